What follows belongs to an exercise in optimizing a design on an open flow for small area and a short achievable clock period; a production flow would make more cautious choices.
The RTL was checked by simulation tests, not by an equivalence proof against the original design.
Runs are listed by start time; runs that overlapped did not see each other's results, and the first one shown may already differ from the original design.
The series may have gaps, and a smaller design here may also do less where the tests do not look.
The clock cells of run 8 come from the design's own scripts or RTL, not from TritonCTS.
No driver is modelled on the clock port, so clock power and skew are understated where the tree is cut down; a real chip needs a root buffer or a tree.
Power and IR drop assume default switching activity.

==> design.v <==
module Decoder #(parameter ALU_FUN_WIDTH = 2)
(
	input 	wire  [ALU_FUN_WIDTH-1:0] 			ALU_FUN					,
	input   wire								ALU_EN					,
	output  reg 								Arith_Enable			,
	output 	reg 								Logic_Enable			,
	output 	reg 								CMP_Enable				,
	output 	reg 								Shift_Enable
);
	always@(*)
		begin
			if(ALU_EN)
				begin
					Arith_Enable = 1'b0										;
					Logic_Enable = 1'b0										;
					CMP_Enable	 = 1'b0										;
					Shift_Enable = 1'b0										;
					case (ALU_FUN)				
						'b00:
							begin
								Arith_Enable = 1'b1							;
								Logic_Enable = 1'b0							;
								CMP_Enable	 = 1'b0							;
								Shift_Enable = 1'b0							;
							end
						'b01:
							begin
								Arith_Enable = 1'b0							;
								Logic_Enable = 1'b1							;
								CMP_Enable	 = 1'b0							;
								Shift_Enable = 1'b0							;
							end
						'b10: 
							begin
								Arith_Enable = 1'b0							;
								Logic_Enable = 1'b0							;
								CMP_Enable	 = 1'b1							;
								Shift_Enable = 1'b0							;
							end
						'b11: 
							begin
								Arith_Enable = 1'b0							;
								Logic_Enable = 1'b0							;
								CMP_Enable	 = 1'b0							;
								Shift_Enable = 1'b1							;
							end
						default:
							begin
								Arith_Enable = 1'b0							;
								Logic_Enable = 1'b0							;
								CMP_Enable	 = 1'b0							;
								Shift_Enable = 1'b0							;
							end
					endcase
				end
			else
				begin
					Arith_Enable = 1'b0										;
					Logic_Enable = 1'b0										;
					CMP_Enable	 = 1'b0										;
					Shift_Enable = 1'b0										;
				end
		end
endmodule
module Arithmetic_unit #(parameter 	A_WIDTH = 8	, B_WIDTH = 8 , OUT_WIDTH = 16, ALU_FUN_WIDTH = 2)						
 (									
	input  wire [A_WIDTH-1:0] 			A												,
	input  wire [B_WIDTH-1:0] 			B												,
	input  wire [ALU_FUN_WIDTH-1:0] 	ALU_FUN											,
	input  wire 						Arith_Enable									,
	input  wire 		  				CLK												,
	input  wire						CLK_EN						,
	input  wire							RST												,
	output reg  [OUT_WIDTH-1:0] 		Arith_OUT										,						
	output reg							OUT_VALID							
 );				
	reg 		[OUT_WIDTH-1:0] 		Arith_Result									;
	reg									VALID											;
	always@(posedge CLK or negedge RST)	
		begin	
			if(!RST)
				begin
					Arith_OUT <= 'b0													;
					OUT_VALID <= 'b0													;
				end
			else if(CLK_EN)
				begin
					Arith_OUT <= Arith_Result											;
					OUT_VALID <= VALID													;
				end
		end	
	always@(*)	
		begin	
			VALID = 1'b0																;
			if (Arith_Enable)		
				begin		
					case (ALU_FUN)	
						'b00: Arith_Result = A + B 										; 							
						'b01: Arith_Result = A - B 										; 
						'b10: Arith_Result = A * B 										; 
						'b11: Arith_Result = (B == 'b0) ? 8'hFF : A / B 										; 
						default: Arith_Result = 'b0										;
					endcase
					VALID = 'b1															;
				end
			else
				begin
					Arith_Result = 'b0													;
					VALID = 'b0															;
				end
		end
endmodule
module Logic_unit #(parameter 	A_WIDTH = 8	, B_WIDTH = 8 , OUT_WIDTH = 16, ALU_FUN_WIDTH = 2)									
 (																
	input  wire [A_WIDTH-1:0] 			A									,
	input  wire [B_WIDTH-1:0] 			B									,
	input  wire [ALU_FUN_WIDTH-1:0] 	ALU_FUN								,
	input  wire 						Logic_Enable						,
	input  wire 		  				CLK									,
	input  wire						CLK_EN						,
	input  wire							RST									,
	output reg  [OUT_WIDTH-1:0] 		Logic_OUT							,
	output reg							OUT_VALID					
 );	
	reg 		[OUT_WIDTH-1:0] 		Logic_Result						;
	reg									VALID								;
	always@(posedge CLK or negedge RST)	
		begin	
			if(!RST)
				begin
					Logic_OUT <= 'b0										;
					OUT_VALID <= 'b0										;
				end
			else if(CLK_EN)
				begin
					Logic_OUT <= Logic_Result								;
					OUT_VALID <= VALID										;
				end
		end	
	always@(*)	
		begin	
			VALID = 1'b0													;
			if (Logic_Enable)		
				begin		
					case (ALU_FUN)	
						'b00: 	 Logic_Result = 	A & B					;
						'b01: 	 Logic_Result = 	A | B					;
						'b10: 	 Logic_Result =   ~(A & B)					;
						'b11:	 Logic_Result =   ~(A | B)					;
						default: Logic_Result =   'd0						;
					endcase
					VALID = 'b1												;
				end
			else
				begin
					Logic_Result = 'b0										;
					VALID = 'b0												;
				end
		end
endmodule
module CMP_unit #(parameter 	A_WIDTH = 8	, B_WIDTH = 8 , OUT_WIDTH = 16, ALU_FUN_WIDTH = 2)									
 (																
	input  wire [A_WIDTH-1:0] 			A											,
	input  wire [B_WIDTH-1:0] 			B											,
	input  wire [ALU_FUN_WIDTH-1:0] 	ALU_FUN										,
	input  wire 						CMP_Enable									,
	input  wire 		  				CLK											,
	input  wire						CLK_EN						,
	input  wire							RST											,
	output reg  [OUT_WIDTH-1:0] 		CMP_OUT										,
	output reg							OUT_VALID
 );	
	reg 		[OUT_WIDTH-1:0] 		CMP_Result									;
	reg									VALID										;
	always@(posedge CLK or negedge RST)	
		begin	
			if(!RST)
				begin
					CMP_OUT   <= 'b0												;
					OUT_VALID <= 'b0												;
				end
			else if(CLK_EN)
				begin
					CMP_OUT   <= CMP_Result											;
					OUT_VALID <= VALID												;
				end
		end	
	always@(*)	
		begin	
			VALID = 1'b0															;
			if (CMP_Enable)	
				begin	
					case (ALU_FUN)
						'b01: CMP_Result = (A == B) ? 'd1 : 'd0 					;				
						'b10: CMP_Result = (A > B)  ? 'd2 : 'd0 					;
						'b11: CMP_Result = (A < B)  ? 'd3 : 'd0 					;
						default: CMP_Result = 'd0  									;
					endcase
					VALID = 'b1														;
				end
			else
				begin
					CMP_Result = 'b0												;
					VALID = 'b0														;
				end
		end
endmodule
module Shift_unit #(parameter 	A_WIDTH = 8	, B_WIDTH = 8 , OUT_WIDTH = 16, ALU_FUN_WIDTH = 2)									
 (																
	input  wire [A_WIDTH-1:0] 			A									,
	input  wire [B_WIDTH-1:0] 			B									,
	input  wire [ALU_FUN_WIDTH-1:0] 	ALU_FUN								,
	input  wire 						Shift_Enable						,
	input  wire 		  				CLK									,
	input  wire						CLK_EN						,
	input  wire							RST									,
	output reg  [OUT_WIDTH-1:0] 		Shift_OUT							,
	output reg							OUT_VALID	
 );
	reg 		[OUT_WIDTH-1:0] 		Shift_Result						;
	reg									VALID								;
	always@(posedge CLK or negedge RST)	
		begin	
			if(!RST)
				begin
					Shift_OUT <= 'b0										;
					OUT_VALID <= 'b0										;
				end
			else if(CLK_EN)
				begin
					Shift_OUT <= Shift_Result								;
					OUT_VALID <= VALID										;
				end
		end	
	always@(*)	
		begin	
			VALID = 1'b0													;
			if (Shift_Enable)	
				begin	
					case (ALU_FUN)
						'b00: 	 Shift_Result = A >> 1'b1					;				
						'b01: 	 Shift_Result = A << 1'b1					;
						'b10:	 Shift_Result = B >> 1'b1					;
						'b11: 	 Shift_Result = B << 1'b1					;
						default: Shift_Result = 'd0							;
					endcase
					VALID = 'b1												;
				end
			else
				begin
					Shift_Result = 'b0										;
					VALID = 'b0												;
				end
		end
endmodule
module ALU_Top #(parameter 	A_WIDTH = 8	, B_WIDTH = 8 , OUT_WIDTH = 16, ALU_FUN_WIDTH = 4)
(	
	input  wire [A_WIDTH-1:0] 			A							,
	input  wire [B_WIDTH-1:0] 			B							,
	input  wire [ALU_FUN_WIDTH-1:0] 	ALU_FUN						,
	input  wire							ALU_EN						,
	input  wire 		  				CLK							,
	input  wire						CLK_EN						,
	input  wire							RST							,
	output reg  [OUT_WIDTH-1:0] 		ALU_OUT						,	
	output reg							OUT_VALID
);
	wire 								Arith_en					;
	wire 								Logic_en					;
	wire 								CMP_en						;
	wire 								Shift_en					;
	wire        [OUT_WIDTH-1:0]			Arith_OUT					;
	wire        [OUT_WIDTH-1:0]			Logic_OUT					;
	wire        [OUT_WIDTH-1:0]			CMP_OUT						;
	wire        [OUT_WIDTH-1:0]			Shift_OUT					;
	wire								Valid_Arith					;
	wire								Valid_Logic					;
	wire								Valid_CMP					;
	wire								Valid_Shift					;
	reg  		[OUT_WIDTH-1:0] 		Result_out					;
	reg									Valid						;
	always@(posedge CLK or negedge RST)
		begin
			if(!RST)
				begin
					ALU_OUT   <= 'b0								;
					OUT_VALID <= 'b0								;
				end			
			else if(CLK_EN)			
				begin			
					ALU_OUT   <= Result_out							;
					OUT_VALID <= Valid								;
				end
		end
	always@(*)
		begin
			if(ALU_EN)
				begin
					Result_out   = 'b0								;
					Valid = 1'b0									;
					case (ALU_FUN[3:2])				
						'b00:
							begin
								Result_out	 = Arith_OUT			;
								Valid		 = Valid_Arith			;
							end
						'b01:
							begin
								Result_out	 = Logic_OUT			;
								Valid		 = Valid_Logic			;
							end
						'b10: 
							begin
								Result_out	 = CMP_OUT				;
								Valid		 = Valid_CMP			;
							end
						'b11: 
							begin
								Result_out	 = Shift_OUT			;
								Valid		 = Valid_Shift			;
							end
						default:
							begin
								Result_out	 = 'b0					;
								Valid		 = 'b0					;
							end
					endcase
				end
			else
				begin
					Result_out	 = 'b0								;
					Valid		 = 'b0								;
				end
		end	
	Decoder #(.ALU_FUN_WIDTH (ALU_FUN_WIDTH-2))
	D1
	(																
		.ALU_FUN(ALU_FUN[3:2])										,
		.ALU_EN(ALU_EN)												,
		.Arith_Enable(Arith_en)										,
		.Logic_Enable(Logic_en)										,
		.CMP_Enable(CMP_en)											,
		.Shift_Enable(Shift_en)
	);
	Arithmetic_unit #(.A_WIDTH(A_WIDTH), .B_WIDTH(B_WIDTH), .OUT_WIDTH(OUT_WIDTH), .ALU_FUN_WIDTH(ALU_FUN_WIDTH-2))		
	Arith 
	(			
		.A(A)													,
		.B(B)													,
		.ALU_FUN(ALU_FUN[1:0])									,
		.Arith_Enable(Arith_en)									,
		.CLK(CLK)												,
		.CLK_EN(CLK_EN)											,
		.RST(RST)												,
		.Arith_OUT(Arith_OUT)									,						
		.OUT_VALID(Valid_Arith)	
	);
	Logic_unit #(.A_WIDTH(A_WIDTH), .B_WIDTH(B_WIDTH), .OUT_WIDTH(OUT_WIDTH), .ALU_FUN_WIDTH(ALU_FUN_WIDTH-2))			
	Logic 
	(				
		.A(A)														,
		.B(B)														,
		.ALU_FUN(ALU_FUN[1:0])										,
		.Logic_Enable(Logic_en)										,
		.CLK(CLK)													,
		.CLK_EN(CLK_EN)											,
		.RST(RST)													,
		.Logic_OUT(Logic_OUT)										,
		.OUT_VALID(Valid_Logic)			
	);		
	CMP_unit #(.A_WIDTH(A_WIDTH), .B_WIDTH(B_WIDTH), .OUT_WIDTH(OUT_WIDTH), .ALU_FUN_WIDTH(ALU_FUN_WIDTH-2))			
	CMP
	(		
		.A(A)														,
		.B(B)														,
		.ALU_FUN(ALU_FUN[1:0])										,
		.CMP_Enable(CMP_en)											,
		.CLK(CLK)													,
		.CLK_EN(CLK_EN)											,
		.RST(RST)													,
		.CMP_OUT(CMP_OUT)											,
		.OUT_VALID(Valid_CMP)
	);	  			
	Shift_unit #(.A_WIDTH(A_WIDTH), .B_WIDTH(B_WIDTH), .OUT_WIDTH(OUT_WIDTH), .ALU_FUN_WIDTH(ALU_FUN_WIDTH-2))				
	Shift 
	(							
		.A(A)														,
		.B(B)														,
		.ALU_FUN(ALU_FUN[1:0])										,
		.Shift_Enable(Shift_en)										,
		.CLK(CLK)													,
		.CLK_EN(CLK_EN)											,
		.RST(RST)													,
		.Shift_OUT(Shift_OUT)										,
		.OUT_VALID(Valid_Shift)								
	);
 endmodule
module Register8x16 #(parameter WIDTH = 8, DEPTH = 16, ADDRESS_WIDTH = 4)			
(			
	input 	wire [WIDTH-1:0] 			WrData					,
	input 	wire [ADDRESS_WIDTH-1:0] 	Address					,
	input 	wire		  				WrEn					,
	input 	wire		  				RdEn					,
	input 	wire		  				CLK						,
	input 	wire		  				RST						,
	output 	reg	 [WIDTH-1:0]			RdData					,
	output	reg							RdData_Valid			,
	output	wire [WIDTH-1:0]			REG0					,
	output	wire [WIDTH-1:0]			REG1					
);
	reg 		 [WIDTH-1:0] 			Register [DEPTH-1:0]	;
	integer 							i						;
	assign REG0 = Register[0]									;
	assign REG1 = Register[1]									;
	always@(posedge CLK or negedge RST)
		begin
			if(!RST)
				begin
					RdData       <= 'b0							;
					RdData_Valid <= 'b0							;
					for ( i = 0 ; i < DEPTH ; i = i + 1 )
						Register[i] <= 'd0						;
				end
			else
				begin
					if(WrEn)
						begin
							Register[Address] <= WrData 		;
							RdData_Valid 	  <= 'b0			;
						end
					else if(RdEn)	
						begin
							RdData <= Register[Address]			;
							RdData_Valid <= 'b1					;
						end
					else
						RdData_Valid <= 'b0						;	
				end
		end
endmodule
module SYST_CTRL #(parameter ADDRESS_WIDTH = 4, ALU_FUN_WIDTH = 4, ALU_OUT_WIDTH = 16, DATA_WIDTH = 8)
(
    input wire [DATA_WIDTH    - 1 : 0]		RdData					                ,
    input wire						        RdData_Valid			                ,
    input wire [ALU_OUT_WIDTH - 1 : 0] 	    ALU_OUT					                ,	
    input wire						        ALU_OUT_VALID                           ,
    input wire [DATA_WIDTH    - 1 : 0]      RX_P_DATA                               ,
    input wire                              RX_data_valid                           ,
    input wire                              TX_Busy                                 ,
    input wire		  				        REF_CLK					                ,
    input wire		  				        RST						                ,
    output reg [DATA_WIDTH    - 1 : 0]      WrData					                ,
    output reg [ADDRESS_WIDTH - 1 : 0] 	    Address					                ,
    output reg		  				        WrEn					                ,
    output reg		  				        RdEn					                ,
    output reg                              CLK_EN                                  ,
    output reg                              CLK_DIV_EN                              ,  
    output reg [ALU_FUN_WIDTH - 1 : 0] 	    ALU_FUN					                ,
    output reg						        ALU_EN					                ,   
    output reg [DATA_WIDTH    - 1 : 0]      TX_P_DATA                               ,
    output reg                              TX_DATA_VALID           					
);
    reg        [3 : 0]	                    current_state	                        ;
    reg        [3 : 0]	                    next_state		                        ;
    localparam [3 : 0]      IDLE                = 4'b0000                           ,
				            RF_Wr_Addr          = 4'b0001                           ,
				            RF_Wr_Data          = 4'b0010                           ,
				            RF_Rd_Addr          = 4'b0011                           ,
                            ALU_OPER_W_OP_A     = 4'b0100                           ,
                            ALU_OPER_W_OP_B     = 4'b0101                           ,
                            ALU_FUN_ST          = 4'b0110                           ,
                            ALU_Result          = 4'b0111                           ,
                            RF_Rd_Wait          = 4'b1000                           ,
                            TX_Send             = 4'b1001                           ,
                            TX_ALU2             = 4'b1010                           ;
    localparam [7 : 0]      RF_WRITE_CMD        = 8'hAA                             ,
                            RF_READ_CMD         = 8'hBB                             ,
                            ALU_W_OP_CMD        = 8'hCC                             ,
                            ALU_WN_OP_CMD       = 8'hDD                             ;
    reg        [ADDRESS_WIDTH - 1 : 0]          Address_REG                         ;
    reg                                         Address_En                          ;
    reg        [DATA_WIDTH    - 1 : 0]          TX_DATA_REG                         ;
    reg        [DATA_WIDTH    - 1 : 0]          TX_DATA_MUX_OUT                     ;
    reg        [1                 : 0]          MUX_SEL                             ;
    reg        [ALU_FUN_WIDTH - 1 : 0]          Fun_REG                             ;
    reg                                         Rsp_ALU                             ;
    always @ (posedge REF_CLK or negedge RST)
        begin
            if(!RST)
                current_state <= IDLE                                               ;
            else
                current_state <= next_state                                         ;
        end
    always @ (*)
        begin
            case(current_state)
                IDLE : 
                    begin
                        if(RX_data_valid)
                            begin
                                case(RX_P_DATA)
                                    RF_WRITE_CMD  : next_state = RF_Wr_Addr         ;
                                    RF_READ_CMD   : next_state = RF_Rd_Addr         ;
                                    ALU_W_OP_CMD  : next_state = ALU_OPER_W_OP_A    ;
                                    ALU_WN_OP_CMD : next_state = ALU_FUN_ST         ;
                                    default       : next_state = IDLE               ;
                                endcase
                            end
                        else
                            next_state = IDLE                                       ;
                    end       
                RF_Wr_Addr :
                    begin
                        if(RX_data_valid)
                            next_state = RF_Wr_Data                                 ;
                        else
                            next_state = RF_Wr_Addr                                 ;
                    end   
                RF_Wr_Data : 
                    begin
                        if(RX_data_valid)
                            next_state = IDLE                                       ;
                        else
                            next_state = RF_Wr_Data                                 ;
                    end             
                RF_Rd_Addr : 
                    begin
                        if(RX_data_valid)
                            next_state = RF_Rd_Wait                                 ;
                        else
                            next_state = RF_Rd_Addr                                 ;
                    end 
                RF_Rd_Wait:
                    begin
                        if(RdData_Valid)
                            next_state = TX_Send                                    ;
                        else
                            next_state = RF_Rd_Wait                                 ;
                    end
                ALU_OPER_W_OP_A : 
                    begin
                        if(RX_data_valid)
                            next_state = ALU_OPER_W_OP_B                            ;
                        else
                            next_state = ALU_OPER_W_OP_A                            ;
                    end  
                ALU_OPER_W_OP_B :
                    begin
                        if(RX_data_valid)
                            next_state = ALU_FUN_ST                                 ;
                        else
                            next_state = ALU_OPER_W_OP_B                            ;
                    end   
                ALU_FUN_ST : 
                    begin
                        if(RX_data_valid)
                            next_state = ALU_Result                                 ;
                        else
                            next_state = ALU_FUN_ST                                 ;
                    end   
                ALU_Result :
                    begin
                        if(ALU_OUT_VALID )
                            next_state = TX_Send                                    ;
                        else 
                            next_state = ALU_Result                                 ;
                    end  
                TX_Send:
                    begin
                        if(TX_Busy)
                            next_state = TX_Send                                    ;
                        else if (Rsp_ALU && ALU_OUT [DATA_WIDTH*2-1:DATA_WIDTH] != 'b0) 
                            next_state = TX_ALU2                                    ;
                        else
                            next_state = IDLE                                       ;    
                    end
                TX_ALU2:
                    begin
                        if(TX_Busy)
                            next_state = TX_ALU2                                    ;
                        else
                            next_state = IDLE                                       ;
                    end
                default: next_state = IDLE                                          ;
            endcase
        end
    always @ (*)
        begin
            WrData		  = 'b0                                                     ;
            Address_En    = 'b0                                                     ;
            WrEn		  = 'b0                                                     ;
            RdEn		  = 'b0                                                     ;
            CLK_EN        = 'b0                                                     ;
            CLK_DIV_EN    = 'b1                                                     ;
            ALU_FUN		  = 'b0                                                     ;
            ALU_EN		  = 'b0                                                     ;
            MUX_SEL       = 'b00                                                      ;
            TX_DATA_VALID = 'b0                                                     ;
            TX_P_DATA     = 'b0                                                     ;
            Address       = 'b0                                                     ;
            case(current_state)
                IDLE : 
                    begin
                        WrData		  = 'b0                                         ;
                        Address_En    = 'b0                                         ;
                        WrEn		  = 'b0                                         ;
                        RdEn		  = 'b0                                         ;
                        CLK_EN        = 'b0                                         ;
                        CLK_DIV_EN    = 'b1                                         ;
                        ALU_FUN		  = 'b0                                         ;
                        ALU_EN		  = 'b0                                         ;
                        MUX_SEL       = 'b00                                        ;
                        TX_DATA_VALID = 'b0                                         ;
                        TX_P_DATA     = 'b0                                         ;
                    end       
                RF_Wr_Addr :
                    begin
                        if(RX_data_valid)
                            Address_En = 'b1                                        ;
                        else
                            Address_En = 'b0                                        ;
                    end        
                RF_Wr_Data : 
                    begin
                        if(RX_data_valid)
                            begin
                                WrEn		= 'b1                                   ;
                                WrData		= RX_P_DATA                             ;
                                Address     = Address_REG                           ;
                            end
                        else
                            begin
                                WrEn		= 'b0                                   ;
                                WrData		= RX_P_DATA                             ;
                                Address     = Address_REG                           ;
                            end
                    end             
                RF_Rd_Addr : 
                    begin
                        if(RX_data_valid)
                            Address_En = 'b1                                        ;
                        else
                            Address_En = 'b0                                        ;
                    end
                RF_Rd_Wait:
                    begin
                        RdEn		= 'b1                                           ;
                        Address     = Address_REG                                   ;
                        if(RdData_Valid)
                            MUX_SEL     = 'b10                                      ;
                        else
                            MUX_SEL     = 'b00                                      ;
                    end
                ALU_OPER_W_OP_A : 
                    begin
                        if(RX_data_valid)
                            begin
                                WrEn		= 'b1                                   ;
                                WrData		= RX_P_DATA                             ;
                                Address     = 'b0                                   ;
                                ALU_EN      = 'b0                                   ;
                            end
                        else
                            begin
                                WrEn		= 'b0                                   ;
                                WrData		= RX_P_DATA                             ;
                                Address     = 'b0                                   ;
                                ALU_EN      = 'b0                                   ;
                            end
                    end  
                ALU_OPER_W_OP_B :
                    begin
                        if(RX_data_valid)
                            begin
                                WrEn		= 'b1                                   ;
                                WrData		= RX_P_DATA                             ;
                                Address     = 'b1                                   ;
                                ALU_EN      = 'b0                                   ;
                            end
                        else
                            begin
                                WrEn		= 'b0                                   ;
                                WrData		= RX_P_DATA                             ;
                                Address     = 'b1                                   ;
                                ALU_EN      = 'b0                                   ;
                            end
                    end   
                ALU_FUN_ST : 
                    begin
                        CLK_EN = 'b1                                                ;
                        if(RX_data_valid)
                            begin
                                ALU_EN = 'b1                                        ;	
                                ALU_FUN	= RX_P_DATA                                 ;
                            end
                        else
                            begin
                                ALU_EN = 'b0                                        ;	
                                ALU_FUN	= RX_P_DATA                                 ;
                            end
                    end   
                ALU_Result :
                    begin
                        CLK_EN = 'b1                                                ;
                        ALU_EN = 'b1                                                ;
                        ALU_FUN = Fun_REG                                           ;
                        if(ALU_OUT_VALID )
                        begin
                            CLK_EN      = 'b0                                       ;
                            ALU_EN      = 'b0                                       ;
                            MUX_SEL     = 'b01                                      ;
                        end
                        else
                            MUX_SEL     = 'b00                                      ;
                    end  
                TX_Send:
                    begin
                        if (TX_Busy) 
                            begin
                                TX_DATA_VALID = 'b0                                 ;
                                TX_P_DATA     = TX_DATA_REG                         ;
                            end
                        else
                            begin
                                TX_DATA_VALID = 'b1                                 ;
                                TX_P_DATA     = TX_DATA_REG                         ;
                                if(Rsp_ALU && ALU_OUT [DATA_WIDTH*2-1:DATA_WIDTH] != 'b0) 
                                    MUX_SEL = 'b11                                  ;
                                else
                                    MUX_SEL = 'b00                                  ;    
                            end
                    end
                TX_ALU2:
                    begin
                        if(TX_Busy)
                            begin
                                TX_DATA_VALID = 'b0                                 ;
                                TX_P_DATA     = TX_DATA_REG                         ;
                            end
                        else
                            begin
                                TX_DATA_VALID = 'b1                                 ;
                                TX_P_DATA     = TX_DATA_REG                         ;
                            end
                    end
                default:
                    begin
                        WrData		  = 'b0                                         ;
                        Address_En    = 'b0                                         ;
                        WrEn		  = 'b0                                         ;
                        RdEn		  = 'b0                                         ;
                        CLK_EN        = 'b0                                         ;
                        CLK_DIV_EN    = 'b1                                         ;
                        ALU_FUN		  = 'b0                                         ;
                        ALU_EN		  = 'b0                                         ;
                        MUX_SEL       = 'b00                                        ;
                        TX_DATA_VALID = 'b0                                         ;
                        TX_P_DATA     = 'b0                                         ;
                    end
            endcase
        end
    always@(*)
        begin
            case(MUX_SEL)
                'b00    :   TX_DATA_MUX_OUT = 'b0                                   ;
                'b01    :   TX_DATA_MUX_OUT = ALU_OUT [DATA_WIDTH:0]                ;
                'b11    :   TX_DATA_MUX_OUT = ALU_OUT [DATA_WIDTH*2-1:DATA_WIDTH]   ;
                'b10    :   TX_DATA_MUX_OUT = RdData                                ;
                default :   TX_DATA_MUX_OUT = 'b0                                   ;
            endcase
        end
    always@(posedge REF_CLK or negedge RST)
        begin
            if(!RST)
                TX_DATA_REG <= 'b0                                                  ;
            else if(MUX_SEL != 'b00)
                TX_DATA_REG <= TX_DATA_MUX_OUT                                      ;
        end
    always@(posedge REF_CLK or negedge RST)
        begin
            if(!RST)
                Address_REG <= 'b0                                                  ;
            else if(Address_En)
                Address_REG <= RX_P_DATA                                            ;
        end
    always@(posedge REF_CLK or negedge RST)
        begin
            if(!RST)
                Fun_REG <= 'b0                                                      ;
            else if(current_state == ALU_FUN_ST && RX_data_valid)
                Fun_REG <= RX_P_DATA                                                ;
        end
    always@(posedge REF_CLK or negedge RST)
        begin
            if(!RST)
                Rsp_ALU <= 'b0                                                      ;
            else if(current_state == ALU_Result)
                Rsp_ALU <= 'b1                                                      ;
            else if(current_state == RF_Rd_Wait)
                Rsp_ALU <= 'b0                                                      ;
        end
endmodule
module SYS_CORE (
    input  wire       CLK,
    input  wire       RST,
    input  wire [7:0] RX_P_DATA,
    input  wire       RX_data_valid,
    input  wire       TX_Busy,
    output wire [7:0] TX_P_DATA,
    output wire       TX_DATA_VALID
);
    wire [7:0]  RdData;
    wire        RdData_Valid;
    wire [7:0]  WrData;
    wire [3:0]  Address;
    wire        WrEn;
    wire        RdEn;
    wire [15:0] ALU_OUT;
    wire        ALU_OUT_VALID;
    wire [3:0]  ALU_FUN;
    wire        ALU_EN;
    wire        ALU_CLK_EN;
    wire        CLK_DIV_EN;
    wire [7:0]  Operand_A;
    wire [7:0]  Operand_B;
    SYST_CTRL #(.ADDRESS_WIDTH(4), .ALU_FUN_WIDTH(4), .ALU_OUT_WIDTH(16), .DATA_WIDTH(8))
    CTRL (
        .RdData(RdData), .RdData_Valid(RdData_Valid),
        .ALU_OUT(ALU_OUT), .ALU_OUT_VALID(ALU_OUT_VALID),
        .RX_P_DATA(RX_P_DATA), .RX_data_valid(RX_data_valid),
        .TX_Busy(TX_Busy),
        .REF_CLK(CLK), .RST(RST),
        .WrData(WrData), .Address(Address), .WrEn(WrEn), .RdEn(RdEn),
        .CLK_EN(ALU_CLK_EN), .CLK_DIV_EN(CLK_DIV_EN),
        .ALU_FUN(ALU_FUN), .ALU_EN(ALU_EN),
        .TX_P_DATA(TX_P_DATA), .TX_DATA_VALID(TX_DATA_VALID)
    );
    Register8x16 #(.WIDTH(8), .DEPTH(16), .ADDRESS_WIDTH(4))
    REG (
        .WrData(WrData), .Address(Address), .WrEn(WrEn), .RdEn(RdEn),
        .CLK(CLK), .RST(RST),
        .RdData(RdData), .RdData_Valid(RdData_Valid),
        .REG0(Operand_A), .REG1(Operand_B)
    );
    ALU_Top #(.A_WIDTH(8), .B_WIDTH(8), .OUT_WIDTH(16), .ALU_FUN_WIDTH(4))
    ALU (
        .A(Operand_A), .B(Operand_B), .ALU_FUN(ALU_FUN), .ALU_EN(ALU_EN),
        .CLK(CLK), .CLK_EN(ALU_CLK_EN), .RST(RST),
        .ALU_OUT(ALU_OUT), .OUT_VALID(ALU_OUT_VALID)
    );
endmodule
==> run.sh <==
#!/bin/bash
# synth_recipe.tcl (not shown) runs the flow's synth.tcl, then flattens the netlist and writes it again
# the make line also repeats each setting of config.mk as NAME=value (left out here)
make -C /OpenROAD-flow-scripts/flow DESIGN_CONFIG=/design/flow/config.mk WORK_HOME=/design/flow/orfs CLKGATE_MAP_FILE= SYNTH_SCRIPT=/design/flow/synth_recipe.tcl finish
==> config.mk <==
export PLATFORM = sky130hd
export DESIGN_NAME = SYS_CORE
export DESIGN_NICKNAME = SYS_CORE
export VERILOG_FILES = /design/flow/design.v
export SDC_FILE = /design/flow/constraint.sdc
export NUM_CORES = 4
export LEC_CHECK = 0
export CAP_MARGIN = 20
export CORE_MARGIN = 2
export CORE_UTILIZATION = 40
export SLEW_MARGIN = 20
==> constraint.sdc <==
create_clock -name core_clock -period 28.0 [get_ports {CLK}]
set_input_delay 5.6000 -clock core_clock [delete_from_list [all_inputs] [get_ports {CLK}]]
set_output_delay 5.6000 -clock core_clock [all_outputs]
set_load 0.01 [all_outputs]
==> summary.txt, run 1 <==
status=complete, no violations; Worst Path Arrival=26.99 ns; Worst slew margin=32.8%; most instantiated cells after synthesis=215 x dfrtp_1, 194 x nand2_1, 172 x nor2_1, 162 x ha_1, 158 x mux2_2; Async SR Flop Fraction=100%; crit start category=flop; pin count of the biggest net entering global routing=138; die width=217 um; Iteration-0 DRC Markers=1014; CTS buffer count=21; Via density=5.82; Die Y=217 um; placed cell areas=19300 sq um; EDFF count, synth=0; crit path kind=flop to flop; pins over their slew limit=0; Worst-Skew Late Latency=0.52 ns; Max Clock Skew=0.0104 ns; Yosys reg bits=215; fin crit period=26.60 ns; Pre-antenna DRT Iters=5; final instance area=20700 sq um; nets@finish=2248; final wirelength=52400 um; fill cell count=4339; Total Routing Usage GR=22.0%; TNS Setup=0 ns; Antenna Nets Post-Route=0; setup slack, reg-to-reg=1.40 ns; number of top-level pins=21; htree depth=1; most used cell, CP=o21a_1; TritonCTS clock tree=done; Mapped Cells=1965; hold_ws=0.477 ns; fraction of synthesized cell area taken by the top area cell type=29.6%; fin crit share=95.0%; Max Cap Violations=0; vias in the first global route=15.2k; std cell rows=78; CTS Hold Bufs=0; routability cong.=0.914; CP max stage delay=0.57 ns; die area=47200 sq um; initial antenna violation count=0; total core area=45100 sq um; Crit Path Max Fanout=9; WL met2=24300 um; top_reg_cell synth=dfrtp_1; largest cells by area after synthesis=dfrtp_1 30%, ha_1 11%, mux2_2 9.8%; Yosys top cell by area=dfrtp_1; worst hold path type=flop to flop; critical path's slowest cell=or4_1; via count=15.4k; Worst EP required=28.39 ns; Worst Path Buf+Inv=6; Achievable Freq=37.6 MHz; Worst-path clk slew=0.07 ns; most common cell in the synthesized netlist=dfrtp_1; Area growth, synth to finish=13.8%; first-pass GRT wire length=83300 um; distinct cell type count after synthesis=96; GR Overflow Total=0; Mapped Area=18200 sq um; mean routed wirelength per cell=19.8 um; hpwl dp=36600 um; number of port buffers=20; slew at the pin with the worst max-slew slack=1.01 ns; Initial Utilization=40.4%; Metal-1 WL=23800 um; crit-path leading delay family=compound AO/OA/AOI/OAI gates; Antenna Cells=0; Synth Warn #=9; Clock Tree Buf Depth=3; Clock Sinks=215; sequential area share after synthesis=29.6%; clock root buffer=clkbuf_16; WL met3=2500 um; share of cells above drive strength 1=20.4%; Setup violations, final=0; final hold vios=0; top sig layer=met4; drt drc=0; CP Capture Type=flop; average size of a mapped cell=9.26 sq um
==> flip-flops by register name (all words and copies together), names as in the netlist, 2 cells and up <==
signal and count:
ALU.ALU_OUT 16, ALU.Arith.Arith_OUT 16, ALU.CMP.CMP_OUT 2, ALU.Logic.Logic_OUT 9
ALU.Shift.Shift_OUT 9, CTRL.Address_REG 4, CTRL.Fun_REG 4, CTRL.TX_DATA_REG 8
CTRL.current_state 4, REG.RdData 8, REG.Register 128
==> routing by layer <==
metal,vias up,GRT usage (%)
li1,7333,-
met1,7556,30.6
met2,433,36.1
met3,109,2.32
met4,0,6.76
met5,-,0
==> metrics by stage <==
| step | worst slack (ns) | util (%) | instances |
|---|---|---|---|
| final | 1.40 | 45.9 | 2650 |
| after global routing | -0.174 | 45.9 | 2650 |
| after CTS | 0.0279 | 44.4 | 2606 |
| after detailed placement | -0.130 | 42.9 | 2566 |
| after global placement | 0.542 | 42.8 | 2565 |
| after floorplan | 0.947 | - | 1972 |
==> worst reg2reg max path, delay by kind of cell, from the launching register on <==
family / cells / cell delay [ns]
compound gates: 70 / 12.43
fa+ha+maj: 13 / 3.67
buf+inv: 6 / 0.96
flops: 1 / 0.37
mux: 4 / 1.15
simple gates: 42 / 7.89
==> cells in the final DEF, fill, tap and decap left out, types with 13 or more instances in the layout <==
cell,n
nor2b_1,18
nor3_1,56
a22oi_1,31
xnor2_1,38
dfrtp_1,215
a21oi_1,97
or3_1,20
nand2_1,189
o21a_1,47
nor4_1,14
nand2b_1,14
mux2i_1,25
nand3_1,37
a222oi_1,13
xor2_1,26
a21o_1,36
fa_1,38
mux2_2,158
buf_4,107
clkdlybuf4s50_1,19
o21ai_0,105
o211ai_1,13
a22o_1,24
o31ai_1,17
clkbuf_16,21
nor2_1,162
inv_1,81
ha_1,155
==> cell type report <==
class / instances / area, sq um / share of cell area (%)
multi-input combinational: 1585 / 12500 / 60.5
sequential: 215 / 5380 / 26.0
timing repair buffer: 130 / 1050 / 5.08
tap: 600 / 751 / 3.63
clock buffer: 28 / 592 / 2.86
inverter: 83 / 312 / 1.50
clock inverter: 9 / 83.8 / 0.405
==> final timing paths <==
kind | start | endpoint | depth (start not counted)
max | REG.Register[1][6] | ALU.Arith.Arith_OUT[0] | 135
min | ALU.Logic.Logic_OUT[7] | ALU.ALU_OUT[7] | 2
max reg2reg | REG.Register[1][6] | ALU.Arith.Arith_OUT[0] | 135
min reg2reg | ALU.Logic.Logic_OUT[7] | ALU.ALU_OUT[7] | 2
max in group asynchronous | RST | ALU.Arith.Arith_OUT[11] | 2
min in group asynchronous | RST | CTRL.TX_DATA_REG[6] | 1
==> logic make-up (layout without fill, tap and decap cells) <==
| family | Yosys count | count (layout) | synth area share (%) |
|---|---|---|---|
| flops | 215 | 215 | 29.6 |
| fa+ha+maj | 201 | 201 | 15.4 |
| mux | 201 | 201 | 13.1 |
| buf+inv | 173 | 250 | 3.73 |
| xor+xnor | 64 | 64 | 3.08 |
| compound gates | 517 | 518 | 19.9 |
| simple gates | 593 | 593 | 15.2 |
| other cells | 1 | 8 | 0.0206 |
==> repair_timing <==
action,4_1_cts,5_1_grt
resized for setup,4,67
setup buffers,3,42
pin swaps,2,33
endpoints found under the setup margin,1,2
gates cloned,0,1
Power of run 1 is left out: the tool's default activity adds up to more than one toggle a clock period on the data nets, which glitch-free logic cannot reach.
==> run 2, diff against run 1 <==
==> design.v (replaced) <==
module SYS_CORE (
    input  wire       CLK,
    input  wire       RST,
    input  wire [7:0] RX_P_DATA,
    input  wire       RX_data_valid,
    input  wire       TX_Busy,
    output wire [7:0] TX_P_DATA,
    output wire       TX_DATA_VALID
);
    localparam [3:0] S_IDLE  = 4'd0,
                     S_WADDR = 4'd1,    
                     S_WDATA = 4'd2,    
                     S_RADDR = 4'd3,    
                     S_RWAIT = 4'd4,    
                     S_OPA   = 4'd5,    
                     S_OPB   = 4'd6,    
                     S_FUN   = 4'd7,    
                     S_ARITH = 4'd8,    
                     S_MUL   = 4'd9,
                     S_DIV   = 4'd10,
                     S_SEND  = 4'd11;
    reg  [3:0]  state;
    reg  [3:0]  addr;       
    reg         wp;         
    reg         clr;        
    reg  [3:0]  pos;        
    reg  [7:0]  ring [0:13];
    reg  [7:0]  rf0, rf1;
    reg  [15:0] P;
    wire        rx  = RX_data_valid;
    wire [7:0]  rxd = RX_P_DATA;
    wire [3:0]  f   = rxd[3:0];
    wire        hit = (pos == addr) & ~clr;
    wire        lo_addr = (addr[3:1] == 3'b000);
    wire [7:0]  inj = clr ? 8'h00 : ((wp & hit) ? P[7:0] : ring[0]);
    integer i;
    always @(posedge CLK) begin
        for (i = 0; i < 13; i = i + 1)
            ring[i] <= ring[i+1];
        ring[13] <= inj;
    end
    always @(posedge CLK or negedge RST)
        if (!RST) begin
            pos <= 4'd2;
            clr <= 1'b1;
        end else begin
            pos <= (pos == 4'd15) ? 4'd2 : pos + 4'd1;
            if (pos == 4'd15) clr <= 1'b0;
        end
    always @(posedge CLK or negedge RST)
        if (!RST) begin
            rf0 <= 8'h00;
            rf1 <= 8'h00;
        end else if (rx) begin
            if (state == S_OPA || (state == S_WDATA && addr == 4'd0)) rf0 <= rxd;
            if (state == S_OPB || (state == S_WDATA && addr == 4'd1)) rf1 <= rxd;
        end
    wire [7:0] A = rf0;
    wire [7:0] B = rf1;
    wire        sub = (state == S_DIV) | ((state == S_ARITH) & (addr != 4'd0));
    wire [8:0]  ax  = (state == S_MUL) ? {1'b0, P[15:8]} :
                      (state == S_DIV) ? {P[15:8], P[7]} : {1'b0, P[7:0]};
    wire [7:0]  ay  = (state == S_MUL && !P[0]) ? 8'h00 : B;
    wire [9:0]  sum = {1'b0, ax} + ({2'b00, ay} ^ {10{sub}}) + {9'd0, sub};
    wire        nb  = ~sum[9];              
    wire        eq  = (sum[7:0] == 8'h00);
    wire        last = (addr[2:0] == 3'd7);
    always @(posedge CLK or negedge RST)
        if (!RST) begin
            state <= S_IDLE;
            wp    <= 1'b0;
        end else begin
            if (wp & hit) wp <= 1'b0;
            case (state)
                S_IDLE:
                    if (rx)
                        case (rxd)
                            8'hAA:   state <= S_WADDR;
                            8'hBB:   state <= S_RADDR;
                            8'hCC:   state <= S_OPA;
                            8'hDD:   state <= S_FUN;
                            default: state <= S_IDLE;
                        endcase
                S_WADDR: if (rx) state <= S_WDATA;
                S_WDATA: if (rx) begin
                             state <= S_IDLE;
                             if (!lo_addr) wp <= 1'b1;
                         end
                S_RADDR: if (rx) state <= S_RWAIT;
                S_RWAIT: if (lo_addr | hit) state <= S_SEND;
                S_OPA:   if (rx) state <= S_OPB;
                S_OPB:   if (rx) state <= S_FUN;
                S_FUN:   if (rx)
                             case (f)
                                 4'd0, 4'd1, 4'd9, 4'd10, 4'd11: state <= S_ARITH;
                                 4'd2:    state <= S_MUL;
                                 4'd3:    state <= S_DIV;
                                 default: state <= S_SEND;
                             endcase
                S_ARITH: state <= S_SEND;
                S_MUL:   if (last) state <= S_SEND;
                S_DIV:   if (last) state <= S_SEND;
                S_SEND:  if (!TX_Busy && P[15:8] == 8'h00) state <= S_IDLE;
                default: state <= S_IDLE;
            endcase
        end
    always @(posedge CLK) begin
        case (state)
            S_WADDR, S_RADDR: if (rx) addr <= rxd[3:0];
            S_FUN:            if (rx) addr <= (f[3:1] == 3'b001) ? 4'd0 : f;
            S_MUL, S_DIV:     addr <= addr + 4'd1;
            default: ;
        endcase
    end
    always @(posedge CLK) begin
        case (state)
            S_WDATA: if (rx) P[7:0] <= rxd;
            S_RWAIT:
                if (lo_addr)
                    P <= {8'h00, addr[0] ? B : A};
                else if (hit)
                    P <= {8'h00, ring[0]};
            S_FUN:
                if (rx)
                    case (f)
                        4'd4:    P <= {8'h00, A & B};
                        4'd5:    P <= {8'h00, A | B};
                        4'd6:    P <= {8'hFF, ~(A & B)};
                        4'd7:    P <= {8'hFF, ~(A | B)};
                        4'd8:    P <= 16'h0000;
                        4'd12:   P <= {9'h000, A[7:1]};
                        4'd13:   P <= {7'h00, A, 1'b0};
                        4'd14:   P <= {9'h000, B[7:1]};
                        4'd15:   P <= {7'h00, B, 1'b0};
                        default: P <= {8'h00, A};
                    endcase
            S_ARITH:
                case (addr)
                    4'd0:    P <= {7'h00, sum[8:0]};
                    4'd9:    P <= {15'h0000, eq};
                    4'd10:   P <= {14'h0000, nb & ~eq, 1'b0};
                    4'd11:   P <= {14'h0000, ~nb, ~nb};
                    default: P <= {{8{~nb}}, sum[7:0]};
                endcase
            S_MUL: P <= {sum[8:0], P[7:1]};
            S_DIV:
                if (nb)
                    P <= {last ? 8'h00 : sum[7:0], P[6:0], 1'b1};
                else
                    P <= {last ? 8'h00 : ax[7:0], P[6:0], 1'b0};
            S_SEND: if (!TX_Busy) P <= {8'h00, P[15:8]};
            default: ;
        endcase
    end
    assign TX_P_DATA     = P[7:0];
    assign TX_DATA_VALID = (state == S_SEND) & ~TX_Busy;
endmodule
==> summary.txt, run 2 <==
post-cts resize count=0 (-4); Pre-antenna DRT Iters=5 (unchanged); CTS buffer count=17 (-19%); first-pass GRT wire length=29000 um (-65%); CTS Hold Bufs=0 (unchanged); Yosys reg bits=158 (-27%); Area growth, synth to finish=12.7%; fin crit period=12.46 ns (-14.13 ns); hpwl dp=13300 um (-64%); Worst-path clk slew=0.06 ns (about the same); Synth Warn #=2 (-7); distinct cell type count after synthesis=73 (-24%); Via density=5.81 (-0.17%); die width=136 um (-37%); Clock Sinks=158 (-27%); most instantiated cells after synthesis=112 x dfxtp_1, 65 x nor2_1, 61 x nand2_1, 43 x o21ai_0, 42 x a21oi_1; status=complete, no violations; Mapped Cells=695 (-65%); Total Routing Usage GR=21.1% (-0.92 points); Mapped Area=6960 sq um (-62%); pre-CTS setup slack=15.55 ns (+15.68 ns); Largest Register=ring; crit start category=input port; slack of the critical path=15.54 ns (+14.13 ns); number of top-level pins=21 (unchanged); fin crit share=44.5% (-50 points); Antenna Cells=0 (unchanged); total core area=17200 sq um (-62%); htree depth=4 (+3); sequential area share after synthesis=50.3% (+21 points); fraction of synthesized cell area taken by the top area cell type=32.2% (+2.7 points); Iteration-0 DRC Markers=607 (-40%); top_reg_cell synth=dfxtp_1; mean routed wirelength per cell=20.1 um (+1.8%); TNS Setup=0 ns (unchanged); Crit Path Max Fanout=3 (-6); average size of a mapped cell=10.0 sq um (+8.1%); drt drc=0 (unchanged); nets@finish=719 (-68%); Yosys top cell by area=dfxtp_1; Worst Path Arrival=6.86 ns (-20.13 ns); Worst EP required=22.40 ns (-5.99 ns); top flop regs=ring x112, P x16; fin util=45.7% (-0.28 points); most frequent cells in the layout=112 x dfxtp_1, 65 x nor2_1, 61 x nand2_1; GR Overflow Total=0 (unchanged); pins over their slew limit=0 (unchanged); Clock Tree Buf Depth=2 (-1); Setup violations, final=0 (unchanged); Worst-Skew Late Latency=0.44 ns (-0.08 ns); die area=18500 sq um (-61%); largest cells by area after synthesis=dfxtp_1 32%, dfrtp_1 8.6%, edfxtp_1 8.6%; Die Y=136 um (-37%); via count=5406 (-65%); initial antenna violation count=0 (unchanged); share of cells above drive strength 1=11.6% (-8.8 points); TritonCTS clock tree=done; number of port buffers=20 (unchanged); commonest non-fill, non-tap cell in the layout=dfxtp_1; unrepaired setup endpoints after global routing=no; final hold vios=0 (unchanged); worst hold path type=flop to flop; Initial Utilization=40.5% (+0.14 points); std cell rows=48 (-38%); routability cong.=0.938 (+2.6%); EDFF count, synth=20 (+20); post-CTS setup repair buffer count=0 (-3); Max Clock Skew=0.0163 ns (+0.00597 ns); Achievable Freq=80.2 MHz (+110%); clock root buffer=clkbuf_16; vias in the first global route=5075 (-67%); Max Cap Violations=0 (unchanged); Antenna Nets Post-Route=0 (unchanged); max FFs per register=112 (-13%); CP Capture Type=output port; final wirelength=18700 um (-64%); pin count of the biggest net entering global routing=41 (-70%); Worst slew margin=27.3% (-5.6 points); most common cell in the synthesized netlist=dfxtp_1; slew at the pin with the worst max-slew slack=1.09 ns (+0.0853 ns); Async SR Flop Fraction=16.5% (-84 points); crit path kind=input port to output port
==> run 2: cell types whose count changed after synthesis, sizes merged, moves of 67 or more <==
cell | previous run | this run
nand2 | 195 | 62
dfxtp | 0 | 112
nor2 | 173 | 66
dfrtp | 215 | 24
o21ai | 116 | 44
inv | 81 | 14
mux2 | 163 | 24
ha | 162 | 14
==> run 2: cell families after synthesis <==
| kind of cell | Yosys count | synth area share [%] |
|---|---|---|
| compound gates | 174 | 16.7 |
| xor+xnor | 24 | 3.13 |
| fa+ha+maj | 18 | 3.24 |
| buf+inv | 62 | 4.03 |
| flops | 158 | 50.3 |
| mux | 55 | 8.89 |
| simple gates | 204 | 13.8 |
==> run 2: through the flow <==
stage | hold slack [ns] | cell area [sq um] | cells
2_1_floorplan | 0.310 | 6960 | 695
3_5_place_dp | 0.312 | 7250 | 898
4_1_cts | 0.325 | 7840 | 930
5_1_grt | 0.329 | 7840 | 930
6_report | 0.324 | 7840 | 930
3_3_place_gp | 0.310 | 7250 | 898
==> run 2: metal layers <==
metal	wire (um)	up-vias	global-route usage, %	share of wire [%]
met5	0	-	0	0
met4	591	0	9.32	3.2
met3	1180	41	4.06	6.3
met2	8410	218	32.2	45
met1	8530	2643	29.2	46
li1	-	2504	-	-
==> run 2: layout make-up <==
class / instances / area (sq um)
Sequential cell: 158 / 3500
Fill cell: 1643 / 9340
Inverter: 15 / 56.3
Multi-Input combinational cell: 475 / 3180
Tap cell: 225 / 282
Clock buffer: 17 / 425
Timing Repair Buffer: 25 / 238
Clock inverter: 15 / 165
==> run 2: critical path: stages <==
cell and delay (ns):
clkdlybuf4s50_1 0.45, nor3_1 0.23, clkdlybuf4s50_1 0.58
==> run 2: worst paths after layout <==
path | end | slack, ns | from | depth (start not counted)
max | TX_DATA_VALID | 15.54 | TX_Busy | 3
min | ring[10][6] | 0.32 | ring[11][6] | 0
max reg2reg | P[7] | 22.99 | state[2] | 12
min reg2reg | ring[10][6] | 0.32 | ring[11][6] | 0
max in group asynchronous | pos[1] | 22.15 | RST | 2
min in group asynchronous | rf1[0] | 5.52 | RST | 2
Power of run 2 is not shown: the default activity estimate is doubtful for this run.
==> run 3, diff against run 2 <==
==> design.v (replaced) <==
module SYS_CORE (
    input  wire       CLK,
    input  wire       RST,
    input  wire [7:0] RX_P_DATA,
    input  wire       RX_data_valid,
    input  wire       TX_Busy,
    output wire [7:0] TX_P_DATA,
    output wire       TX_DATA_VALID
);
    localparam [3:0] S_IDLE  = 4'd0,
                     S_WADDR = 4'd1,    
                     S_WDATA = 4'd2,    
                     S_RADDR = 4'd3,    
                     S_RWAIT = 4'd4,    
                     S_OPA   = 4'd5,    
                     S_OPB   = 4'd6,    
                     S_FUN   = 4'd7,    
                     S_ARITH = 4'd8,    
                     S_MUL   = 4'd9,
                     S_DIV   = 4'd10,
                     S_SEND  = 4'd11;
    reg  [3:0]  state;
    reg  [3:0]  addr;       
    reg         wp;         
    reg         clr;        
    reg  [3:0]  pos;        
    reg  [7:0]  ring [0:13];
    reg  [7:0]  rf0, rf1;   
    reg  [15:0] P;
    wire        rx  = RX_data_valid;
    wire [7:0]  rxd = RX_P_DATA;
    wire [3:0]  f   = rxd[3:0];
    wire        hit = (pos == addr) & ~clr;
    wire        lo_addr = (addr[3:1] == 3'b000);
    wire [7:0]  inj = clr ? 8'h00 : ((wp & hit) ? P[7:0] : ring[0]);
    integer i;
    always @(posedge CLK) begin
        for (i = 0; i < 13; i = i + 1)
            ring[i] <= ring[i+1];
        ring[13] <= inj;
    end
    always @(posedge CLK or negedge RST)
        if (!RST) begin
            pos <= 4'd2;
            clr <= 1'b1;
        end else begin
            pos <= (pos == 4'd15) ? 4'd2 : pos + 4'd1;
            if (pos == 4'd15) clr <= 1'b0;
        end
    wire       we0 = rx & (state == S_OPA || (state == S_WDATA && addr == 4'd0));
    wire       we1 = rx & (state == S_OPB || (state == S_WDATA && addr == 4'd1));
    wire [7:0] wd  = clr ? 8'h00 : rxd;
    always @(posedge CLK) begin
        if (clr | we0) rf0 <= wd;
        if (clr | we1) rf1 <= wd;
    end
    wire [7:0] A = rf0;
    wire [7:0] B = rf1;
    wire       sub = (state == S_DIV) | ((state == S_ARITH) & ~addr[2] & (addr != 4'd0));
    wire [8:0] ax  = (state == S_MUL) ? {1'b0, P[15:8]} :
                     (state == S_DIV) ? {P[15:8], P[7]} : {1'b0, P[7:0]};
    wire [7:0] ayb = (state == S_MUL && !(P[0] & ~addr[3])) ? 8'h00 : B;
    wire [8:0] ay  = {sub, ayb ^ {8{sub}}};
    wire [8:0] pp  = ax ^ ay;
    wire [8:0] gg  = ax & ay;
    wire [9:0] cc;
    assign cc[0] = sub;
    genvar k;
    generate
        for (k = 0; k < 9; k = k + 1) begin : g_add
            assign cc[k+1] = gg[k] | (pp[k] & cc[k]);
        end
    endgenerate
    wire [8:0] sum = pp ^ cc[8:0];
    wire       nb  = cc[9];                 
    wire       eq  = (sum[7:0] == 8'h00);
    wire        f_add = (addr == 4'd0);
    wire        f_sub = (addr == 4'd1);
    wire        f_inv = (addr[3:1] == 3'b011);       
    wire [7:0]  lg    = {8{addr[1]}} ^ (gg[7:0] | ({8{addr[0]}} & pp[7:0]));
    wire        gt    = nb & ~eq;
    wire        lt    = ~nb;
    wire [7:0]  alo   = addr[3] ? {6'd0,
                                   (addr[1:0] == 2'd2 & gt) | (addr[1:0] == 2'd3 & lt),
                                   (addr[1:0] == 2'd1 & eq) | (addr[1:0] == 2'd3 & lt)}
                      : addr[2] ? lg : sum[7:0];
    wire        ahi   = (f_sub & ~nb) | f_inv;
    wire [15:0] ares  = {{7{ahi}}, ahi | (f_add & sum[8]), alo};
    wire        last = (addr[2:0] == 3'd7);
    always @(posedge CLK or negedge RST)
        if (!RST) begin
            state <= S_IDLE;
            wp    <= 1'b0;
        end else begin
            if (wp & hit) wp <= 1'b0;
            case (state)
                S_IDLE:
                    if (rx)
                        case (rxd)
                            8'hAA:   state <= S_WADDR;
                            8'hBB:   state <= S_RADDR;
                            8'hCC:   state <= S_OPA;
                            8'hDD:   state <= S_FUN;
                            default: state <= S_IDLE;
                        endcase
                S_WADDR: if (rx) state <= S_WDATA;
                S_WDATA: if (rx) begin
                             state <= S_IDLE;
                             if (!lo_addr) wp <= 1'b1;
                         end
                S_RADDR: if (rx) state <= S_RWAIT;
                S_RWAIT: if (lo_addr | hit) state <= S_SEND;
                S_OPA:   if (rx) state <= S_OPB;
                S_OPB:   if (rx) state <= S_FUN;
                S_FUN:   if (rx)
                             case (f)
                                 4'd2, 4'd12, 4'd14: state <= S_MUL;
                                 4'd3, 4'd13, 4'd15: state <= S_DIV;
                                 default:            state <= S_ARITH;
                             endcase
                S_ARITH: state <= S_SEND;
                S_MUL:   if (last) state <= S_SEND;
                S_DIV:   if (last) state <= S_SEND;
                S_SEND:  if (!TX_Busy && P[15:8] == 8'h00) state <= S_IDLE;
                default: state <= S_IDLE;
            endcase
        end
    always @(posedge CLK) begin
        case (state)
            S_WADDR, S_RADDR: if (rx) addr <= rxd[3:0];
            S_FUN:            if (rx) addr <= (f[3:1] == 3'b001) ? 4'd0 :
                                              (f[3:2] == 2'b11)  ? 4'd15 : f;
            S_MUL, S_DIV:     addr <= addr + 4'd1;
            default: ;
        endcase
    end
    wire       selb = (state == S_FUN) ? (f[3:1] == 3'b111) : addr[0];
    wire [7:0] ab   = selb ? B : A;
    always @(posedge CLK) begin
        case (state)
            S_WDATA: if (rx) P[7:0] <= rxd;
            S_RWAIT:
                if (lo_addr)
                    P <= {8'h00, ab};
                else if (hit)
                    P <= {8'h00, ring[0]};
            S_FUN:   if (rx) P <= {8'h00, ab};
            S_ARITH: P <= ares;
            S_MUL:   P <= {sum, P[7:1]};
            S_DIV:
                if (nb & ~addr[3])
                    P <= {last ? 8'h00 : sum[7:0], P[6:0], 1'b1};
                else
                    P <= {(last & ~addr[3]) ? 8'h00 : ax[7:0], P[6:0], 1'b0};
            S_SEND: if (!TX_Busy) P <= {8'h00, P[15:8]};
            default: ;
        endcase
    end
    assign TX_P_DATA     = P[7:0];
    assign TX_DATA_VALID = (state == S_SEND) & ~TX_Busy;
endmodule
==> summary.txt, run 3 <==
R2R cell count=24 (+12); initial antenna violation count=0 (unchanged); critical path's slowest cell=clkdlybuf4s50_1; vias in the first global route=4277 (-16%); largest cells by area after synthesis=dfxtp_1 36%, edfxtp_1 17%, mux2i_1 5.3%; number of top-level pins=21 (unchanged); Setup violations, final=0 (unchanged); CTS Hold Bufs=0 (unchanged); Pleak=2.78 nW; final instance area=7170 sq um (-8.6%); setup slack, reg-to-reg=20.77 ns (-2.22 ns); Antenna Cells=0 (unchanged); crit start category=input port; most frequent cells in the layout=112 x dfxtp_1, 53 x nor2_1, 51 x a21oi_1; top flop regs=ring x112, P x16; CTS buffer count=17 (unchanged); RR Startpoint=addr[1]; max FFs per register=112 (unchanged); Placed Cells incl. Taps=778 (-13%); hpwl dp=10900 um (-18%); Iteration-0 DRC Markers=269 (-56%); Worst EP required=22.40 ns (about the same); most used cell, CP=clkdlybuf4s50_1; Clk pwr share=26.2%; CP cell instances=clkdlybuf4s50_1 > nor3_1 > clkdlybuf4s50_1; NetSw=325 uW; routability cong.=0.930 (-0.94%); CP max stage delay=0.57 ns (about the same); slew at the pin with the worst max-slew slack=1.07 ns (-0.0235 ns); Clock Tree Buf Depth=2 (unchanged); GR Overflow Total=0 (unchanged); Clock Sinks=158 (unchanged); TNS Setup=0 ns (unchanged); first-pass GRT wire length=24300 um (-16%); Die Y=129 um (-5.0%); sequential area share after synthesis=57.1% (+6.9 points); post-cts resize count=0 (unchanged); Worst-path clk slew=0.07 ns (about the same); FF+latch area=3580 sq um (+2.3%); Hold Path Cell Cnt=0 (unchanged); Mapped Cells=574 (-17%); area of the multi-input gates=2410 sq um (-24%); CP Capture Type=output port; Synth Warn #=2 (unchanged); Max Clock Skew=0.0194 ns (+0.00302 ns); Via density=5.34 (-8.1%); Sw Share=38.0%; fill cell count=1415 (-14%); sequential power share=39.1%; Yosys reg bits=158 (unchanged); std cell rows=45 (-6.3%); die area=16700 sq um (-9.8%); Antenna Nets Post-Route=0 (unchanged); Largest Register=ring; Max Cap Violations=0 (unchanged); top_reg_cell synth=dfxtp_1; die width=129 um (-5.0%); reg2reg end=P[1]; htree depth=4 (unchanged); Internal=530 uW; worst vdd ir=0.0000548 V; Worst slew margin=28.8% (+1.6 points); Total Routing Usage GR=19.6% (-1.5 points); final hold vios=0 (unchanged); crit path kind=input port to output port; TritonCTS clock tree=done; Worst Path Arrival=6.86 ns (about the same); post-CTS setup repair buffer count=0 (unchanged); status=complete, no violations; Mapped Area=6260 sq um (-10%); commonest non-fill, non-tap cell in the layout=dfxtp_1; share of cells above drive strength 1=7.68% (-4.0 points); fraction of synthesized cell area taken by the top area cell type=35.8% (+3.6 points); average size of a mapped cell=10.9 sq um (+8.9%); total core area=15300 sq um (-11%); via count=4328 (-20%); hold path startpoint=ring[13][5]; Pre-antenna DRT Iters=5 (unchanged); most instantiated cells after synthesis=112 x dfxtp_1, 53 x nor2_1, 51 x a21oi_1, 44 x nand2_1, 36 x edfxtp_1; WHS Endpoint=ring[12][5]; placed cell areas=6580 sq um (-9.3%); unrepaired setup endpoints after global routing=no; fin crit share=44.5% (about the same); worst hold path type=flop to flop; EDFF count, synth=36 (+80%); power density over the cells=119 nW/um^2; pin count of the biggest net entering global routing=24 (-41%); final wirelength=15200 um (-19%); fin crit period=12.46 ns (-0.00100 ns); Area growth, synth to finish=14.6%; Crit Path Max Fanout=3 (unchanged); Achievable Freq=80.2 MHz (about the same); hold_ws=0.325 ns (+0.000509 ns); number of port buffers=20 (unchanged); distinct cell type count after synthesis=59 (-19%); Worst-Skew Late Latency=0.43 ns (about the same); Yosys top cell by area=dfxtp_1; drt drc=0 (unchanged); most common cell in the synthesized netlist=dfxtp_1; Initial Utilization=41.0% (+0.51 points); pins over their slew limit=0 (unchanged); mean routed wirelength per cell=18.8 um (-6.7%); nets@finish=620 (-14%); clock root buffer=clkbuf_16; combinational share of power=34.7%; Cell Count, Final, Fillers Out=810 (-13%); Async SR Flop Fraction=6.33% (-10 points)
[run 3: cell count changes in the layout (fill, tap and decap cells not counted), sizes merged, moves of 9 or more]
| cell | delta |
|---|---|
| nor2 | -13 |
| mux2 | -23 |
| nor3 | -10 |
| nand2 | -18 |
| dfrtp | -16 |
| o21ai | -22 |
| a21oi | +9 |
| edfxtp | +16 |
[run 3: power by group through the flow]
stage                     registers (mW)  logic, mW  clock network [mW]
after floorplan                    0.315      0.224                   0
after CTS                          0.334      0.294               0.230
final                              0.334      0.297               0.224
after global routing               0.340      0.330               0.239
after detailed placement           0.337      0.292                   0
after global placement             0.337      0.289                   0
[run 3: per-stage QoR]
| stage | setup slack [ns] | util (%) | power [mW] |
|---|---|---|---|
| 3_3_place_gp | 15.54 | 43.1 | 0.626 |
| 5_1_grt | 15.52 | 47.0 | 0.908 |
| 2_1_floorplan | 16.50 | - | 0.539 |
| 6_report | 15.54 | 47.0 | 0.855 |
| 4_1_cts | 15.54 | 47.0 | 0.857 |
| 3_5_place_dp | 15.54 | 43.1 | 0.629 |
[run 3: cells by family (layout without fill, tap and decap cells)]
group,Yosys count,after routing,synth area share (%)
AOI/OAI and AO/OA,117,117,11.4
and+or+nand+nor,160,160,12.2
adders and majority gates,24,24,5.68
DFF,158,158,57.1
buffers and inverters,54,79,4.26
xor gates and xnor gates,27,27,3.78
muxes,34,34,5.52
[run 3: worst max path at each step]
stage                     cells after the start             to  slack, ns  startpoint
after global placement                        3  TX_DATA_VALID      15.54     TX_Busy
after floorplan                               1  TX_DATA_VALID      16.50     TX_Busy
final                                         3  TX_DATA_VALID      15.54     TX_Busy
after global routing                          3  TX_DATA_VALID      15.52     TX_Busy
after CTS                                     3  TX_DATA_VALID      15.54     TX_Busy
after detailed placement                      3  TX_DATA_VALID      15.54     TX_Busy
[run 3: final cells by class]
class | instances | area share (%)
multi-input combinational | 362 | 33.7
tap | 211 | 3.68
inverter | 21 | 1.10
sequential | 158 | 49.9
clock inverter | 15 | 2.32
timing repair buffer | 26 | 3.42
clock buffer | 17 | 5.93
[run 3: critical path: cells and delay by family]
family	cells	cell delay (ns)
buf+inv	2	1.04
simple gates	1	0.22
[run 3: metal layers]
| metal | GRT usage [%] | wire, um |
|---|---|---|
| met1 | 25.9 | 6770 |
| met2 | 30.0 | 6810 |
| met3 | 5.74 | 1110 |
| met4 | 8.76 | 509 |
| met5 | 0 | 0 |
==> run 4, diff against run 3 <==
--- a/config.mk
+++ b/config.mk
@@ -7,5 +7,6 @@
 export LEC_CHECK = 0
 export CAP_MARGIN = 20
 export CORE_MARGIN = 2
-export CORE_UTILIZATION = 40
+export CORE_UTILIZATION = 60
+export CTS_BUF_LIST = sky130_fd_sc_hd__clkbuf_4 sky130_fd_sc_hd__clkbuf_8
 export SLEW_MARGIN = 20
==> summary.txt, run 4 <==
fill cell count=758 (-46%); Initial Utilization=61.2% (+20 points); Setup violations, final=0 (unchanged); placed cell areas=6480 sq um (-1.5%); EDFF count, synth=36 (unchanged); slew at the pin with the worst max-slew slack=0.843 ns (-0.225 ns); Async SR Flop Fraction=6.33% (unchanged); CTS Hold Bufs=0 (unchanged); Power, Total=796 uW (-7.0%); status=complete, no violations; CTS buffer count=17 (unchanged); Internal=491 uW (-7.4%); Worst Path Arrival=6.80 ns (-0.06 ns); hold_ws=0.324 ns (-0.000749 ns); Clock Sinks=158 (unchanged); Die Y=106 um (-18%); Area growth, synth to finish=9.90%; power density over the cells=116 nW/um^2 (-3.0%); Placed Cells incl. Taps=702 (-9.8%); sequential power share=42.1% (+3.0 points); most common cell in the synthesized netlist=dfxtp_1; Sw Share=38.3% (+0.29 points); TritonCTS clock tree=done; std cell rows=37 (-18%); Max Clock Skew=0.0111 ns (-0.00822 ns); Pre-antenna DRT Iters=5 (unchanged); distinct cell type count after synthesis=59 (unchanged); htree depth=4 (unchanged); Crit Path Max Fanout=3 (unchanged); share of cells above drive strength 1=7.37% (-0.31 points); first-pass GRT wire length=23600 um (-3.1%); fin crit share=44.3% (-0.23 points); Achievable Freq=80.7 MHz (+0.53%); Clock Tree Buf Depth=2 (unchanged); fraction of synthesized cell area taken by the top area cell type=35.8% (unchanged); vias in the first global route=4243 (-0.79%); crit start category=input port; GR Overflow Total=0 (unchanged); mean routed wirelength per cell=20.1 um (+6.8%); area of the multi-input gates=2410 sq um (unchanged); fin crit period=12.40 ns (-0.0652 ns); NetSw=305 uW (-6.2%); final wirelength=14700 um (-3.3%); hold path startpoint=ring[10][4]; die area=11300 sq um (-32%); Yosys reg bits=158 (unchanged); Worst-path clk slew=0.08 ns (about the same); CP Capture Type=output port; final hold vios=0 (unchanged); nets@finish=619 (-0.16%); Via density=5.93 (+11%); Max Cap Violations=0 (unchanged); commonest non-fill, non-tap cell in the layout=dfxtp_1; Antenna Cells=0 (unchanged); Worst slew margin=43.8% (+15 points); most frequent cells in the layout=112 x dfxtp_1, 53 x nor2_1, 51 x a21oi_1; worst hold path type=flop to flop; slack of the critical path=15.60 ns (+0.0652 ns); Mapped Cells=574 (unchanged); Clk pwr share=21.1% (-5.1 points); average size of a mapped cell=10.9 sq um (unchanged); Total Routing Usage GR=28.2% (+8.6 points); Synth Warn #=2 (unchanged); largest cells by area after synthesis=dfxtp_1 36%, edfxtp_1 17%, mux2i_1 5.3%; post-CTS setup repair buffer count=0 (unchanged); Critical Path Source=TX_Busy; number of top-level pins=21 (unchanged); hpwl dp=10500 um (-3.6%); Mapped Area=6260 sq um (unchanged); top_reg_cell synth=dfxtp_1; combinational share of power=36.8% (+2.1 points); initial antenna violation count=0 (unchanged); total core area=10200 sq um (-33%); top flop regs=ring x112, P x16; Largest Register=ring; crit path kind=input port to output port; sequential area share after synthesis=57.1% (unchanged); pins over their slew limit=0 (unchanged); drt drc=0 (unchanged); post-cts resize count=0 (unchanged); worst vdd ir=0.0000620 V (+13%); Worst-Skew Late Latency=0.44 ns (about the same); pin count of the biggest net entering global routing=24 (unchanged); Cell Count, Final, Fillers Out=733 (-9.5%); Yosys top cell by area=dfxtp_1; die width=106 um (-18%); Antenna Nets Post-Route=0 (unchanged); unrepaired setup endpoints after global routing=no; most instantiated cells after synthesis=112 x dfxtp_1, 53 x nor2_1, 51 x a21oi_1, 44 x nand2_1, 36 x edfxtp_1; Iteration-0 DRC Markers=507 (+88%); pre-CTS setup slack=15.59 ns (+0.0518 ns); RR Startpoint=addr[1]; via count=4345 (+0.39%); fin util=67.2% (+20 points); number of port buffers=20 (unchanged); FF+latch area=3580 sq um (unchanged); final instance area=6880 sq um (-4.1%); Worst EP required=22.40 ns (about the same); TNS Setup=0 ns (unchanged); clock root buffer=clkbuf_8; routability cong.=0.975 (+4.9%); Pleak=2.69 nW (-3.2%); max FFs per register=112 (unchanged)
-- run 4: cell counts after synthesis --
Identical to the previous run, type by type.
-- run 4: power by group through the flow --
stage          Combinational, mW  Sequential [mW]  Clock (mW)
2_1_floorplan              0.224            0.315           0
3_3_place_gp               0.283            0.337           0
3_5_place_dp               0.283            0.338           0
4_1_cts                    0.285            0.334       0.172
5_1_grt                    0.320            0.340       0.181
6_report                   0.293            0.335       0.168
-- run 4: worst max-delay path, cell delays in order --
cell and delay, ns:
clkdlybuf4s50_1 0.44, nor3_1 0.19, clkdlybuf4s50_1 0.57
-- run 4: worst paths after layout --
kind                                  to  slack [ns]  cells after the start
hold reg to reg               ring[9][4]        0.32                      0
setup reg to reg                    P[1]       20.94                     24
hold / removal                ring[9][4]        0.32                      0
setup / recovery           TX_DATA_VALID       15.60                      3
min in group asynchronous       state[3]        5.47                      1
max in group asynchronous         pos[1]       22.17                      1
-- run 4: cells by family (layout without fill, tap and decap cells) --
kind of cell	count (synthesis)	in the layout	share of synthesized area, %
AND/OR/NAND/NOR	160	160	12.2
flip-flops	158	158	57.1
AO/OA/AOI/OAI	117	117	11.4
buffers and inverters	54	77	4.26
multiplexers	34	34	5.52
XOR/XNOR	27	27	3.78
adder cells (fa/ha/maj)	24	24	5.68
-- run 4: cell type report --
type | instances | area share [%]
repair buffers | 25 | 3.46
well taps | 136 | 2.47
flip-flops and latches | 158 | 52.0
inverters | 21 | 1.15
clock buffers | 18 | 3.60
multi-input cells | 362 | 35.1
clock inverters | 13 | 2.20
-- run 4: layer usage --
layer / wire length [um] / share of wire (%) / vias to the layer above / track usage (%)
met4: 376 / 2.6 / 0 / 10.4
met2: 6130 / 42 / 240 / 40.0
li1: - / - / 2027 / -
met1: 6590 / 45 / 2050 / 40.9
met3: 1600 / 11 / 28 / 8.34
met5: 0 / 0 / - / 0
==> run 5, diff against run 4 <==
==> flow/run.sh (new file) <==
#!/bin/bash
# Layout flow: the standard ORFS flow, with two changes that only affect
# how the layout is built:
#  * port buffers are small sky130_fd_sc_hd__buf_2 cells instead of the
#    default delay-buffer cells (every port still gets its buffer);
#  * repair_timing works to a larger setup margin, so it also sizes the
#    short input-to-output path (TX_Busy -> TX_DATA_VALID) that sets the
#    achieved period, which it would otherwise leave alone at 28 ns.
# Each step's full output stays in orfs/logs/; make's own output goes to
# flow_make.log in this folder.
set -euo pipefail
export BUFFER_PORTS_ARGS="-buffer_cell sky130_fd_sc_hd__buf_2"
bash standard.sh SETUP_SLACK_MARGIN=15.9 finish > flow_make.log 2>&1
==> standard.sh (new file) <==
#!/bin/bash
# synth_recipe.tcl (not shown) runs the flow's synth.tcl, then flattens the netlist and writes it again
# the make line also repeats each setting of config.mk as NAME=value (left out here)
make -C /OpenROAD-flow-scripts/flow DESIGN_CONFIG=/design/flow/config.mk WORK_HOME=/design/flow/orfs CLKGATE_MAP_FILE= SYNTH_SCRIPT=/design/flow/synth_recipe.tcl "${@:-finish}"
removed: run.sh
==> summary.txt, run 5 <==
fraction of synthesized cell area taken by the top area cell type=35.8% (unchanged); crit path kind=input port to output port; Power, Total=799 uW (+0.41%); CTS buffer count=17 (unchanged); Placed Cells incl. Taps=701 (-0.14%); distinct cell type count after synthesis=59 (unchanged); vias in the first global route=4171 (-1.7%); total core area=10200 sq um (unchanged); Via density=6.01 (+1.3%); top_reg_cell synth=dfxtp_1; die width=106 um (unchanged); Die Y=106 um (unchanged); status=complete, no violations; Cell Count, Final, Fillers Out=733 (unchanged); worst vdd ir=0.0000688 V (+11%); commonest non-fill, non-tap cell in the layout=dfxtp_1; sequential area share after synthesis=57.1% (unchanged); Max Clock Skew=0.0149 ns (+0.00380 ns); Setup violations, final=0 (unchanged); power density over the cells=118 nW/um^2 (+1.8%); std cell rows=37 (unchanged); Pre-antenna DRT Iters=5 (unchanged); Worst-Skew Late Latency=0.46 ns (+0.02 ns); average size of a mapped cell=10.9 sq um (unchanged); clock root buffer=clkbuf_8; post-CTS setup repair buffer count=0 (unchanged); TNS Setup=0 ns (unchanged); most frequent cells in the layout=112 x dfxtp_1, 53 x nor2_1, 51 x a21oi_1; via count=4403 (+1.3%); Yosys reg bits=158 (unchanged); Iteration-0 DRC Markers=572 (+13%); number of top-level pins=21 (unchanged); Worst Path Arrival=6.06 ns (-0.74 ns); number of port buffers=20 (unchanged); initial antenna violation count=0 (unchanged); Antenna Nets Post-Route=0 (unchanged); post-cts resize count=0 (unchanged); die area=11300 sq um (unchanged); Achievable Freq=85.7 MHz (+6.3%); top flop regs=ring x112, P x16; Worst-path clk slew=0.08 ns (about the same); fin crit period=11.66 ns (-0.736 ns); largest cells by area after synthesis=dfxtp_1 36%, edfxtp_1 17%, mux2i_1 5.3%; Crit Path Max Fanout=3 (unchanged); nets@finish=618 (-0.16%); Clock Tree Buf Depth=2 (unchanged); hpwl dp=10500 um (about the same); Initial Utilization=61.2% (unchanged); Antenna Cells=0 (unchanged); CTS Hold Bufs=0 (unchanged); Mapped Cells=574 (unchanged); pins over their slew limit=0 (unchanged); GR Overflow Total=0 (unchanged); worst hold path type=flop to flop; Async SR Flop Fraction=6.33% (unchanged); max FFs per register=112 (unchanged); slew at the pin with the worst max-slew slack=0.881 ns (+0.0383 ns); final hold vios=0 (unchanged); Mapped Area=6260 sq um (unchanged); pin count of the biggest net entering global routing=24 (unchanged); share of cells above drive strength 1=10.7% (+3.4 points); crit start category=input port; EDFF count, synth=36 (unchanged); Max Cap Violations=0 (unchanged); Worst EP required=22.40 ns (about the same); routability cong.=0.990 (+1.6%); Worst slew margin=41.2% (-2.6 points); mean routed wirelength per cell=20.2 um (+0.67%); first-pass GRT wire length=23400 um (-0.79%); Area growth, synth to finish=8.40%; Total Routing Usage GR=28.1% (-0.12 points); most instantiated cells after synthesis=112 x dfxtp_1, 53 x nor2_1, 51 x a21oi_1, 44 x nand2_1, 36 x edfxtp_1; drt drc=0 (unchanged); htree depth=4 (unchanged); CP Capture Type=output port; TritonCTS clock tree=done; final wirelength=14800 um (+0.67%); Clock Sinks=158 (unchanged); Yosys top cell by area=dfxtp_1; unrepaired setup endpoints after global routing=no; Largest Register=ring; most common cell in the synthesized netlist=dfxtp_1; Pleak=2.70 nW (+0.32%); fin crit share=41.7% (-2.6 points); Synth Warn #=2 (unchanged)
## run 5: cell families after synthesis
group / after synthesis / synth area share (%)
simple gates: 160 / 12.2
xor+xnor: 27 / 3.78
fa+ha+maj: 24 / 5.68
buf+inv: 54 / 4.26
mux: 34 / 5.52
flops: 158 / 57.1
compound gates: 117 / 11.4
## run 5: path summary, 6_finish.rpt
check / from / end / slack (ns) / depth (start not counted)
hold reg to reg: ring[10][6] / ring[9][6] / 0.32 / 0
hold / removal: ring[10][6] / ring[9][6] / 0.32 / 0
setup reg to reg: addr[1] / P[1] / 20.74 / 24
max in group asynchronous: RST / clr / 22.72 / 1
min in group asynchronous: RST / state[2] / 5.00 / 1
setup / recovery: TX_Busy / TX_DATA_VALID / 16.34 / 3
## run 5: critical path, cell delays in order
cell,delay [ns]
buf_2,0.11
nor3_1,0.18
buf_2,0.17
## run 5: metal layers
layer  routed length, um  GRT usage (%)  vias to the layer above
li1                    -              -                     2033
met2                6260           39.6                      240
met5                   0              0                        -
met1                6720           40.4                     2088
met4                 542           13.3                        0
met3                1280           7.30                       42
## run 5: cell type report
| cell class | instances | area, sq um |
|---|---|---|
| flip-flops and latches | 158 | 3580 |
| fillers | 797 | 3450 |
| inverters | 21 | 78.8 |
| well taps | 136 | 170 |
| multi-input cells | 362 | 2410 |
| clock inverters | 9 | 134 |
| repair buffers | 24 | 130 |
| clock buffers | 23 | 279 |
## run 5: power breakdown
group / leakage [nW] / switching [mW] / internal [mW]
logic: 1.12 / 0.176 / 0.108
clock network: 0.218 / 0.0790 / 0.0945
registers: 1.37 / 0.0460 / 0.295
total: 2.70 / 0.301 / 0.498
## run 5: per-stage QoR
step	utilization (%)	setup WS (ns)	hold slack, ns	instance area, sq um
2_1_floorplan	-	16.50	0.310	6260
3_3_place_gp	62.3	16.35	0.311	6370
3_5_place_dp	62.3	16.35	0.312	6370
4_1_cts	66.3	16.34	0.324	6780
5_1_grt	66.3	16.27	0.320	6780
6_report	66.3	16.34	0.320	6780
==> run 6, diff against run 5 <==
--- a/design.v
+++ b/design.v
@@ -17,11 +17,11 @@
                      S_FUN   = 4'd7,    
                      S_ARITH = 4'd8,    
                      S_MUL   = 4'd9,
-                     S_DIV   = 4'd10,
-                     S_SEND  = 4'd11;
+                     S_DIV   = 4'd10;
     reg  [3:0]  state;
     reg  [3:0]  addr;       
     reg         wp;         
+    reg         snd;        
     reg         clr;        
     reg  [3:0]  pos;        
     reg  [7:0]  ring [0:13];
@@ -91,8 +91,10 @@
         if (!RST) begin
             state <= S_IDLE;
             wp    <= 1'b0;
+            snd   <= 1'b0;
         end else begin
             if (wp & hit) wp <= 1'b0;
+            if (snd & ~TX_Busy & (P[15:8] == 8'h00)) snd <= 1'b0;
             case (state)
                 S_IDLE:
                     if (rx)
@@ -109,7 +111,10 @@
                              if (!lo_addr) wp <= 1'b1;
                          end
                 S_RADDR: if (rx) state <= S_RWAIT;
-                S_RWAIT: if (lo_addr | hit) state <= S_SEND;
+                S_RWAIT: if (lo_addr | hit) begin
+                             state <= S_IDLE;
+                             snd   <= 1'b1;
+                         end
                 S_OPA:   if (rx) state <= S_OPB;
                 S_OPB:   if (rx) state <= S_FUN;
                 S_FUN:   if (rx)
@@ -118,10 +123,15 @@
                                  4'd3, 4'd13, 4'd15: state <= S_DIV;
                                  default:            state <= S_ARITH;
                              endcase
-                S_ARITH: state <= S_SEND;
-                S_MUL:   if (last) state <= S_SEND;
-                S_DIV:   if (last) state <= S_SEND;
-                S_SEND:  if (!TX_Busy && P[15:8] == 8'h00) state <= S_IDLE;
+                S_ARITH: begin
+                             state <= S_IDLE;
+                             snd   <= 1'b1;
+                         end
+                S_MUL, S_DIV:
+                         if (last) begin
+                             state <= S_IDLE;
+                             snd   <= 1'b1;
+                         end
                 default: state <= S_IDLE;
             endcase
         end
@@ -152,10 +162,9 @@
                     P <= {last ? 8'h00 : sum[7:0], P[6:0], 1'b1};
                 else
                     P <= {(last & ~addr[3]) ? 8'h00 : ax[7:0], P[6:0], 1'b0};
-            S_SEND: if (!TX_Busy) P <= {8'h00, P[15:8]};
-            default: ;
+            default: if (snd & ~TX_Busy) P <= {8'h00, P[15:8]};
         endcase
     end
     assign TX_P_DATA     = P[7:0];
-    assign TX_DATA_VALID = (state == S_SEND) & ~TX_Busy;
+    assign TX_DATA_VALID = snd & ~TX_Busy;
 endmodule
==> flow/run.sh (replaced) <==
#!/bin/bash
# Layout flow: the standard ORFS flow (standard.sh), with settings that
# only change how the layout is built:
#  * synthesis is synth_recipe.tcl unchanged except for ABC's combinational
#    mapping script (flow/synth.tcl: area-oriented amap); registers are the
#    standard synthesis's;
#  * port buffers are small sky130_fd_sc_hd__buf_1 cells instead of the
#    default delay-buffer cells (every port still gets its buffer);
#  * clock tree: clkbuf_8 buffers and no dummy balancing loads;
#  * repair_timing works to a larger setup margin, so it also sizes the
#    short input-to-output path (TX_Busy -> TX_DATA_VALID) that sets the
#    achieved period; at 28 ns it would otherwise leave that path alone.
# Each step's full output stays in orfs/logs/; make's own output goes to
# flow_make.log in this folder.
set -euo pipefail
HERE=$(pwd)
export FLOW_SYNTH_TCL="$HERE/synth_recipe.tcl"
export BUFFER_PORTS_ARGS="-buffer_cell sky130_fd_sc_hd__buf_1"
export CTS_ARGS="-sink_clustering_enable -repair_clock_nets -dont_use_dummy_load -buf_list sky130_fd_sc_hd__clkbuf_8"
bash standard.sh "SYNTH_SCRIPT=$HERE/flow/synth.tcl" SETUP_SLACK_MARGIN=17.5 finish > flow_make.log 2>&1
==> flow/synth.tcl (new file) <==
# Synthesis: the standard synthesis script (synth_recipe.tcl, unchanged),
# with only ABC's combinational mapping script replaced by an area-oriented
# one (amap). Registers are mapped before ABC runs, so they are the standard
# synthesis's registers, with the same names and cell types.
proc abc {args} {
  set keep {}
  set skip 0
  foreach a $args {
    if {$skip} { set skip 0; continue }
    if {$a eq "-script" || $a eq "-D"} { set skip 1; continue }
    lappend keep $a
  }
  lappend keep -script "+strash;dch,-f;amap;strash;dch,-f;amap;topo"
  puts "area abc: $keep"
  yosys abc {*}$keep
}
source $::env(FLOW_SYNTH_TCL)
--- a/config.mk
+++ b/config.mk
@@ -8,5 +8,4 @@
 export CAP_MARGIN = 20
 export CORE_MARGIN = 2
 export CORE_UTILIZATION = 60
-export CTS_BUF_LIST = sky130_fd_sc_hd__clkbuf_4 sky130_fd_sc_hd__clkbuf_8
 export SLEW_MARGIN = 20
==> summary.txt, run 6 <==
pre-CTS setup slack=16.40 ns (+0.0542 ns); pins over their slew limit=0 (unchanged); unrepaired setup endpoints after global routing=yes; hpwl dp=10300 um (-1.8%); CTS Hold Bufs=0 (unchanged); fill cell count=749 (-6.0%); TritonCTS clock tree=done; average size of a mapped cell=10.6 sq um (-2.3%); Clock Tree Buf Depth=2 (unchanged); total core area=9330 sq um (-8.8%); final wirelength=14100 um (-4.5%); initial antenna violation count=0 (unchanged); Worst Path Arrival=5.92 ns (-0.14 ns); fin crit period=11.52 ns (-0.140 ns); WHS Endpoint=ring[12][3]; Total Routing Usage GR=29.2% (+1.1 points); number of port buffers=20 (unchanged); Area growth, synth to finish=8.51%; Synth Warn #=2 (unchanged); power density over the cells=96.5 nW/um^2 (-18%); Die Y=103 um (-3.3%); Antenna Cells=0 (unchanged); setup slack, reg-to-reg=20.61 ns (-0.13 ns); number of top-level pins=21 (unchanged); TNS Setup=0 ns (unchanged); CP Capture Type=output port; crit path kind=input port to output port; Setup violations, final=0 (unchanged); xor-xnor portion of the synthesized cell area=0% (-3.8 points); CP cell instances=buf_6 > nor2b_4 > buf_6; pin count of the biggest net entering global routing=24 (unchanged); crit-path leading delay family=buffers and inverters; mean routed wirelength per cell=19.9 um (-1.5%); R2R cell count=24 (unchanged); RR Startpoint=state[2]; most instantiated cells after synthesis=112 x dfxtp_1, 70 x nor2_1, 67 x clkinv_1, 37 x o21ai_0, 36 x edfxtp_1; Achievable Freq=86.8 MHz (+1.2%); top flop regs=ring x112, P x16; Worst-Skew Late Latency=0.45 ns (about the same); worst vdd ir=0.0000763 V (+11%); Compound-Gate Fraction of Synth Area=16.4% (+5.0 points); max FFs per register=112 (unchanged); largest cells by area after synthesis=dfxtp_1 38%, edfxtp_1 19%, nor2_1 4.5%; commonest non-fill, non-tap cell in the layout=dfxtp_1; final instance area=6330 sq um (-6.6%); mux share of post-synthesis cell area=0% (-5.5 points); Antenna Nets Post-Route=0 (unchanged); hold path startpoint=ring[13][3]; Yosys reg bits=159 (+0.63%); die area=10500 sq um (-6.5%); slew at the pin with the worst max-slew slack=0.995 ns (+0.114 ns); routability cong.=0.929 (-6.2%); Pre-antenna DRT Iters=5 (unchanged); fraction of synthesized cell area taken by the top area cell type=38.4% (+2.6 points); Hold Path Cell Cnt=0 (unchanged); Worst EP required=22.40 ns (about the same); Pleak=2.34 nW (-13%); CTS buffer count=17 (unchanged); Clock Sinks=159 (+0.63%); Worst Path Buf+Inv=2 (unchanged); final hold vios=0 (unchanged); simple-gate portion of the synthesized area=10.8% (-1.4 points); most common cell in the synthesized netlist=dfxtp_1; Worst slew margin=33.0% (-8.3 points); Via density=6.08 (+1.2%); most used cell, CP=buf_6; htree depth=4 (unchanged); die width=103 um (-3.3%); Iteration-0 DRC Markers=531 (-7.2%); Max Clock Skew=0.0284 ns (+0.0135 ns); crit start category=input port; Max Cap Violations=0 (unchanged); Largest Register=ring; GR Overflow Total=0 (unchanged); Mapped Cells=548 (-4.5%); adder-cell share of the synthesized area=5.75% (+0.067 points); via count=4322 (-1.8%); reg2reg end=P[8]; main combinational cell family by area after synthesis=compound AO/OA/AOI/OAI gates; critical path's slowest cell=nor2b_4; Mapped Area=5840 sq um (-6.7%); Power, Total=611 uW (-24%); placed cell areas=6060 sq um (-4.9%); worst hold path type=flop to flop; vias in the first global route=4125 (-1.1%); Async SR Flop Fraction=6.92% (+0.59 points); Crit Path Max Fanout=2 (-1); nets@finish=618 (unchanged); top_reg_cell synth=dfxtp_1; sequential area share after synthesis=61.7% (+4.6 points); fin crit share=41.2% (-0.50 points); status=complete, no violations; std cell rows=35 (-5.4%); drt drc=0 (unchanged); Critical Path Source=TX_Busy; distinct cell type count after synthesis=38 (-36%); Initial Utilization=62.6% (+1.4 points); most frequent cells in the layout=112 x dfxtp_1, 70 x nor2_1, 67 x clkinv_1; slack of the critical path=16.48 ns (+0.140 ns); share of cells above drive strength 1=4.98% (-5.7 points); Yosys top cell by area=dfxtp_1; Worst-path clk slew=0.10 ns (+0.02 ns); first-pass GRT wire length=22300 um (-4.5%); clock root buffer=clkbuf_8; CP max stage delay=0.12 ns (-0.06 ns); EDFF count, synth=36 (unchanged)
-- run 6: cell types whose count changed in the layout (fill, tap and decap cells not counted), sizes merged, moves of 10 or more --
cell and delta:
a21oi -19, clkinv +62, inv -22, mux2i -33, nand2 -17, nand2b -10, nor2 +17, o21ai +15
o22ai +25, xnor2 -22
-- run 6: cell type report --
class / instances / area, sq um / area share, %
Multi-Input combinational cell: 314 / 1960 / 30.9
Timing Repair Buffer: 25 / 128 / 2.02
Sequential cell: 159 / 3600 / 56.9
Clock buffer: 17 / 234 / 3.69
Inverter: 67 / 251 / 3.97
Tap cell: 129 / 161 / 2.55
-- run 6: through the flow --
stage | cells | hold WS (ns) | util (%)
floorplan | 548 | 0.310 | -
detailed placement | 693 | 0.312 | 64.9
CTS | 711 | 0.308 | 67.7
finish | 711 | 0.312 | 67.9
global route | 711 | 0.308 | 67.9
global placement | 693 | 0.310 | 64.9
-- run 6: what timing repair did --
item                       CTS  global route
setup buffers                1             0
setup endpoints to repair    1             1
gates resized for setup      4             0
-- run 6: layer usage --
layer	vias to the layer above	global-route usage [%]	share of wire, %
met4	0	11.5	2.6
met2	237	44.8	46
met5	-	0	0
li1	2018	-	-
met1	2029	39.5	43
met3	38	8.47	8.9
-- run 6: how the worst max path moves through the flow --
stage | end | slack [ns] | cells past startpoint
6_report | TX_DATA_VALID | 16.48 | 3
5_1_grt | TX_DATA_VALID | 16.47 | 3
4_1_cts | TX_DATA_VALID | 16.48 | 3
3_5_place_dp | TX_DATA_VALID | 16.40 | 3
3_3_place_gp | TX_DATA_VALID | 16.42 | 3
2_1_floorplan | TX_DATA_VALID | 16.67 | 1
-- run 6: logic make-up (layout without fill, tap and decap cells) --
logic type | Yosys count | in the layout
compound gates | 149 | 149
buf+inv | 75 | 109
fa+ha+maj | 22 | 22
simple gates | 143 | 143
flops | 159 | 159
-- run 6: worst register-to-register path, cell delays in order, from the launching register on --
cell and delay [ns]:
dfrtp_1 0.40, clkinv_1 0.08, nand2_1 0.08, nor2_1 0.12, buf_4 0.29, clkinv_1 0.40, a21oi_1 0.70, nor2b_1 0.19
nand2_1 0.10, o21ai_0 0.16, fa_1 0.48, fa_1 0.49, fa_1 0.44, clkinv_1 0.08, fa_1 0.17, clkinv_1 0.08
fa_1 0.46, fa_1 0.45, fa_1 0.38, clkinv_1 0.07, fa_1 0.28, nor2_1 0.06, o21ai_0 0.78, o221a_1 0.31
o21ai_0 0.08
-- run 6: where the power goes --
group	switching [mW]	internal [mW]	total (mW)	leakage, nW
clock	0.0667	0.0535	0.120	0.122
combinational	0.101	0.0560	0.157	0.829
sequential	0.0373	0.296	0.334	1.39
total	0.205	0.406	0.611	2.34
==> run 7, diff against run 6 <==
==> flow/run.sh (replaced) <==
#!/bin/bash
# Layout flow: the standard ORFS flow (standard.sh, unchanged synthesis),
# with settings that only change how the layout is built:
#  * port buffers are small sky130_fd_sc_hd__buf_1 cells instead of the
#    default delay-buffer cells (every port still gets its buffer);
#  * clock tree: clkbuf_8 buffers and no dummy balancing loads;
#  * repair_timing works to a larger setup margin, so it also sizes the
#    short input-to-output path (TX_Busy -> TX_DATA_VALID) that sets the
#    achieved period; at 28 ns it would otherwise leave that path alone.
# Each step's full output stays in orfs/logs/; make's own output goes to
# flow_make.log in this folder.
set -euo pipefail
export BUFFER_PORTS_ARGS="-buffer_cell sky130_fd_sc_hd__buf_1"
export CTS_ARGS="-sink_clustering_enable -repair_clock_nets -dont_use_dummy_load -buf_list sky130_fd_sc_hd__clkbuf_8"
bash standard.sh SETUP_SLACK_MARGIN=17.5 finish > flow_make.log 2>&1
removed: flow/synth.tcl
==> summary.txt, run 7 <==
Internal=396 uW (-2.4%); Iteration-0 DRC Markers=369 (-31%); most instantiated cells after synthesis=112 x dfxtp_1, 55 x nor2_1, 39 x a21oi_1, 39 x nand2_1, 36 x edfxtp_1; mean routed wirelength per cell=18.9 um (-4.8%); share of cells above drive strength 1=5.90% (+0.92 points); die width=106 um (+3.2%); CTS Hold Bufs=0 (unchanged); crit start category=input port; Initial Utilization=61.2% (-1.4 points); Synth Warn #=2 (unchanged); std cell rows=37 (+5.7%); CTS buffer count=17 (unchanged); power density over the cells=91.4 nW/um^2 (-5.3%); fin crit period=11.51 ns (-0.0138 ns); fraction of synthesized cell area taken by the top area cell type=36.0% (-2.5 points); Placed Cells incl. Taps=694 (+0.14%); Mapped Area=6230 sq um (+6.8%); FF+latch area=3600 sq um (unchanged); die area=11200 sq um (+6.5%); slew at the pin with the worst max-slew slack=1.07 ns (+0.0740 ns); total core area=10200 sq um (+9.2%); slack of the critical path=16.49 ns (+0.0138 ns); final instance area=6600 sq um (+4.2%); Via density=5.88 (-3.2%); top_reg_cell synth=dfxtp_1; Clk pwr share=20.1% (+0.4 points); Crit Path Max Fanout=2 (unchanged); Metal-1 WL=6380 um (+5.2%); drt drc=0 (unchanged); EDFF count, synth=36 (unchanged); vias in the first global route=4081 (-1.1%); Mapped Cells=569 (+3.8%); routability cong.=0.941 (+1.3%); most common cell in the synthesized netlist=dfxtp_1; Worst EP required=22.40 ns (about the same); final hold vios=0 (unchanged); worst hold path type=flop to flop; number of port buffers=20 (unchanged); distinct cell type count after synthesis=61 (+61%); top sig layer=met4; Total Routing Usage GR=26.0% (-3.2 points); pins over their slew limit=0 (unchanged); fill cell count=856 (+14%); setup slack, reg-to-reg=20.38 ns (-0.23 ns); Max Cap Violations=0 (unchanged); NetSw=207 uW (+0.93%); Max Clock Skew=0.0284 ns (-0.0000759 ns); Antenna Nets Post-Route=0 (unchanged); unrepaired setup endpoints after global routing=yes; Async SR Flop Fraction=6.92% (unchanged); Worst-path clk slew=0.07 ns (-0.03 ns); Clock Tree Buf Depth=2 (unchanged); reg2reg end=P[8]; R2R cell count=23 (-4.2%); fin crit share=41.1% (-0.049 points); Pleak=2.64 nW (+13%); Pre-antenna DRT Iters=8 (+3); largest cells by area after synthesis=dfxtp_1 36%, edfxtp_1 17%, mux2i_1 4.2%; CP Capture Type=output port; hold path startpoint=ring[2][4]; RR Startpoint=state[3]; number of top-level pins=21 (unchanged); average size of a mapped cell=11.0 sq um (+2.9%); GR Overflow Total=0 (unchanged); initial antenna violation count=0 (unchanged); hpwl dp=9440 um (-8.7%); Yosys reg bits=159 (unchanged); Worst-Skew Late Latency=0.44 ns (about the same); Worst slew margin=28.2% (-4.8 points); TNS Setup=0 ns (unchanged); nets@finish=612 (-0.97%); htree depth=4 (unchanged); Yosys top cell by area=dfxtp_1; top flop regs=ring x112, P x16; Antenna Cells=0 (unchanged); Setup violations, final=0 (unchanged); most frequent cells in the layout=112 x dfxtp_1, 55 x nor2_1, 39 x a21oi_1, 39 x nand2_1, 36 x edfxtp_1; TritonCTS clock tree=done; pin count of the biggest net entering global routing=25 (+4.2%); Sw Share=34.4% (+0.76 points); status=complete, no violations; Cell Count, Final, Fillers Out=712 (+0.14%); WL met3=912 um (-28%); commonest non-fill, non-tap cell in the layout=dfxtp_1; via count=4188 (-3.1%); sequential area share after synthesis=57.8% (-3.9 points); Achievable Freq=86.9 MHz (+0.12%); crit path kind=input port to output port; final wirelength=13500 um (-4.7%); max FFs per register=112 (unchanged); Clock Sinks=159 (unchanged); first-pass GRT wire length=22100 um (-1.3%); pre-CTS setup slack=16.41 ns (+0.00620 ns); Worst Path Arrival=5.91 ns (about the same); clock root buffer=clkbuf_8; Area growth, synth to finish=5.84%; WL met2=5860 um (-8.9%); combinational share of power=28.8% (+3.1 points); placed cell areas=6340 sq um (+4.7%); worst vdd ir=0.0000564 V (-26%); sequential power share=51.2% (-3.4 points); Largest Register=ring; Hold Path Cell Cnt=0 (unchanged); area of the multi-input gates=2350 sq um (+20%); WHS Endpoint=ring[1][4]; Die Y=106 um (+3.2%)
## run 7: routing by layer
layer,track usage (%),vias to the layer above
met4,9.12,0
met2,38.1,176
met1,38.0,1995
met5,0,-
li1,-,1994
met3,6.38,23
## run 7: metrics by stage
stage / total power [mW] / hold slack (ns) / utilization, %
floorplan: 0.434 / 0.310 / -
global placement: 0.477 / 0.310 / 62.3
detailed placement: 0.481 / 0.312 / 62.3
CTS: 0.604 / 0.321 / 64.8
global route: 0.638 / 0.320 / 64.8
finish: 0.603 / 0.320 / 64.8
## run 7: worst max-delay path, cell delays in order
cell     delay [ns]
buf_6          0.10
nor2b_4        0.11
buf_6          0.10
## run 7: how the worst max path moves through the flow
| stage | from | to | slack, ns | cells past startpoint |
|---|---|---|---|---|
| 2_1_floorplan | TX_Busy | TX_DATA_VALID | 16.67 | 1 |
| 3_3_place_gp | TX_Busy | TX_DATA_VALID | 16.43 | 3 |
| 3_5_place_dp | TX_Busy | TX_DATA_VALID | 16.41 | 3 |
| 4_1_cts | TX_Busy | TX_DATA_VALID | 16.49 | 3 |
| 5_1_grt | TX_Busy | TX_DATA_VALID | 16.47 | 3 |
| 6_report | TX_Busy | TX_DATA_VALID | 16.49 | 3 |
## run 7: repair_timing
action,CTS,global route
resized for setup,4,0
setup buffers,1,0
setup endpoints to repair,1,1
## run 7: power by group through the flow
stage	clock network (mW)	registers [mW]	logic [mW]
6_report	0.121	0.309	0.174
5_1_grt	0.134	0.312	0.193
4_1_cts	0.125	0.308	0.171
3_5_place_dp	0	0.313	0.168
3_3_place_gp	0	0.312	0.165
2_1_floorplan	0	0.290	0.144
## run 7: kinds of logic (layout without fill, tap and decap cells)
logic type,Yosys count,in the layout,share of synthesized area (%)
multiplexers,26,26,4.18
adder cells (fa/ha/maj),22,22,5.38
buffers and inverters,65,72,4.70
XOR/XNOR,26,26,3.77
AND/OR/NAND/NOR,154,154,11.8
flip-flops,159,159,57.8
AO/OA/AOI/OAI,117,117,12.4
## run 7: final cells by class
cell class,count,area share [%]
Tap cell,136,2.58
Clock buffer,17,3.55
Inverter,29,1.65
Sequential cell,159,54.6
Multi-Input combinational cell,345,35.6
Timing Repair Buffer,26,2.05
==> run 8, diff against run 7 <==
==> flow/run.sh (replaced) <==
#!/bin/bash
# Layout flow: the standard ORFS flow (standard.sh), with settings that
# only change how the layout is built:
#  * synthesis is synth_recipe.tcl unchanged except for ABC's combinational
#    mapping script (flow/synth.tcl: area-oriented amap); registers are the
#    standard synthesis's;
#  * port buffers are small sky130_fd_sc_hd__buf_1 cells instead of the
#    default delay-buffer cells (every port still gets its buffer);
#  * clock tree: flow/clock_tree.tcl (ORFS PRE_CTS_TCL hook) builds a
#    balanced two-level tree, one clkbuf_16 root and ten clkbuf_8 leaves
#    over compact groups of flip-flops, in place of TritonCTS's H-tree;
#  * repair_timing works to a larger setup margin, so it also sizes the
#    short input-to-output path (TX_Busy -> TX_DATA_VALID) that sets the
#    achieved period; at 28 ns it would otherwise leave that path alone.
# Each step's full output stays in orfs/logs/; make's own output goes to
# flow_make.log in this folder.
set -euo pipefail
HERE=$(pwd)
export FLOW_SYNTH_TCL="$HERE/synth_recipe.tcl"
export BUFFER_PORTS_ARGS="-buffer_cell sky130_fd_sc_hd__buf_1"
export PRE_CTS_TCL="$HERE/flow/clock_tree.tcl"
export FLOW_CLOCK_PORT=CLK
export CTREE_LEAVES=10
bash standard.sh "SYNTH_SCRIPT=$HERE/flow/synth.tcl" SETUP_SLACK_MARGIN=17.5 finish > flow_make.log 2>&1
==> flow/clock_tree.tcl (new file) <==
# Clock tree, sourced as ORFS's PRE_CTS_TCL hook: replaces the
# clock_tree_synthesis call of cts.tcl with a plain two-level tree.
# The flip-flop clock pins on the clock port's net are split by recursive
# bisection of their placed locations into nleaves near-equal groups;
# each group gets one leaf buffer at its centroid, and one root buffer at
# the centroid of the leaves is the only cell the clock port drives.
# Every register sees the same two buffer stages (no deliberate skew).
# The rest of cts.tcl (placement legalization, timing repair) runs as usual.

proc ctree_split {items k} {
  # items: list of {iterm x y}; returns k groups of near-equal size, each
  # split across the wider side of its bounding box
  if {$k <= 1 || [llength $items] < 2} { return [list $items] }
  set xs {}; set ys {}
  foreach it $items { lappend xs [lindex $it 1]; lappend ys [lindex $it 2] }
  set xs [lsort -integer $xs]; set ys [lsort -integer $ys]
  set dx [expr {[lindex $xs end] - [lindex $xs 0]}]
  set dy [expr {[lindex $ys end] - [lindex $ys 0]}]
  set c [expr {$dx >= $dy ? 1 : 2}]
  set sorted [lsort -integer -index $c $items]
  set k1 [expr {$k / 2}]
  set h [expr {([llength $sorted] * $k1 + $k / 2) / $k}]
  return [concat [ctree_split [lrange $sorted 0 [expr {$h - 1}]] $k1] \
                 [ctree_split [lrange $sorted $h end] [expr {$k - $k1}]]]
}

proc ctree_place {inst x y} {
  # detailed_placement in cts.tcl legalizes the location
  $inst setLocation [expr {int($x)}] [expr {int($y)}]
  $inst setPlacementStatus PLACED
}

proc clock_tree_synthesis {args} {
  set nleaves 9
  if {[info exists ::env(CTREE_LEAVES)]} { set nleaves $::env(CTREE_LEAVES) }
  set leaf_cell sky130_fd_sc_hd__clkbuf_8
  set root_cell sky130_fd_sc_hd__clkbuf_16
  if {[info exists ::env(CTREE_LEAF)]} { set leaf_cell $::env(CTREE_LEAF) }
  if {[info exists ::env(CTREE_ROOT)]} { set root_cell $::env(CTREE_ROOT) }
  set db [ord::get_db]
  set block [ord::get_db_block]
  set port [$block findBTerm $::env(FLOW_CLOCK_PORT)]
  set clknet [$port getNet]
  set items {}
  foreach it [$clknet getITerms] {
    set inst [$it getInst]
    set bb [$inst getBBox]
    lappend items [list $it [expr {([$bb xMin] + [$bb xMax]) / 2}] [expr {([$bb yMin] + [$bb yMax]) / 2}]]
  }
  puts "clock tree: [llength $items] sinks on [$clknet getName], $nleaves leaves"
  set groups [ctree_split $items $nleaves]

  set rootnet [odb::dbNet_create $block "clknet_root"]
  $rootnet setSigType CLOCK
  set root [odb::dbInst_create $block [$db findMaster $root_cell] "clkbuf_root"]
  [$root findITerm A] connect $clknet
  [$root findITerm X] connect $rootnet
  set i 0
  set sx 0; set sy 0
  foreach g $groups {
    set net [odb::dbNet_create $block "clknet_leaf_$i"]
    $net setSigType CLOCK
    set buf [odb::dbInst_create $block [$db findMaster $leaf_cell] "clkbuf_leaf_$i"]
    [$buf findITerm A] connect $rootnet
    [$buf findITerm X] connect $net
    set cx 0; set cy 0
    foreach it $g {
      set iterm [lindex $it 0]
      $iterm disconnect
      $iterm connect $net
      set cx [expr {$cx + [lindex $it 1]}]
      set cy [expr {$cy + [lindex $it 2]}]
    }
    set cx [expr {$cx / [llength $g]}]; set cy [expr {$cy / [llength $g]}]
    ctree_place $buf $cx $cy
    set sx [expr {$sx + $cx}]; set sy [expr {$sy + $cy}]
    puts "clock tree: leaf $i drives [llength $g] sinks at ($cx, $cy)"
    incr i
  }
  ctree_place $root [expr {$sx / $i}] [expr {$sy / $i}]
  $clknet setSigType CLOCK
  global_connect
  set_propagated_clock [all_clocks]
}
==> flow/synth.tcl (new file) <==
# Synthesis: the standard synthesis script (synth_recipe.tcl, unchanged),
# with only ABC's combinational mapping script replaced by an area-oriented
# one (amap). Registers are mapped before ABC runs, so they are the standard
# synthesis's registers, with the same names and cell types.
proc abc {args} {
  set keep {}
  set skip 0
  foreach a $args {
    if {$skip} { set skip 0; continue }
    if {$a eq "-script" || $a eq "-D"} { set skip 1; continue }
    lappend keep $a
  }
  lappend keep -script "+strash;dch,-f;amap;strash;dch,-f;amap;topo"
  puts "area abc: $keep"
  yosys abc {*}$keep
}
source $::env(FLOW_SYNTH_TCL)
==> summary.txt, run 8 <==
worst vdd ir=0.0000654 V (+16%); GR Overflow Total=0 (unchanged); worst hold path type=flop to flop; vias in the first global route=4115 (+0.83%); average size of a mapped cell=10.6 sq um (-2.8%); adder-cell share of the synthesized area=5.75% (+0.37 points); Mapped Area=5840 sq um (-6.4%); Sw Share=33.9% (-0.49 points); via count=4265 (+1.8%); reg2reg end=P[8]; Via density=6.05 (+2.8%); distinct cell type count after synthesis=38 (-38%); final instance area=6260 sq um (-5.1%); most frequent cells in the layout=112 x dfxtp_1, 70 x nor2_1, 67 x clkinv_1; Area growth, synth to finish=7.29%; Yosys top cell by area=dfxtp_1; final hold vios=0 (unchanged); final wirelength=14000 um (+4.0%); setup slack, reg-to-reg=20.59 ns (+0.21 ns); xor-xnor portion of the synthesized cell area=0% (-3.8 points); busiest grt layer=met2; max FFs per register=112 (unchanged); Worst Path Arrival=5.92 ns (about the same); Total Routing Usage GR=27.7% (+1.6 points); Worst EP required=22.40 ns (about the same); RR Startpoint=state[1]; unrepaired setup endpoints after global routing=yes; TNS Setup=0 ns (unchanged); Synth Warn #=2 (unchanged); Internal=391 uW (-1.3%); Max Cap Violations=0 (unchanged); die width=103 um (-3.1%); top_reg_cell synth=dfxtp_1; slack of the critical path=16.48 ns (-0.00640 ns); fin crit share=41.1% (about the same); top flop regs=ring x112, P x16; pre-CTS setup slack=16.40 ns (-0.00620 ns); hpwl dp=10300 um (+9.5%); routability cong.=0.929 (-1.3%); combinational share of power=26.6% (-2.2 points); Iteration-0 DRC Markers=523 (+42%); mux share of post-synthesis cell area=0% (-4.2 points); total core area=9330 sq um (-8.4%); Initial Utilization=62.6% (+1.4 points); largest cells by area after synthesis=dfxtp_1 38%, edfxtp_1 19%, nor2_1 4.5%; number of port buffers=20 (unchanged); status=complete, no violations; Yosys reg bits=159 (unchanged); main combinational cell family by area after synthesis=compound AO/OA/AOI/OAI gates; pins over their slew limit=0 (unchanged); Async SR Flop Fraction=6.92% (unchanged); Antenna Nets Post-Route=0 (unchanged); Mapped Cells=548 (-3.7%); nets@finish=612 (unchanged); fraction of synthesized cell area taken by the top area cell type=38.4% (+2.5 points); Power, Total=591 uW (-2.0%); mean routed wirelength per cell=19.9 um (+5.1%); Die Y=103 um (-3.1%); Pre-antenna DRT Iters=5 (-3); Worst-Skew Late Latency=0.36 ns (-0.08 ns); R2R cell count=24 (+4.3%); met3 Usage GRT=4.95% (-1.4 points); initial antenna violation count=0 (unchanged); Crit Path Max Fanout=2 (unchanged); NetSw=200 uW (-3.4%); Clk pwr share=17.0% (-3.1 points); commonest non-fill, non-tap cell in the layout=dfxtp_1; Worst slew margin=32.0% (+3.8 points); Critical Path Source=TX_Busy; hold path startpoint=ring[2][4]; Largest Register=ring; drt drc=0 (unchanged); number of top-level pins=21 (unchanged); Hold Path Cell Cnt=0 (unchanged); fin crit period=11.52 ns (+0.00640 ns); simple-gate portion of the synthesized area=10.8% (-0.95 points); Pleak=2.30 nW (-13%); most instantiated cells after synthesis=112 x dfxtp_1, 70 x nor2_1, 67 x clkinv_1, 37 x o21ai_0, 36 x edfxtp_1; first-pass GRT wire length=22300 um (+1.3%); CP Capture Type=output port; sequential area share after synthesis=61.7% (+3.9 points); most common cell in the synthesized netlist=dfxtp_1; crit path kind=input port to output port; end of the critical path=TX_DATA_VALID; die area=10500 sq um (-6.1%); M2 GR Usage=44.3% (+6.3 points); Compound-Gate Fraction of Synth Area=16.4% (+4.0 points); share of cells above drive strength 1=3.99% (-1.9 points); EDFF count, synth=36 (unchanged); pin count of the biggest net entering global routing=24 (-4.0%); Antenna Cells=0 (unchanged); Worst-path clk slew=0.10 ns (+0.03 ns); std cell rows=35 (-5.4%); met1 global-route usage=39.8% (+1.7 points); slew at the pin with the worst max-slew slack=1.01 ns (-0.0596 ns); sequential power share=56.4% (+5.2 points); power density over the cells=94.4 nW/um^2 (+3.2%); crit start category=input port; Achievable Freq=86.8 MHz (about the same); placed cell areas=6060 sq um (-4.5%); Max Clock Skew=0.0289 ns (+0.000577 ns); Setup violations, final=0 (unchanged)
==> run 8: how the worst min path moves through the flow <==
stage	end
after detailed placement	ring[12][2]
after CTS	ring[1][1]
after floorplan	ring[0][0]
after global placement	ring[7][6]
final	ring[1][4]
after global routing	ring[1][4]
==> run 8: worst max-delay path, cell delays in order <==
cell,delay (ns)
buf_6,0.10
nor2b_4,0.11
buf_6,0.11
==> run 8: through the flow <==
step / hold WS [ns] / cells / util (%)
after floorplan: 0.310 / 548 / -
after global placement: 0.310 / 693 / 64.9
after detailed placement: 0.312 / 693 / 64.9
after CTS: 0.327 / 705 / 66.9
after global routing: 0.330 / 705 / 67.1
final: 0.316 / 705 / 67.1
==> run 8: power by group through the flow <==
| stage | Sequential, mW | Clock (mW) | Combinational, mW |
|---|---|---|---|
| finish | 0.333 | 0.101 | 0.157 |
| floorplan | 0.319 | 0 | 0.117 |
| CTS | 0.333 | 0.103 | 0.153 |
| detailed placement | 0.337 | 0 | 0.151 |
| global placement | 0.336 | 0 | 0.148 |
| global route | 0.339 | 0.113 | 0.173 |
==> run 8: timing repair <==
action                                  4_1_cts  5_1_grt
gates resized for setup                       4        0
endpoints found under the setup margin        1        1
buffers inserted                              1        0
hold buffers                                  0        0
gates cloned                                  0        0
==> run 8: per-layer routing <==
| metal | wire length [um] | up-vias |
|---|---|---|
| met3 | 1380 | 26 |
| met4 | 253 | 0 |
| met1 | 5930 | 2031 |
| met2 | 6460 | 211 |
| li1 | - | 1997 |
| met5 | 0 | - |
==> run 8: layout make-up <==
| type | instances | area [sq um] |
|---|---|---|
| tap | 129 | 161 |
| timing repair buffer | 25 | 128 |
| inverter | 67 | 251 |
| buffer | 11 | 163 |
| sequential | 159 | 3600 |
| multi-input combinational | 314 | 1960 |
| fill | 749 | 3070 |
==> run 8: cell families after synthesis <==
group	Yosys count
AO/OA/AOI/OAI	149
adder cells (fa/ha/maj)	22
buffers and inverters	75
flip-flops	159
AND/OR/NAND/NOR	143

-- afterwards: timing with drivers on the ports --
In the flow no input, the clock included, has a driving cell. The finished layouts below were timed again as built, in two steps.
Step 1 assumes that a clkbuf_16 drives the clock port and a buf_2 every other input.
Step 2 times the ports against the registers' clock, not the clock port: input delays grow and output delays shrink by t, the midpoint of the rising clock arrivals with the driver on.
Three values: no drivers, after step 1, after step 2; two values: the first two.
run | t (ns) | slack for setup (ns) | hold WS [ns] | pins driven straight from the clock port
run 1 | 0.561 | 1.402 / 1.402 / 1.402 | 0.477 / 0.477 / 0.477 | 1
run 2 | 0.470 | 15.535 / 15.514 / 15.514 | 0.324 / 0.324 / 0.324 | 1
run 3 | 0.461 | 15.536 / 15.514 / 15.514 | 0.325 / 0.325 / 0.325 | 1
run 4 | 0.475 | 15.601 / 15.578 / 15.578 | 0.324 / 0.324 / 0.324 | 1
run 5 | 0.485 | 16.337 / 16.319 / 16.319 | 0.320 / 0.320 / 0.320 | 1
run 6 | 0.465 | 16.477 / 16.447 / 16.447 | 0.312 / 0.312 / 0.312 | 1
run 7 | 0.463 | 16.491 / 16.460 / 16.460 | 0.320 / 0.320 / 0.320 | 1
run 8 | 0.372 | 16.485 / 16.454 / 16.454 | 0.316 / 0.316 / 0.316 | 1
After both steps every run listed still meets setup and hold.
